This design comes from an exercise in tuning for small area on the open sky130 flow, not from production work.
The RTL was checked by simulation tests, not by an equivalence proof against the original design.
Order is by start time. A run may have started before the one above it ended, and the first run may already hold edits.
The series may have gaps, and a smaller design here may also do less where the tests do not look.
Power is estimated from default activity; no workload was simulated.

--- design/flow/design.v ---
module flappy_bird
	(
		clk,
		resetn,
		key1,
		x,
		y,
		colour,
		plot,
		crash,
		HEX0,
		HEX1
	);
	input			clk;
	input			resetn;
	input			key1;
	output	[7:0]	x;
	output	[6:0]	y;
	output	[2:0]	colour;
	output			plot;
	output			crash;
	output	[6:0]	HEX0;
	output	[6:0]	HEX1;
	wire [2:0] colour;
	wire [7:0] x;
	wire [6:0] y;
	wire writeEn;
	assign plot = writeEn;
	wire [2:0] colour_clear;
	wire [7:0] x_clear;
	wire [6:0] y_clear;
	wire [2:0] colour_go;
	wire [7:0] x_go;
	wire [6:0] y_go;
	wire clr_go;
	wire clr_load_en;
	wire clr_end_signal;
	wire [7:0] scores;
	wire fm;
	wire old_cur;
	wire load_en;
	wire [6:0] y_out;
	wire printEnd;
	wire moveEn_ac;
	wire moveEn_pp;
	wire jumpEn;
	wire jump_c2;
	wire is_crash;
	datapath d0(.x_in(8'd78), .y_in(y_out), .load_en(load_en), .pp_move_en(moveEn_pp),
	.x_out(x_go), .y_out(y_go), .clk(clk), .reset_n(resetn), .color_output(colour_go), .old_cur(old_cur), 
	.all_end_signal(printEnd), .is_crash(is_crash), .scores(scores));
	control c0(.key1(key1), .frame(fm), .clk(clk), .reset_n(resetn), .print_end(printEnd), .is_crash(is_crash), .clear_end_signal(clr_end_signal),
	.write_en(writeEn), .old_cur(old_cur), .load_en(load_en), .move_en_ac(moveEn_ac), .move_en_pp(moveEn_pp),
	.clr_load_en(clr_load_en), .clr_go(clr_go));
	control_2 c1(.click(key1), .jump_en(jump_c2), .clk(clk), .reset_n(resetn));
	gravity g(.move_signal(moveEn_ac), .jump_enable(jumpEn), .old_cur(old_cur), .y_out(y_out), .clk(clk), .reset_n(resetn));
	FrameCounter fc(.frame(clk), .reset_n(resetn), .fm(fm));
	clear_go cg(.clr_go(clr_go), .x_clear_in(x_clear), .y_clear_in(y_clear), .clear_color(colour_clear),
				.x_go_in(x_go), .y_go_in(y_go), .go_color(colour_go),
				.x_out(x), .y_out(y), .color_out(colour));
	datapath_clear dc(.color_input(3'b000), .load_en(clr_load_en), .x_out(x_clear), .y_out(y_clear), .clk(clk), .reset_n(resetn), 
				.color_output(colour_clear), .end_signal(clr_end_signal));
	decoder dec0(.in(scores[3:0]), .hex(HEX0));
	decoder dec1(.in(scores[7:4]), .hex(HEX1));
	assign jumpEn = jump_c2 & !is_crash;
	assign crash = is_crash;
endmodule
module control(key1, frame, clk, reset_n, print_end, is_crash, clear_end_signal, write_en, 
			old_cur, load_en, move_en_ac, move_en_pp, clr_load_en, clr_go);
	input key1;
	input frame;
	input clk;
	input reset_n;
	input print_end;
	input is_crash;
	input clear_end_signal;
	output reg write_en;
	output reg old_cur;
	output reg load_en;
	output reg move_en_ac;
	output reg move_en_pp;
	output reg clr_load_en;
	output reg clr_go;
   localparam  KEEP = 4'd0,
               CLEAN_LOAD = 4'd1,
					CLEAN = 4'd2,
					PRINT_LOAD = 4'd3,
					PRINT = 4'd4,
					MOVE = 4'd5,
					CRASH_CHECK = 4'd6,
					CRASH = 4'd7,
					CLEAR = 4'd8,
					CLEAR_LOAD = 4'd9,
					FIRST_FRAME_LOAD = 4'd10,
					FIRST_FRAME = 4'd11,
					START_WAIT = 4'd12;
	reg [3:0] next_state;
	reg [3:0] current_state;
   always@(*)
   begin: state_table 
           case (current_state)
					CLEAR_LOAD: 			next_state = CLEAR; 
					CLEAR:					next_state = clear_end_signal ? FIRST_FRAME_LOAD : CLEAR;
					FIRST_FRAME_LOAD: 	next_state = FIRST_FRAME;
					FIRST_FRAME: 			next_state = print_end ? START_WAIT : FIRST_FRAME;
					START_WAIT: 			next_state = key1 ? START_WAIT : KEEP;
					KEEP: 					next_state = frame ? CLEAN_LOAD : KEEP;
					CLEAN_LOAD: 			next_state = CLEAN;
					CLEAN: 					next_state = print_end ? PRINT_LOAD: CLEAN;
					PRINT_LOAD: 			next_state = PRINT;
               PRINT: 					next_state = print_end ? CRASH_CHECK : PRINT;
					CRASH_CHECK: 			next_state = is_crash ? CRASH : MOVE;
					MOVE: 					next_state = KEEP;
					CRASH: 					next_state = KEEP;
					default:     next_state = KEEP;
       endcase
   end  
   always@(posedge clk)
   begin: state_FFs
		if(!reset_n)
			begin
				current_state <= CLEAR_LOAD;
			end
      else
           current_state <= next_state;
   end  
	always @(*)
	begin: enable_signals
		move_en_ac = 1'b0;
		move_en_pp = 1'b0;
		clr_load_en = 1'b0;
		clr_go = 1'b1;
		write_en = 1'b0;
		load_en = 1'b0;
		old_cur = 1'b0;
		case (current_state)
			KEEP:	write_en = 1'b0;
			CLEAN_LOAD: begin
				load_en = 1'b1;
				old_cur = 1'b0;
			end
			CLEAN: begin
				load_en = 1'b0;
				write_en = 1'b1;
			end
			PRINT_LOAD: begin
				load_en = 1'b1;
				old_cur = 1'b1;
				if (is_crash)
					move_en_pp = 1'b0;
				else
					move_en_pp = 1'b1;
			end
			PRINT: begin
				load_en = 1'b0;
				write_en = 1'b1;
			end
			MOVE: begin
				move_en_ac = 1'b1;
			end
			CRASH: begin
				move_en_ac = 1'b1;
			end
			CLEAR_LOAD: begin
				clr_load_en = 1'b1;
				clr_go = 1'b0;
			end
			CLEAR: begin
				clr_load_en = 1'b0;
				clr_go = 1'b0;
				write_en = 1'b1;
			end
			FIRST_FRAME_LOAD: begin
				load_en = 1'b1;
				old_cur = 1'b1;
				move_en_pp = 1'b0;
			end
			FIRST_FRAME: begin
				load_en = 1'b0;
				write_en = 1'b1;
			end
		endcase
	end
endmodule
module datapath(x_in, y_in, load_en, pp_move_en, x_out, y_out, clk, reset_n, color_output, old_cur, 
		all_end_signal, is_crash, scores);
	input [7:0] x_in;
	input [6:0] y_in;
	input load_en;
	input pp_move_en;
	input clk;
	input reset_n;
	input old_cur;
	output reg [7:0] scores;
	output reg [7:0] x_out;
	output reg [6:0] y_out;
	output reg [2:0] color_output;
	output reg all_end_signal;
	output is_crash;
	reg [2:0] ac_pp;
	reg [7:0] x;
	reg [6:0] y;
	reg [3:0] count;
	reg [7:0] x_pp_1;
	reg [6:0] y_pp_1;
	reg [7:0] x_pp_2;
	reg [6:0] y_pp_2;
	reg [7:0] x_pp_3;
	reg [6:0] y_pp_3;
	reg [4:0] count_width;
	reg [7:0] count_height;
	reg upper_half_end;
	reg [2:0] color_ac;
	reg [2:0] color_pp;
	reg [2:0] color_coin;
	wire [2:0] speed;
	assign speed = 3'd1;
	wire [7:0] height;
	wire [4:0] width;
	assign height = 8'd40;  
	assign width = 5'd6;  
	reg [4:0] new_pipe_y;
	wire is_crash_1;
	wire is_crash_2;
	wire is_crash_3;
	wire is_crash_4;
	wire is_ac;
	assign is_ac = (ac_pp > 0) ? 1'b0 : 1'b1;  
	crash ck0(.check_en(1'b1), .craft_x(x_in), .craft_y(y_in), .pipe_x(x_pp_1), .pipe_y(y_pp_1), .clk(clk),
			.reset_n(reset_n), .height(height), .width(width), .is_crash(is_crash_1));
	crash ck1(.check_en(1'b1), .craft_x(x_in), .craft_y(y_in), .pipe_x(x_pp_2), .pipe_y(y_pp_2), .clk(clk),
			.reset_n(reset_n), .height(height), .width(width), .is_crash(is_crash_2));
	crash ck2(.check_en(1'b1), .craft_x(x_in), .craft_y(y_in), .pipe_x(x_pp_3), .pipe_y(y_pp_3), .clk(clk),
			.reset_n(reset_n), .height(height), .width(width), .is_crash(is_crash_3));
	crash_ground ck3(.check_en(1'b1), .craft_y(y_in), .reset_n(reset_n), .clk(clk), .is_crash(is_crash_4));
	assign is_crash = is_crash_1 | is_crash_2 | is_crash_3 | is_crash_4;
	always @(posedge clk)
	begin
		if (reset_n == 1'b0)
		begin
			x <= 8'd78;
			y <= 7'd58;
			x_out <= 8'd0;
			y_out <= 7'd0;
			x_pp_1 <= 8'd135;
			y_pp_1 <= 7'd40;
			x_pp_2 <= 8'd20;
			y_pp_2 <= 7'd60;
			x_pp_3 <= 8'd60;
			y_pp_3 <= 7'd30;
			scores <= 8'd0;
			ac_pp <= 3'd7;
			color_coin <= 3'd0;
			count_width <= 5'd0;
			count_height <= 8'd0;
			upper_half_end <= 1'd0;
			color_ac <= 3'd0;
			color_pp <= 3'd0;
			count <= 4'd0;
			all_end_signal <= 1'd0;
			color_output <= 3'd0;
		end
		else if (load_en == 1'b1)
		begin
				x <= x_in;
				x_out <= x_in;
				y <= y_in;
				x_out <= y_in;
				count <= 4'b0000;
				all_end_signal <= 1'b0;
				ac_pp = 1'b0;
				if (old_cur == 1'b1)
					if (x_pp_1 - speed >= 8'd160)
					begin
						x_pp_1 <= 8'd154;
						y_pp_1 <= 7'd30 + new_pipe_y;
					end
					else
					begin
						if (!is_crash) 
						begin
							if (x_pp_1 + width >= 8'd78 && x_pp_1 + width - speed < 8'd78)
								scores <= scores + 1;
							x_pp_1 <= x_pp_1 - speed;
						end
						else
							x_pp_1 <= x_pp_1;
					end
				else
					x_pp_1 <= x_pp_1;
				if (old_cur == 1'b1)
					if (x_pp_2 - speed >= 8'd160)
					begin
						x_pp_2 <= 8'd160;
						y_pp_2 <= 7'd20 + new_pipe_y;
					end
					else
					begin
						if (!is_crash)
						begin
							if (x_pp_2 + width >= 8'd78 && x_pp_2 + width - speed < 8'd78)
								scores <= scores + 1;
							x_pp_2 <= x_pp_2 - speed;
						end
						else
							x_pp_2 <= x_pp_2;
					end
				else
					x_pp_2 <= x_pp_2;
				if (old_cur == 1'b1)
					if (x_pp_3 - speed >= 8'd160)
					begin
						x_pp_3 <= 8'd160;
						y_pp_3 <= 7'd40 + new_pipe_y;
					end
					else
					begin
						if (!is_crash)
						begin
							if (x_pp_3 + width >= 8'd78 && x_pp_3 + width - speed < 8'd78)
								scores <= scores + 1;
							x_pp_3 <= x_pp_3 - speed;
						end
						else
							x_pp_3 <= x_pp_3;
					end
				else
					x_pp_3 <= x_pp_3;
				x_out <= 8'd0;
				y_out <= 7'd0;
				count_width <= 5'd0;
				count_height <= 8'd0;
				all_end_signal <= 1'b0;
				upper_half_end <= 1'b0;
				if (old_cur == 1'b0)
				begin
					color_ac <= 3'b000;
					color_pp <= 3'b000;
					color_coin <= 3'b000;
				end
				else
				begin
					color_ac <= 3'b100;
					color_pp <= 3'b010;
					color_coin <= 3'b110;
				end
		end
		else if (ac_pp == 3'b0)
		begin
			color_output <= color_ac;
			if (count != 4'b1111)
			begin
				x_out <= x + count[3:2];
				y_out <= y + count[1:0];
				count <= count + 1'b1;
			end
			else
			begin
				x_out <= x + count[3:2];
				y_out <= y + count[1:0];
				ac_pp = 3'd1;
			end
		end
		else if (ac_pp == 3'b1)
		begin
			color_output <= color_pp;
			if (!upper_half_end)
			begin
				if (count_width != (width - 1) || y_out != 0)  
				begin
					if (count_width < width)
					begin  
						color_output <= color_pp;
						x_out <= x_pp_1 + count_width;
						count_width <= count_width + 1'b1;
						y_out <= y_pp_1 - count_height;
					end
					else
					begin  
						count_width <= 0;
						count_height <= count_height + 1;
						x_out <= x_pp_1;
						y_out <= y_pp_1 - count_height;
					end
				end
				else
				begin  
					x_out <= x_pp_1 + count_width;
					count_width <= 0;
					count_height <= height;
					upper_half_end <= 1'b1;
				end
			end
			else
			begin
				if (count_width != (width - 1) || y_out != 119)  
				begin
					if (count_width < width)
					begin  
						x_out <= x_pp_1 + count_width;
						count_width <= count_width + 1'b1;
						y_out <= y_pp_1 + count_height;
					end
					else
					begin  
						count_width <= 0;
						count_height <= count_height + 1;
						x_out <= x_pp_1;
						y_out <= y_pp_1 + count_height;
					end
				end
				else
				begin  
					x_out <= x_pp_1 + count_width;
					upper_half_end <= 1'b0;
					count_width <= 5'd0;
					count_height <= 8'd0;
					count <= 4'b0000;
					if (x_pp_1 >= 8'd82)
						ac_pp <= 3'd4;
					else
						ac_pp <= 3'd2;
				end
			end
		end
		else if (ac_pp == 3'd4)
		begin  
			color_output <= color_coin;
			if (count != 4'b1111)
			begin
				x_out <= x_pp_1 + count[3:2];
				y_out <= y_pp_1 + 7'd19 + count[1:0];
				count <= count + 1'b1;
			end
			else
			begin
				x_out <= x_pp_1 + count[3:2];
				y_out <= y_pp_1 + 7'd19 + count[1:0];
				ac_pp <= 3'd2;
			end
		end
		else if (ac_pp == 3'd2)
		begin
			color_output <= color_pp;
			if (!upper_half_end)
			begin
				if (count_width != (width - 1) || y_out != 0)  
				begin
					if (count_width < width)
					begin  
						color_output <= color_pp;
						x_out <= x_pp_2 + count_width;
						count_width <= count_width + 1'b1;
						y_out <= y_pp_2 - count_height;
					end
					else
					begin  
						count_width <= 0;
						count_height <= count_height + 1;
						x_out <= x_pp_2;
						y_out <= y_pp_2 - count_height;
					end
				end
				else
				begin  
					x_out <= x_pp_2 + count_width;
					count_width <= 0;
					count_height <= height;
					upper_half_end <= 1'b1;
				end
			end
			else
			begin
				if (count_width != (width - 1) || y_out != 119)  
				begin
					if (count_width < width)
					begin  
						x_out <= x_pp_2 + count_width;
						count_width <= count_width + 1'b1;
						y_out <= y_pp_2 + count_height;
					end
					else
					begin  
						count_width <= 0;
						count_height <= count_height + 1;
						x_out <= x_pp_2;
						y_out <= y_pp_2 + count_height;
					end
				end
				else
				begin  
					x_out <= x_pp_2 + count_width;	
					upper_half_end <= 1'b0;
					count_width <= 5'd0;
					count_height <= 8'd0;
					count <= 4'b0000;
					if (x_pp_2 >= 8'd82)
						ac_pp <= 3'd5;
					else
						ac_pp <= 3'd3;
				end
			end
		end
		else if (ac_pp == 3'd5)
		begin  
			color_output <= color_coin;
			if (count != 4'b1111)
			begin
				x_out <= x_pp_2 + count[3:2];
				y_out <= y_pp_2 + 7'd19 + count[1:0];
				count <= count + 1'b1;
			end
			else
			begin
				x_out <= x_pp_2 + count[3:2];
				y_out <= y_pp_2 + 7'd19 + count[1:0];
				ac_pp <= 3'd3;
			end
		end
		else if (ac_pp == 3'd3)
		begin
			color_output <= color_pp;
			if (!upper_half_end)
			begin
				if (count_width != (width - 1) || y_out != 0)  
				begin
					if (count_width < width)
					begin  
						color_output <= color_pp;
						x_out <= x_pp_3 + count_width;
						count_width <= count_width + 1'b1;
						y_out <= y_pp_3 - count_height;
					end
					else
					begin  
						count_width <= 0;
						count_height <= count_height + 1;
						x_out <= x_pp_3;
						y_out <= y_pp_3 - count_height;
					end
				end
				else
				begin  
					x_out <= x_pp_3 + count_width;
					count_width <= 0;
					count_height <= height;
					upper_half_end <= 1'b1;
				end
			end
			else
			begin
				if (count_width != (width - 1) || y_out != 119)  
				begin
					if (count_width < width)
					begin  
						x_out <= x_pp_3 + count_width;
						count_width <= count_width + 1'b1;
						y_out <= y_pp_3 + count_height;
					end
					else
					begin  
						count_width <= 0;
						count_height <= count_height + 1;
						x_out <= x_pp_3;
						y_out <= y_pp_3 + count_height;
					end
				end
				else
				begin  
					x_out <= x_pp_3 + count_width;	
					upper_half_end <= 1'b0;
					count_width <= 5'd0;
					count_height <= 8'd0;
					count <= 4'b0000;
					if (x_pp_3 >= 8'd82)
						ac_pp <= 3'd6;
					else
						all_end_signal = 1'b1;
				end
			end
		end  
		else if (ac_pp == 3'd6)
		begin  
			color_output <= color_coin;
			if (count != 4'b1111)
			begin
				x_out <= x_pp_3 + count[3:2];
				y_out <= y_pp_3 + 7'd19 + count[1:0];
				count <= count + 1'b1;
			end
			else
			begin
				x_out <= x_pp_3 + count[3:2];
				y_out <= y_pp_3 + 7'd19 + count[1:0];
				all_end_signal = 1'b1;
			end
		end
	end
	always @(posedge clk)
	begin
		if (!reset_n)
			new_pipe_y <= 7'd0;
		else
			new_pipe_y <= new_pipe_y + 4'd5;
	end
endmodule
module clear_go(clr_go, x_clear_in, y_clear_in, clear_color, x_go_in, y_go_in, go_color, x_out, y_out, color_out);
	input clr_go;
	input [7:0] x_clear_in;
	input [6:0] y_clear_in;
	input [2:0] clear_color;
	input [7:0] x_go_in;
	input [6:0] y_go_in;
	input [2:0] go_color;
	output reg [7:0] x_out;
	output reg [6:0] y_out;
	output reg [2:0] color_out;
	always @(*)
	begin
		case (clr_go)
			1'b0:
			begin
				x_out = x_clear_in;
				y_out = y_clear_in;
				color_out = clear_color;
			end
			1'b1:
			begin
				x_out = x_go_in;
				y_out = y_go_in;
				color_out = go_color;
			end
		endcase
	end
endmodule
module datapath_clear(color_input, load_en, x_out, y_out, clk, reset_n, color_output, end_signal);
	input load_en;
	input clk;
	input reset_n;
	input [2:0] color_input;
	output reg [7:0] x_out;
	output reg [6:0] y_out;
	output reg [2:0] color_output;
	output reg end_signal;
	reg [7:0] x;
	reg [6:0] y;
	reg [7:0] count_x;
	reg [6:0] count_y;
	always @(posedge clk)
	begin
		if (reset_n == 1'b0)
		begin
			x <= 8'd0;
			y <= 7'd0;
		end
		else if (load_en == 1'b1)
		begin
			x_out <= x;
			y_out <= y;
			count_x <= 8'd0;
			count_y <= 7'd0;
			end_signal <= 1'b0;
			color_output <= color_input;
		end
		else	
		begin
			if (count_y != 7'd120)
			begin
				if (count_x != 8'd160)
				begin
					x_out <= x + count_x;
					y_out <= y + count_y;
					count_x <= count_x + 1'd1;
					color_output <= color_input;
				end
				else if (count_x == 8'd160)
				begin
					count_x <= 8'd0;
					x_out <= x + count_x;
					y_out <= y + count_y;
					count_y <= count_y + 1'd1;
					color_output <= color_input;
				end
			end
			else
			begin
				x_out <= x + count_x;
				y_out <= y + count_y;
				color_output <= color_output;
				end_signal <= 1'b1;
			end
		end
	end
endmodule
module control_2(click, jump_en, clk, reset_n);
	input click;
	input clk;
	input reset_n;
	output reg jump_en;
	reg [4:0] current_state;
	reg [4:0] next_state;
	localparam JUMP = 2'd0,  JUMP_WAIT = 2'd1;
	always @(*)
	begin
		case (current_state)
			JUMP:			next_state = JUMP_WAIT;
			JUMP_WAIT:  next_state = click ? JUMP_WAIT : JUMP;
			default: 	next_state = JUMP_WAIT;
		endcase
	end
	always @(posedge clk)
   begin: state_FFs
		if(!reset_n)
			begin
				current_state <= JUMP_WAIT;
			end
      else
           current_state <= next_state;
   end
	always @(*)
	begin
		case (current_state)
			JUMP: jump_en = 1'b1;
			JUMP_WAIT: jump_en = 1'b0;
			default: jump_en = 1'b0;
		endcase
	end
endmodule
module gravity(move_signal, jump_enable, old_cur, y_out, clk, reset_n);
	input move_signal;
	input jump_enable;
	input clk;
	input reset_n;
	input old_cur;
	output wire [6:0] y_out;
	reg signed [7:0] y_cur;
	reg signed [7:0] y_old;
	reg signed [6:0] velocity;
	wire [3:0] gravity;
	wire [6:0] init_v;
	assign y_out = old_cur ? y_cur : y_old;
	assign gravity = 4'd1;
	assign init_v = 7'd2;
	always @(posedge clk)
	begin
		if (!reset_n)
		begin
			y_cur <= 8'd58;
			y_old <= 8'd58;
			velocity <= init_v;
		end
		if (jump_enable)
		begin
			velocity <= init_v;
			if (move_signal)
			begin
				y_old <= y_cur;
				y_cur <= y_cur - init_v;
			end
		end	
		else if (move_signal)
			begin
				if (y_cur - velocity >= 0 && y_cur - velocity <= 116)
				begin
					y_old <= y_cur;
					y_cur <= y_cur - velocity;
					velocity <= velocity - gravity;
				end
				else if (y_cur - velocity < 0)
				begin
					if (y_cur == 8'd0)
						y_old <= 8'd0;
					else
						y_old <= y_cur;
					y_cur <= 8'd0;
					velocity <= velocity - gravity;
				end
				else if (y_cur - velocity > 116)
				begin
					if (y_cur == 8'd116)
						y_old <= 8'd116;
					else
						y_old <= y_cur;
					y_cur <= 116;
				end
			end
	end
endmodule
module crash(check_en, craft_x, craft_y, pipe_x, pipe_y, reset_n, clk, height, width, is_crash);
	input check_en;
	input [7:0] craft_x;
	input [6:0] craft_y;
	input [7:0] pipe_x;
	input [6:0] pipe_y;
	input reset_n;
	input [7:0] height;
	input [4:0] width;
	input clk;
	output reg is_crash;
	always@(posedge clk)
	if (!reset_n)
		is_crash <= 1'b0;
	else
	begin
		if (check_en)
		begin
			if (is_crash == 0)
			begin
				if (pipe_x - 4 <= craft_x && craft_x <= pipe_x + width && craft_y <= pipe_y + 1)
					is_crash <= 1'b1;
				else if (pipe_x - 4 <= craft_x && craft_x <= pipe_x + width && craft_y >= pipe_y + height - 4)
					is_crash <= 1'b1;
				else
					is_crash <= 1'b0;
			end
			else
				is_crash <= 1'b1;
		end
	end
endmodule
module crash_ground(check_en, craft_y, reset_n, clk, is_crash);
	input check_en;
	input [6:0] craft_y;
	input reset_n;
	input clk;
	output reg is_crash;
	always@(posedge clk)
	if (!reset_n)
		is_crash <= 1'b0;
	else
	begin
		if (check_en)
		begin
			if (is_crash == 0)
			begin
				if (craft_y >= 7'd116)
					is_crash <= 1'b1;
				else
					is_crash <= 1'b0;
			end
			else
				is_crash <= 1'b1;
		end
	end
endmodule
module FrameCounter(frame, reset_n, fm);
	input frame;
	input reset_n;
	output fm;
	reg [40:0] q;
	always @(posedge frame)
	begin
		if (reset_n == 1'b0)
			q <= 0;
		else
		begin
			if (q == 0)
					q <= 8191; 
			else
				q <= q - 1'b1;
		end
	end
	assign fm = (q == 0) ? 1 : 0;
endmodule
module decoder(in, hex);
	input [3:0] in;
   	output [6:0] hex;
	assign hex[0] = ~((in[3] | in[2] | in[1] | ~in[0]) & (in[3] | ~in[2] | in[1] | in[0])
		& (~in[3] | ~in[2] | in[1] | ~in[0]) & (~in[3] | in[2] | ~in[1] | ~in[0]));
	assign hex[1] = ~((in[3] | ~in[2] | in[1] | ~in[0]) & (~in[3] | ~in[2] | in[1] | in[0]) 
		& (~in[3] | ~in[1] | ~in[0]) & (~in[2] | ~in[1] | in[0]));
	assign hex[2] = ~((~in[3] | ~in[2] | in[1] | in[0]) & (in[3] | in[2] | ~in[1] | in[0]) 
		& (~in[3] | ~in[2] | ~in[1]));
	assign hex[3] = ~((in[3] | ~in[2] | in[1] | in[0]) & (in[3] | in[2] | in[1] | ~in[0]) 
		& (~in[2] | ~in[1] | ~in[0]) & (~in[3] | in[2] | ~in[1] | in[0]));
	assign hex[4] = ~((in[3] | ~in[2] | in[1]) & (in[2] | in[1] | ~in[0]) & (in[3] | ~in[0]));
	assign hex[5] = ~((~in[3] | ~in[2] | in[1] | ~in[0]) & (in[3] | in[2] | ~in[0]) 
		& (in[3] | in[2] | ~in[1]) & (in[3] | ~in[1] | ~in[0]));
	assign hex[6] = ~((in[3] | in[2] | in[1]) & (in[3] | ~in[2] | ~in[1] | ~in[0]) 
		& (~in[3] | ~in[2] | in[1] | in[0]));
endmodule
--- design/flow/run.sh ---
#!/bin/bash
# synth_recipe.tcl (not shown) runs the flow's synth.tcl, then flattens the netlist and writes it again
# the make line also repeats each setting of config.mk as NAME=value (left out here)
make -C /OpenROAD-flow-scripts/flow DESIGN_CONFIG=/design/flow/config.mk WORK_HOME=/design/flow/orfs CLKGATE_MAP_FILE= SYNTH_SCRIPT=/design/flow/synth_recipe.tcl finish
--- design/flow/config.mk ---
export PLATFORM = sky130hd
export DESIGN_NAME = flappy_bird
export DESIGN_NICKNAME = flappy_bird
export VERILOG_FILES = /design/flow/design.v
export SDC_FILE = /design/flow/constraint.sdc
export NUM_CORES = 4
export LEC_CHECK = 0
export CAP_MARGIN = 20
export CORE_MARGIN = 2
export CORE_UTILIZATION = 40
export SLEW_MARGIN = 20
--- design/flow/constraint.sdc ---
create_clock -name core_clock -period 10.0 [get_ports {clk}]
set_input_delay 2.0000 -clock core_clock [delete_from_list [all_inputs] [get_ports {clk}]]
set_output_delay 2.0000 -clock core_clock [all_outputs]
set_load 0.01 [all_outputs]
==> impl_metrics.ini, run 1 <==
[timing]
final.setup.tns_ps = 0
fin_ws_ps = 5430
hold_violations = 0
fmax_ghz = 0.219
setup_viol = 0
rsz0062_at_grt = false
period_share_pct = 45.7
fin_skew_ps = 20.5
tightest_slew_ps = 972
final_max_slew_viol_count = 0
maxSlewHeadroom_pct = 35.2
post-route-min-period_ps = 4570

[yosys]
synth_edf_count = 32
synth_compound_area_share_pct = 21.0
synth_top_family_by_area = simple AND/OR/NAND/NOR gates
yosys_warnings = 9
synth_ff_type = dfxtp_1
synth_top_area_share_pct = 21.3
synthArstFlopShare_pct = 0
synth-xor-area-share_pct = 8.90
ys_types = 91
synth_cells = 2056
synthMuxAreaShare_pct = 2.00
synth.cells.most_frequent = 240 x nor2_1, 173 x dfxtp_1, 172 x nand2_1, 163 x ha_1, 155 x a21oi_1
syn_area_sq_mm = 0.0162
yosys.area_share.simple_pct = 21.3
yosysTopAreaCell = dfxtp_1
syn_avg_cell_area_sq_um = 7.90
synth-seq-cells = 205
yosysMostFrequentCell = nor2_1
synthAdderAreaFrac_pct = 14.3
yosys-top-cells-area = dfxtp_1 21%, ha_1 13%, edfxtp_1 5.9%, nor2_1 5.5%, xnor2_1 5.4%
synth.yosys.seq_area_share_pct = 27.2
syn_nets = 2236

[cells_and_area]
fin_util_pct = 44.7
fin_area_sq_mm = 0.0178
n_antenna_cell = 0
fin_cells = 2570
layout.nets = 2207
syn_to_final_growth_pct = 9.88
layout-drive-gt1-share_pct = 5.87

[outcome]
run_status = no timing/DRC/antenna violations

[clock_network]
htreeDepth = 1
path_clk_slew_ps = 60
cts_resized = 0
tritoncts.num_buffers = 24
clock_latency_ps = 550
ctsHoldBuffers = 0
cts_setup_buffers = 0
root_buffer = clkbuf_16
clockBufferDepth = 3
cts_tree = done
clkSinkCount = 205

[grt]
grt_start_max_net_pins = 57
grt_pass1_vias = 13900
grt_antenna_before_repair = 2
grt_usage_pct = 22.1
grt_pass1_wl_mm = 74.9
grt_overflow = 0

[floorplan]
fp.dieH_microns = 205
rows = 73
num_io_pins = 37
die_w_microns = 205
dieArea_sq_mm = 0.0422
initial_core_util_pct = 40.7
design.core.area_sq_mm = 0.0399

[power_and_ir_drop]
vdd_ir_drop_max_uv = 124
leakage_nw = 7.09
power.density_mw_per_mm2 = 159

[placement]
dp.cells = 2526
place_ws_ps = 5720
io_buffers = 35
place_area_sq_mm = 0.0169
gp_congestion = 0.971
hpwl_mm = 35.0

[flow_run]
cap_violations = 0

[routing]
vias_per_cell = 5.70
totalWireLength_mm = 46.7
drt_iter0_markers = 1062
dr.pass1.iters = 7
routedWlPerCell_microns = 18.2
vias = 14600
drc = 0
final_antenna_net_count = 0

[setup_path]
crit_path_cell_trace = nand2_1 > nor2_1 > buf_4 > mux2_2 > clkdlybuf4s50_1
endpoint_kind = output pin
cp_slowest_cell = dfxtp_1
crit_buf_inv = 2
crit_path_start = c0.current_state[3]
cp.required_ps = 8000
criticalPathCategory = flip-flop to output pin
start_kind = flip-flop
cp_slowest_stage_delay_ps = 620
arrival_ps = 2570
path_delay_family = buffers and inverters
crit_fanout = 18
r2r-start = c0.current_state[3]

[hold_path]
hp-class = flip-flop to flip-flop
hp-start = c1.current_state[0]
==> cell type report <==
cell class,count,area [sq um]
Clock inverter,16,226
Clock buffer,28,678
Timing Repair Buffer,51,465
Multi-Input combinational cell,1634,11000
Sequential cell,205,4420
Inverter,111,417
Fill cell,3963,22100
Tap cell,525,657
==> cell usage in the layout, fill, tap and decap left out, drive strengths merged, types with 30 or more instances in the layout <==
master,instances
a21oi,155
clkdlybuf4s50,34
dfxtp,173
edfxtp,32
ha,163
inv,110
nand2,173
nand3,65
nor2,244
nor2b,30
nor3,53
o211ai,31
o21ai,126
xnor2,100
xor2,65
==> worst paths after layout <==
path / slack (ps) / cells past startpoint / to
min: 440 / 1 / c1.current_state[0]
max: 5430 / 5 / y[6]
min reg2reg: 440 / 1 / c1.current_state[0]
max reg2reg: 5810 / 13 / d0.ck0.is_crash
==> kinds of logic (layout without fill, tap and decap cells) <==
| logic type | Yosys count | in the layout |
|---|---|---|
| AND/OR/NAND/NOR | 722 | 722 |
| multiplexers | 30 | 30 |
| buffers and inverters | 217 | 206 |
| flip-flops | 205 | 205 |
| AO/OA/AOI/OAI | 538 | 538 |
| XOR/XNOR | 165 | 165 |
| adder cells (fa/ha/maj) | 178 | 178 |
| other | 1 | 1 |
==> where the power goes <==
group,switching [mW],internal [mW],total [mW],leakage (nW)
Combinational,0.427,0.337,0.764,4.93
Sequential,0.120,0.953,1.07,1.73
Clock,0.377,0.616,0.993,0.427
Total,0.924,1.91,2.83,7.09
==> stage by stage <==
step | power (mW) | hold WS, ps
2_1_floorplan | 1.67 | 389
4_1_cts | 2.85 | 440
3_3_place_gp | 1.83 | 404
6_report | 2.83 | 438
3_5_place_dp | 1.85 | 423
5_1_grt | 2.99 | 456
==> state kept, by name (all words and copies together) (netlist names), 8 cells and up <==
name / count
d0.scores: 8
dc.count_x: 8
fc.q: 41
dc.x_out: 8
d0.x_pp_1: 8
d0.x_pp_3: 8
d0.x_pp_2: 8
g.y_cur: 8
d0.x_out: 8
==> routing by layer <==
metal / GRT usage (%) / vias to the layer above / wire length, microns
li1: - / 7245 / -
met1: 30.6 / 6940 / 21800
met2: 36.1 / 381 / 21200
met3: 2.11 / 78 / 2370
met4: 6.96 / 2 / 1240
met5: 0 / - / 17
==> worst reg2reg max path, delay by kind of cell, from the launching register on <==
kind,cells,cell delay (ps)
XOR/XNOR,1,120
adder cells (fa/ha/maj),1,360
buffers and inverters,2,740
AO/OA/AOI/OAI,7,1710
AND/OR/NAND/NOR,2,500
flip-flops,1,620
==> inputs of run 2 (changes only) <==
==> design/flow/design.v (replaced) <==
module flappy_bird
	(
		clk,
		resetn,
		key1,
		x,
		y,
		colour,
		plot,
		crash,
		HEX0,
		HEX1
	);
	input			clk;
	input			resetn;
	input			key1;
	output	[7:0]	x;
	output	[6:0]	y;
	output	[2:0]	colour;
	output			plot;
	output			crash;
	output	[6:0]	HEX0;
	output	[6:0]	HEX1;
	localparam	S_KEEP        = 4'd0,
				S_CLEAN_LOAD  = 4'd1,
				S_PRINT_LOAD  = 4'd2,
				S_FF_LOAD     = 4'd3,
				S_CRASH_CHECK = 4'd4,
				S_MOVE        = 4'd5,
				S_START_WAIT  = 4'd6,
				S_CLEAR_LOAD  = 4'd7,
				S_CLEAN       = 4'd8,
				S_PRINT       = 4'd9,
				S_FF          = 4'd10,
				S_CLEAR       = 4'd11;
	localparam	D_P0 = 2'd0, D_BIRD = 2'd1, D_PIPE = 2'd2, D_COIN = 2'd3;
	reg [3:0] st;
	reg [12:0] fc;
	reg jmp;
	reg crash_r;
	reg [7:0] score;
	reg signed [7:0] yc;
	reg [6:0] yo;
	reg signed [4:0] vel;
	reg [7:0] x1, x2, x3;
	reg [6:0] y1, y2, y3;
	reg [1:0] dph;
	reg [1:0] k;
	reg up;
	reg [2:0] cw;
	reg [1:0] j;
	reg [6:0] yd;
	reg p;
	reg [7:0] cx;
	wire load     = (st == S_CLEAN_LOAD) | (st == S_PRINT_LOAD) | (st == S_FF_LOAD);
	wire old_cur  = (st == S_PRINT_LOAD) | (st == S_FF_LOAD);
	wire drawing  = (st == S_CLEAN) | (st == S_PRINT) | (st == S_FF);
	wire clearing = (st == S_CLEAR);
	wire move_ac  = (st == S_MOVE);
	wire fm       = (fc == 13'd0);
	assign plot = st[3];
	assign crash = crash_r;
	reg [7:0] xk;
	always @(*)
		case (k)
			2'd1: xk = x1;
			2'd2: xk = x2;
			default: xk = x3;
		endcase
	wire coin_k = (xk >= 8'd82);
	wire [1:0] m = k + (((dph == D_PIPE) & ~up & ~coin_k) | (dph == D_COIN));
	reg [6:0] ym;
	always @(*)
		case (m)
			2'd1: ym = y1;
			2'd2: ym = y2;
			default: ym = y3;
		endcase
	wire [6:0] ybird = p ? yc[6:0] : yo;
	wire [2:0] xoff = (cw == 3'd6) ? 3'd0 : cw;
	wire [7:0] xbase = (dph == D_P0) ? 8'd0 : (dph == D_BIRD) ? 8'd78 : xk;
	assign x = clearing ? cx : xbase + xoff;
	assign y = yd + j;
	wire coin3 = (x3 >= 8'd82);
	assign colour[0] = 1'b0;
	assign colour[1] = ~clearing & ((dph == D_P0) ? ~p : p & dph[1]);
	assign colour[2] = ~clearing & ((dph == D_P0) ? ~p & coin3 : p & dph[0]);
	wire row_end   = (cw == 3'd5) & (up ? (yd == 7'd0) : (yd == 7'd119));
	wire blk_end   = (cw[1:0] == 2'd3) & (j == 2'd3);
	wire pipe_done = (dph == D_PIPE) & ~up & row_end & ~coin_k;
	wire coin_done = (dph == D_COIN) & blk_end;
	wire print_end = (k == 2'd3) & (pipe_done | coin_done);
	wire clear_end = (yd == 7'd120);
	always @(posedge clk) begin
		if (load) begin
			dph <= D_P0;
			k <= 2'd1;
			cw <= 3'd0;
			j <= 2'd0;
			yd <= 7'd0;
			p <= old_cur;
		end else if (clearing) begin
			if (dph == D_P0)
				dph <= D_BIRD;
			else if (cx == 8'd160) begin
				cx <= 8'd0;
				yd <= yd + 7'd1;
			end else
				cx <= cx + 8'd1;
		end else if (st == S_CLEAR_LOAD) begin
			dph <= D_P0;
			yd <= 7'd0;
			j <= 2'd0;
			cx <= 8'd0;
		end else begin
			case (dph)
				D_P0: begin
					dph <= D_BIRD;
					yd <= ybird;
				end
				D_BIRD, D_COIN: begin
					j <= j + 2'd1;
					if (j == 2'd3)
						cw <= cw + 3'd1;
					if (blk_end) begin
						dph <= D_PIPE;
						up <= 1'b1;
						cw <= 3'd0;
						yd <= ym;
						if (dph == D_COIN)
							k <= k + 2'd1;
					end
				end
				D_PIPE: begin
					if (row_end) begin
						cw <= 3'd0;
						if (up) begin
							up <= 1'b0;
							yd <= ym + 7'd40;
						end else if (coin_k) begin
							dph <= D_COIN;
							yd <= ym + 7'd19;
						end else begin
							up <= 1'b1;
							yd <= ym;
							k <= k + 2'd1;
						end
					end else if (cw == 3'd6) begin
						cw <= 3'd0;
						yd <= up ? yd - 7'd1 : yd + 7'd1;
					end else
						cw <= cw + 3'd1;
				end
			endcase
		end
	end
	always @(posedge clk) begin
		if (!resetn)
			st <= S_CLEAR_LOAD;
		else
			case (st)
				S_CLEAR_LOAD:  st <= S_CLEAR;
				S_CLEAR:       st <= clear_end ? S_FF_LOAD : S_CLEAR;
				S_FF_LOAD:     st <= S_FF;
				S_FF:          st <= print_end ? S_START_WAIT : S_FF;
				S_START_WAIT:  st <= key1 ? S_START_WAIT : S_KEEP;
				S_KEEP:        st <= fm ? S_CLEAN_LOAD : S_KEEP;
				S_CLEAN_LOAD:  st <= S_CLEAN;
				S_CLEAN:       st <= print_end ? S_PRINT_LOAD : S_CLEAN;
				S_PRINT_LOAD:  st <= S_PRINT;
				S_PRINT:       st <= print_end ? S_CRASH_CHECK : S_PRINT;
				S_CRASH_CHECK: st <= S_MOVE;
				default:       st <= S_KEEP;
			endcase
	end
	always @(posedge clk)
		if (!resetn)
			fc <= 13'd0;
		else
			fc <= fc + 13'd1;
	wire [4:0] npy = {fc[4:2] + fc[2:0], fc[1:0]};
	always @(posedge clk)
		if (!resetn)
			jmp <= 1'b0;
		else
			jmp <= ~jmp & ~key1;
	wire jump_en = jmp & ~crash_r;
	wire signed [8:0] dy = yc - vel;
	always @(posedge clk) begin
		if (!resetn) begin
			yc <= 8'sd58;
			yo <= 7'd58;
			vel <= 5'sd2;
		end else if (jump_en) begin
			vel <= 5'sd2;
			if (move_ac) begin
				yo <= yc[6:0];
				yc <= yc - 8'sd2;
			end
		end else if (move_ac) begin
			yo <= yc[6:0];
			if (dy > 9'sd116)
				yc <= 8'sd116;
			else begin
				vel <= vel - 5'sd1;
				yc <= dy[8] ? 8'sd0 : dy[7:0];
			end
		end
	end
	wire [6:0] cy = old_cur ? yc[6:0] : yo;
	function hit;
		input [7:0] px;
		input [6:0] py;
		input [6:0] by;
		begin
			hit = (px >= 8'd72) && (px <= 8'd82) &&
				(({1'b0, by} <= {1'b0, py} + 8'd1) || ({1'b0, by} >= {1'b0, py} + 8'd36));
		end
	endfunction
	always @(posedge clk)
		if (!resetn)
			crash_r <= 1'b0;
		else if (hit(x1, y1, cy) | hit(x2, y2, cy) | hit(x3, y3, cy) | (cy >= 7'd116))
			crash_r <= 1'b1;
	always @(posedge clk) begin
		if (!resetn) begin
			x1 <= 8'd135; y1 <= 7'd40;
			x2 <= 8'd20;  y2 <= 7'd60;
			x3 <= 8'd60;  y3 <= 7'd30;
			score <= 8'd0;
		end else if (old_cur) begin
			if (x1 == 8'd0) begin
				x1 <= 8'd154; y1 <= 7'd30 + npy;
			end else if (!crash_r)
				x1 <= x1 - 8'd1;
			if (x2 == 8'd0) begin
				x2 <= 8'd160; y2 <= 7'd20 + npy;
			end else if (!crash_r)
				x2 <= x2 - 8'd1;
			if (x3 == 8'd0) begin
				x3 <= 8'd160; y3 <= 7'd40 + npy;
			end else if (!crash_r)
				x3 <= x3 - 8'd1;
			if (!crash_r && (x1 == 8'd72 || x2 == 8'd72 || x3 == 8'd72))
				score <= score + 8'd1;
		end
	end
	decoder dec0(.in(score[3:0]), .hex(HEX0));
	decoder dec1(.in(score[7:4]), .hex(HEX1));
endmodule
module decoder(in, hex);
	input [3:0] in;
   	output [6:0] hex;
	assign hex[0] = ~((in[3] | in[2] | in[1] | ~in[0]) & (in[3] | ~in[2] | in[1] | in[0])
		& (~in[3] | ~in[2] | in[1] | ~in[0]) & (~in[3] | in[2] | ~in[1] | ~in[0]));
	assign hex[1] = ~((in[3] | ~in[2] | in[1] | ~in[0]) & (~in[3] | ~in[2] | in[1] | in[0]) 
		& (~in[3] | ~in[1] | ~in[0]) & (~in[2] | ~in[1] | in[0]));
	assign hex[2] = ~((~in[3] | ~in[2] | in[1] | in[0]) & (in[3] | in[2] | ~in[1] | in[0]) 
		& (~in[3] | ~in[2] | ~in[1]));
	assign hex[3] = ~((in[3] | ~in[2] | in[1] | in[0]) & (in[3] | in[2] | in[1] | ~in[0]) 
		& (~in[2] | ~in[1] | ~in[0]) & (~in[3] | in[2] | ~in[1] | in[0]));
	assign hex[4] = ~((in[3] | ~in[2] | in[1]) & (in[2] | in[1] | ~in[0]) & (in[3] | ~in[0]));
	assign hex[5] = ~((~in[3] | ~in[2] | in[1] | ~in[0]) & (in[3] | in[2] | ~in[0]) 
		& (in[3] | in[2] | ~in[1]) & (in[3] | ~in[1] | ~in[0]));
	assign hex[6] = ~((in[3] | in[2] | in[1]) & (in[3] | ~in[2] | ~in[1] | ~in[0]) 
		& (~in[3] | ~in[2] | in[1] | in[0]));
endmodule
==> run 2 against run 1 <==
- routed wire length fell by 47%
- first-iteration DRC count fell by 43%
- power fell by 40%
- worst setup slack got worse by 1400 ps
- sequential share of layout area fell by 2.0 points
- via count fell by 40%
- critical path depth rose by 7
- largest power group is now the clock network
- count of clock-buffer cells in the layout fell by 7
- critical path type unchanged
- highest routed layer is now met4
==> impl_metrics.ini, run 2 <==
[timing]
setup_viol = 0
tightest_slew_ps = 1150
fmax_ghz = 0.169
post-route-min-period_ps = 5930
final.setup.tns_ps = 0
hold_violations = 0
final_max_slew_viol_count = 0
period_share_pct = 59.3
whs_ps = 448
fin_skew_ps = 6.75
fin_ws_ps = 4070
maxSlewHeadroom_pct = 21.2
rsz0062_at_grt = false

[routing]
vias = 8741
routedWlPerCell_microns = 15.7
drc = 0
totalWireLength_mm = 24.9
final_antenna_net_count = 0
drt_iter0_markers = 607
dr.pass1.iters = 7
vias_per_cell = 5.51

[floorplan]
initial_core_util_pct = 40.7
num_io_pins = 37
design.core.area_sq_mm = 0.0235
die_w_microns = 158
rows = 56
fp.dieH_microns = 158
dieArea_sq_mm = 0.0251

[setup_path]
criticalPathCategory = flip-flop to output pin
cp_slowest_stage_delay_ps = 600
start_kind = flip-flop
ff2ff_path_depth = 19
arrival_ps = 3930
cp.required_ps = 8000
r2r_slack_ps = 4740
cp_slowest_cell = clkdlybuf4s50_1
crit_fanout = 17
crit_path_cell_trace = inv_1 > ha_1 > a221oi_1 > o31ai_1 > ha_1 > a21o_1 > a21oi_1 > nor3_1 > nand3_1 > xnor2_1 > o31ai_1 > clkdlybuf4s50_1
endpoint_kind = output pin

[placement]
place_area_sq_mm = 0.0100
place_ws_ps = 4440
io_buffers = 35
dp.cells = 1554
hpwl_mm = 18.5
gp_congestion = 0.868

[hold_path]
hold_path_depth = 1
hp-class = flip-flop to flip-flop

[yosys]
yosysTopAreaCell = dfxtp_1
synth.cells.most_frequent = 153 x nand2_1, 109 x nor2_1, 106 x dfxtp_1, 97 x ha_1, 91 x o21ai_0
synth_ff_type = dfxtp_1
synth_top_area_share_pct = 22.2
syn_avg_cell_area_sq_um = 7.57
synth.yosys.seq_area_share_pct = 25.4
synth-seq-cells = 116
synthArstFlopShare_pct = 0
ys_types = 79
yosys-top-cells-area = dfxtp_1 22%, ha_1 13%, nand2_1 6.0%, o21ai_0 4.8%, xnor2_1 4.6%
synth_cells = 1260
syn_area_sq_mm = 0.00954
yosys_warnings = 1
synth_edf_count = 10
yosysMostFrequentCell = nand2_1
syn_nets = 1364

[power_and_ir_drop]
power.density_mw_per_mm2 = 160
leakage_nw = 4.04
vdd_ir_drop_max_uv = 103
power_mw = 1.70

[clock_network]
path_clk_slew_ps = 60
cts_tree = done
clockBufferDepth = 2
ctsHoldBuffers = 0
htreeDepth = 4
clkSinkCount = 116
cts_resized = 0
cts_setup_buffers = 0
tritoncts.num_buffers = 17
root_buffer = clkbuf_16
clock_latency_ps = 420

[cells_and_area]
layout-drive-gt1-share_pct = 4.74
layout_commonest_cell = nand2_1
top_register = fc
largest_reg_flops = 13
mostFrequentLayoutCells = 153 x nand2_1, 109 x nor2_1, 106 x dfxtp_1
fin_area_sq_mm = 0.0106
layout.nets = 1358
fin_util_pct = 45.3
syn_to_final_growth_pct = 11.3
n_antenna_cell = 0
fin_cells = 1585

[grt]
grt_pass1_wl_mm = 40.2
grt_start_max_net_pins = 51
grt_overflow = 0
grt_usage_pct = 20.1
grt_pass1_vias = 7893
grt_antenna_before_repair = 1

[flow_run]
cap_violations = 0

[outcome]
run_status = no timing/DRC/antenna violations
-- run 2: worst paths after layout --
path | to | start
worst max-delay path | x[7] | k[0]
worst min-delay path | jmp | jmp
worst max register to register | yd[6] | k[0]
worst min register to register | jmp | jmp
-- run 2: metal layers --
layer  GRT usage [%]  up-vias  routed length [microns]
li1                -     4490                        -
met1            28.5     4022                    12300
met2            31.1      195                    11000
met3            3.35       34                     1050
met4            6.74        0                      544
met5               0        -                        0
-- run 2: final cells by class --
cell class / count / area [sq um]
Tap cell: 319 / 399
Sequential cell: 116 / 2420
Clock buffer: 21 / 472
Fill cell: 2351 / 12800
Multi-Input combinational cell: 1003 / 6530
Clock inverter: 10 / 121
Timing Repair Buffer: 41 / 395
Inverter: 75 / 282
-- run 2: power breakdown --
group / leakage (nW) / switching, mW / internal [mW]
combinational: 2.79 / 0.279 / 0.213
sequential: 0.957 / 0.0801 / 0.511
clock: 0.286 / 0.233 / 0.389
total: 4.04 / 0.592 / 1.11
-- run 2: worst max-delay path: cells and delay by family (launching register included) --
| family | cells | cell delay, ps |
|---|---|---|
| and+or+nand+nor | 2 | 210 |
| DFF | 1 | 380 |
| xor gates and xnor gates | 1 | 70 |
| AOI/OAI and AO/OA | 5 | 1280 |
| buffers and inverters | 2 | 680 |
| adders and majority gates | 2 | 880 |
-- run 2: logic make-up after synthesis --
logic type / synth area share (%)
other: 0.0393
adders and majority gates: 13.7
and+or+nand+nor: 24.6
muxes: 1.72
DFF: 25.4
buffers and inverters: 6.17
xor gates and xnor gates: 7.52
AOI/OAI and AO/OA: 20.9
==> inputs of run 3 (changes only) <==
==> design/flow/design.v (replaced) <==
module flappy_bird
	(
		clk,
		resetn,
		key1,
		x,
		y,
		colour,
		plot,
		crash,
		HEX0,
		HEX1
	);
	input			clk;
	input			resetn;
	input			key1;
	output	[7:0]	x;
	output	[6:0]	y;
	output	[2:0]	colour;
	output			plot;
	output			crash;
	output	[6:0]	HEX0;
	output	[6:0]	HEX1;
	localparam	S_KEEP        = 4'd0,
				S_CLEAN_LOAD  = 4'd1,
				S_PRINT_LOAD  = 4'd2,
				S_FF_LOAD     = 4'd3,
				S_CRASH_CHECK = 4'd4,
				S_MOVE        = 4'd5,
				S_START_WAIT  = 4'd6,
				S_CLEAR_LOAD  = 4'd7,
				S_CLEAR       = 4'd8,
				S_FF          = 4'd9,
				S_CLEAN       = 4'd10,
				S_PRINT       = 4'd11;
	reg [3:0] st;
	reg [12:0] fc;
	reg jmp;
	reg crash_r;
	reg [7:0] score;
	reg signed [7:0] yc;
	reg [6:0] yo;
	reg signed [4:0] vel;
	reg [7:0] x1, x2, x3;
	reg [6:0] y1, y2, y3;
	reg [2:0] ph;
	reg up;
	reg [2:0] cw;
	reg [1:0] j;
	reg [6:0] yd;
	reg ha, hb, sc;
	wire clean_load = (st == S_CLEAN_LOAD);
	wire print_load = (st == S_PRINT_LOAD);
	wire ff_load    = (st == S_FF_LOAD);
	wire load       = clean_load | print_load | ff_load;
	wire old_cur    = print_load | ff_load;
	wire drawing    = st[3] & (st[1] | st[0]);
	wire clearing   = (st == S_CLEAR);
	wire p          = st[0];
	wire fm         = (fc == 13'd0);
	assign plot = st[3];
	assign crash = crash_r;
	wire [1:0] k = ph[2:1];
	wire is_p0   = (ph == 3'd0);
	wire is_bird = (ph == 3'd1);
	wire is_pipe = (k != 2'd0) & ~ph[0];
	wire is_coin = (k != 2'd0) & ph[0];
	reg [7:0] xk;
	always @(*)
		case (k)
			2'd1: xk = x1;
			2'd2: xk = x2;
			default: xk = x3;
		endcase
	wire coin_k = (xk >= 8'd82);
	wire [1:0] m = k + (is_coin | (is_pipe & ~up & ~coin_k));
	reg [6:0] ym;
	always @(*)
		case (m)
			2'd2: ym = y2;
			2'd3: ym = y3;
			default: ym = y1;
		endcase
	wire [6:0] ybird = p ? yc[6:0] : yo;
	wire [2:0] xoff = (cw[2] & cw[1]) ? 3'd0 : cw;
	wire [7:0] xbase = is_p0 ? 8'd0 : is_bird ? 8'd78 : xk;
	assign x = xbase + xoff;
	assign y = yd + j;
	assign colour[0] = 1'b0;
	assign colour[1] = is_p0 ? ~p : p & (ph[2] | ph[1]);
	assign colour[2] = is_p0 ? ~p & coin_k : p & ph[0];
	wire row_end   = (cw == 3'd5) & (up ? (yd == 7'd0) : (yd == 7'd119));
	wire blk_end   = (cw[1:0] == 2'd3) & (j == 2'd3);
	wire print_end = ((ph == 3'd6) & ~up & row_end & ~coin_k) | ((ph == 3'd7) & blk_end);
	wire clear_end = (yd == 7'd120);
	always @(posedge clk) begin
		if (load) begin
			ph <= 3'd0;
			cw <= 3'd0;
			j <= 2'd0;
			yd <= 7'd0;
		end else if (st == S_CLEAR_LOAD) begin
			ph <= 3'd2;
			cw <= 3'd6;
			j <= 2'd0;
			yd <= 7'd0;
		end else if (clearing) begin
			cw <= 3'd0;
			if (cw == 3'd0 && x1 == 8'd160)
				yd <= yd + 7'd1;
		end else if (is_p0) begin
			ph <= 3'd1;
			yd <= ybird;
		end else if (~is_pipe) begin
			j <= j + 2'd1;
			if (j == 2'd3)
				cw <= cw + 3'd1;
			if (blk_end) begin
				ph <= ph + 3'd1;
				up <= 1'b1;
				cw <= 3'd0;
				yd <= ym;
			end
		end else begin
			if (row_end) begin
				cw <= 3'd0;
				if (up) begin
					up <= 1'b0;
					yd <= ym + 7'd40;
				end else if (coin_k) begin
					ph <= ph + 3'd1;
					yd <= ym + 7'd19;
				end else begin
					ph <= ph + 3'd2;
					up <= 1'b1;
					yd <= ym;
				end
			end else if (cw == 3'd6) begin
				cw <= 3'd0;
				yd <= up ? yd - 7'd1 : yd + 7'd1;
			end else
				cw <= cw + 3'd1;
		end
	end
	always @(posedge clk) begin
		if (!resetn)
			st <= S_CLEAR_LOAD;
		else
			case (st)
				S_CLEAR_LOAD:  st <= S_CLEAR;
				S_CLEAR:       st <= clear_end ? S_FF_LOAD : S_CLEAR;
				S_FF_LOAD:     st <= S_FF;
				S_FF:          st <= print_end ? S_START_WAIT : S_FF;
				S_START_WAIT:  st <= key1 ? S_START_WAIT : S_KEEP;
				S_KEEP:        st <= fm ? S_CLEAN_LOAD : S_KEEP;
				S_CLEAN_LOAD:  st <= S_CLEAN;
				S_CLEAN:       st <= print_end ? S_PRINT_LOAD : S_CLEAN;
				S_PRINT_LOAD:  st <= S_PRINT;
				S_PRINT:       st <= print_end ? S_CRASH_CHECK : S_PRINT;
				S_CRASH_CHECK: st <= S_MOVE;
				default:       st <= S_KEEP;
			endcase
	end
	always @(posedge clk)
		if (!resetn)
			fc <= 13'd0;
		else
			fc <= fc + 13'd1;
	wire [4:0] npy = {fc[4:2] + fc[2:0], fc[1:0]};
	always @(posedge clk)
		if (!resetn)
			jmp <= 1'b0;
		else
			jmp <= ~jmp & ~key1;
	wire jump_en = jmp & ~crash_r;
	wire signed [8:0] dy = yc - (jump_en ? 5'sd2 : vel);
	always @(posedge clk) begin
		if (!resetn) begin
			yc <= 8'sd58;
			yo <= 7'd58;
			vel <= 5'sd2;
		end else begin
			if (jump_en)
				vel <= 5'sd2;
			if (st == S_MOVE) begin
				yo <= yc[6:0];
				if (jump_en)
					yc <= dy[7:0];
				else if (dy > 9'sd116)
					yc <= 8'sd116;
				else begin
					vel <= vel - 5'sd1;
					yc <= dy[8] ? 8'sd0 : dy[7:0];
				end
			end
		end
	end
	wire [6:0] cy = old_cur ? yc[6:0] : yo;
	wire sel_b = cw[0];
	wire [6:0] cyc = sel_b ? yo : yc[6:0];
	wire xoffc = sel_b & ~crash_r;
	wire in_x = xoffc ? (xk >= 8'd73 && xk <= 8'd83) : (xk >= 8'd72 && xk <= 8'd82);
	wire in_y = ({1'b0, cyc} <= {1'b0, ym} + 8'd1) || ({1'b0, cyc} >= {1'b0, ym} + 8'd36);
	wire hit = in_x & in_y;
	wire acc = drawing & is_pipe & up;
	always @(posedge clk) begin
		if (load)
			ha <= 1'b0;
		else if (acc & ~sel_b & hit)
			ha <= 1'b1;
		if (clean_load) begin
			hb <= 1'b0;
			sc <= 1'b0;
		end else if (acc & ~p) begin
			if (sel_b & hit)
				hb <= 1'b1;
			if (xk == 8'd72)
				sc <= 1'b1;
		end
	end
	always @(posedge clk)
		if (!resetn)
			crash_r <= 1'b0;
		else if ((cy >= 7'd116) | (ha & (print_load | (st == S_KEEP))) | (hb & (st == S_PRINT)))
			crash_r <= 1'b1;
	always @(posedge clk) begin
		if (!resetn)
			score <= 8'd0;
		else if (print_load & ~crash_r & sc)
			score <= score + 8'd1;
	end
	always @(posedge clk) begin
		if (st == S_CLEAR_LOAD)
			x1 <= 8'd0;
		else if (clearing) begin
			if (cw == 3'd0)
				x1 <= (x1 == 8'd160) ? 8'd0 : x1 + 8'd1;
		end else if (ff_load) begin
			x1 <= 8'd134; y1 <= 7'd40;
			x2 <= 8'd19;  y2 <= 7'd60;
			x3 <= 8'd59;  y3 <= 7'd30;
		end else if (print_load) begin
			if (x1 == 8'd0) begin
				x1 <= 8'd154; y1 <= 7'd30 + npy;
			end else if (!crash_r)
				x1 <= x1 - 8'd1;
			if (x2 == 8'd0) begin
				x2 <= 8'd160; y2 <= 7'd20 + npy;
			end else if (!crash_r)
				x2 <= x2 - 8'd1;
			if (x3 == 8'd0) begin
				x3 <= 8'd160; y3 <= 7'd40 + npy;
			end else if (!crash_r)
				x3 <= x3 - 8'd1;
		end
	end
	decoder dec0(.in(score[3:0]), .hex(HEX0));
	decoder dec1(.in(score[7:4]), .hex(HEX1));
endmodule
module decoder(in, hex);
	input [3:0] in;
   	output [6:0] hex;
	assign hex[0] = ~((in[3] | in[2] | in[1] | ~in[0]) & (in[3] | ~in[2] | in[1] | in[0])
		& (~in[3] | ~in[2] | in[1] | ~in[0]) & (~in[3] | in[2] | ~in[1] | ~in[0]));
	assign hex[1] = ~((in[3] | ~in[2] | in[1] | ~in[0]) & (~in[3] | ~in[2] | in[1] | in[0]) 
		& (~in[3] | ~in[1] | ~in[0]) & (~in[2] | ~in[1] | in[0]));
	assign hex[2] = ~((~in[3] | ~in[2] | in[1] | in[0]) & (in[3] | in[2] | ~in[1] | in[0]) 
		& (~in[3] | ~in[2] | ~in[1]));
	assign hex[3] = ~((in[3] | ~in[2] | in[1] | in[0]) & (in[3] | in[2] | in[1] | ~in[0]) 
		& (~in[2] | ~in[1] | ~in[0]) & (~in[3] | in[2] | ~in[1] | in[0]));
	assign hex[4] = ~((in[3] | ~in[2] | in[1]) & (in[2] | in[1] | ~in[0]) & (in[3] | ~in[0]));
	assign hex[5] = ~((~in[3] | ~in[2] | in[1] | ~in[0]) & (in[3] | in[2] | ~in[0]) 
		& (in[3] | in[2] | ~in[1]) & (in[3] | ~in[1] | ~in[0]));
	assign hex[6] = ~((in[3] | in[2] | in[1]) & (in[3] | ~in[2] | ~in[1] | ~in[0]) 
		& (~in[3] | ~in[2] | in[1] | in[0]));
endmodule
==> design/flow/flow/run.sh (new file) <==
#!/bin/bash
# Layout flow: the standard synthesis, then the combinational logic
# between the registers is re-mapped by ABC for area (registers, their
# names and cell types are kept), then the standard layout from the
# re-mapped netlist. Each tool's output goes to a log file in this folder.
set -euo pipefail
R=orfs/results/${FLOW_PLATFORM}/flappy_bird/base
bash standard.sh synth > synth.log 2>&1
cp $R/1_2_yosys.v $R/1_2_yosys.std.v
LIB=$(ls ${FLOW_HOME}/platforms/${FLOW_PLATFORM}/lib/sky130_fd_sc_hd__tt_025C_1v80.lib)
YOSYS=$(command -v yosys || echo ${FLOW_HOME}/../tools/install/yosys/bin/yosys)
IN=$R/1_2_yosys.std.v OUT=$R/1_2_yosys.remap.v LIB=$LIB ABCSCRIPT=flow/abc.script \
  $YOSYS -c flow/remap.tcl > remap.log 2>&1
cp $R/1_2_yosys.remap.v $R/1_2_yosys.v
bash standard.sh finish > layout.log 2>&1
==> design/flow/flow/abc.script (new file) <==
strash
balance
rewrite
refactor
balance
rewrite
rewrite -z
balance
refactor -z
rewrite -z
balance
dch
amap
strash
dch
amap
topo
==> design/flow/flow/remap.tcl (new file) <==
yosys -import
set lib $::env(LIB)
set dont_use {}
foreach c {probe_p_8 probec_p_8 lpflow_bleeder_1 lpflow_clkbufkapwr_1 lpflow_clkbufkapwr_16
  lpflow_clkbufkapwr_2 lpflow_clkbufkapwr_4 lpflow_clkbufkapwr_8 lpflow_clkinvkapwr_1
  lpflow_clkinvkapwr_16 lpflow_clkinvkapwr_2 lpflow_clkinvkapwr_4 lpflow_clkinvkapwr_8
  lpflow_decapkapwr_12 lpflow_decapkapwr_3 lpflow_decapkapwr_4 lpflow_decapkapwr_6
  lpflow_decapkapwr_8 lpflow_inputiso0n_1 lpflow_inputiso0p_1 lpflow_inputiso1n_1
  lpflow_inputiso1p_1 lpflow_inputisolatch_1 lpflow_isobufsrc_1 lpflow_isobufsrc_16
  lpflow_isobufsrc_2 lpflow_isobufsrc_4 lpflow_isobufsrc_8 lpflow_isobufsrckapwr_16
  lpflow_lsbuf_lh_hl_isowell_tap_1 lpflow_lsbuf_lh_hl_isowell_tap_2
  lpflow_lsbuf_lh_hl_isowell_tap_4 lpflow_lsbuf_lh_isowell_4 lpflow_lsbuf_lh_isowell_tap_1
  lpflow_lsbuf_lh_isowell_tap_2 lpflow_lsbuf_lh_isowell_tap_4} {
  lappend dont_use -dont_use sky130_fd_sc_hd__$c
}
read_liberty -ignore_miss_func $lib
read_verilog $::env(IN)
hierarchy -top flappy_bird
# keep every sequential cell and tie cell as it is
set seq {}
foreach c [split [exec grep -o {sky130_fd_sc_hd__[a-z0-9_]*} $::env(IN)] "\n"] {
  if {[regexp {__(e?dfx|dfr|dfs|dfb|sdf|edfx|dl|conb)} $c]} { lappend seq $c }
}
set seq [lsort -unique $seq]
puts "kept cells: $seq"
foreach c $seq { delete $c }
read_liberty -lib -nooverwrite $lib
flatten -wb
opt_clean -purge
yosys rename -hide w:*.*
opt_clean -purge
stat
abc -liberty $lib {*}$dont_use -script $::env(ABCSCRIPT)
read_liberty -lib -nooverwrite $lib
opt_clean -purge
hilomap -singleton -hicell sky130_fd_sc_hd__conb_1 HI -locell sky130_fd_sc_hd__conb_1 LO
insbuf -buf sky130_fd_sc_hd__buf_4 A X
splitnets
opt_clean -purge
stat -liberty $lib
check -assert -mapped
select -module flappy_bird
write_verilog -noattr -nohex -nodec -selected $::env(OUT)
==> design/flow/standard.sh (new file) <==
#!/bin/bash
# synth_recipe.tcl (not shown) runs the flow's synth.tcl, then flattens the netlist and writes it again
# the make line also repeats each setting of config.mk as NAME=value (left out here)
make -C /OpenROAD-flow-scripts/flow DESIGN_CONFIG=/design/flow/config.mk WORK_HOME=/design/flow/orfs CLKGATE_MAP_FILE= SYNTH_SCRIPT=/design/flow/synth_recipe.tcl "${@:-finish}"
--- a/design/flow/config.mk
+++ b/design/flow/config.mk
@@ -6,4 +6,5 @@
 export NUM_CORES = 4
 export LEC_CHECK = 0
+export ABC_AREA = 1
 export CAP_MARGIN = 20
 export CORE_MARGIN = 2
removed: design/flow/run.sh
==> run 3 against run 2 <==
- critical path depth is 4 higher
- clock skew is 4.4 ps higher
- non-clock buffer count is 2 lower
- still clean
- count of clock-buffer cells in the layout is 11 lower
==> impl_metrics.ini, run 3 <==
[cells_and_area]
layout-drive-gt1-share_pct = 2.00
layout.nets = 1000
n_antenna_cell = 0
seqCellArea_sq_mm = 0.00254
layout_commonest_cell = nor2_1
mostFrequentLayoutCells = 232 x nor2_1, 123 x clkinv_1, 85 x nand2_1
largest_reg_flops = 13
multi_input_area_sq_mm = 0.00367
fin_util_pct = 46.2
fin_cells = 1222
top_register = fc
n_fill_cell = 1659
syn_to_final_growth_pct = 14.1
fin_area_sq_mm = 0.00761

[setup_path]
crit_path_cell_trace = clkinv_1 > nor2_1 > nor2_1 > a222oi_1 > clkinv_1 > o21ai_0 > nor2_1 > a21oi_1 > nand2_1 > o21ai_0 > and2_0 > nand2_1 > nor2_1 > nand2_1 > a211oi_1 > clkdlybuf4s50_1
ff2ff_path_depth = 22
r2r_slack_ps = 3850
crit_fanout = 11
cp_slowest_stage_delay_ps = 570
start_kind = flip-flop
r2r-start = ph[1]
critPathMostFrequentCell = nor2_1
criticalPathCategory = flip-flop to output pin
reg2reg_to = hb
arrival_ps = 4380
cp.required_ps = 8000
crit_buf_inv = 3
cp_slowest_cell = clkdlybuf4s50_1
path_delay_family = simple AND/OR/NAND/NOR gates
endpoint_kind = output pin

[timing]
fin_ws_ps = 3620
period_share_pct = 63.8
whs_ps = 412
hold_violations = 0
maxSlewHeadroom_pct = 39.4
fin_skew_ps = 11.1
fmax_ghz = 0.157
rsz0062_at_grt = false
final.setup.tns_ps = 0
setup_viol = 0
post-route-min-period_ps = 6380
final_max_slew_viol_count = 0
tightest_slew_ps = 905

[routing]
vias_per_cell = 5.61
drc = 0
drt_iter0_markers = 551
routedWlPerCell_microns = 15.0
totalWireLength_mm = 18.3
dr.pass1.iters = 6
vias = 6858
final_antenna_net_count = 0

[power_and_ir_drop]
leakage_nw = 2.58
power.density_mw_per_mm2 = 238
power_mw = 1.81
vdd_ir_drop_max_uv = 115

[placement]
hpwl_mm = 13.9
place_ws_ps = 3990
place_area_sq_mm = 0.00733
gp_congestion = 0.922
io_buffers = 35
dp.cells = 1206

[clock_network]
cts_setup_buffers = 0
cts_tree = done
cts_resized = 0
root_buffer = clkbuf_16
clockBufferDepth = 2
path_clk_slew_ps = 80
htreeDepth = 3
ctsHoldBuffers = 0
tritoncts.num_buffers = 9
clkSinkCount = 109
clock_latency_ps = 360

[hold_path]
hold_path_depth = 1
min_to = jmp
hp-class = flip-flop to flip-flop
hp-start = jmp

[yosys]
syn_nets = 950
syn_area_sq_mm = 0.00668
synth_cells = 947
yosys_warnings = 1
syn_avg_cell_area_sq_um = 7.05

[floorplan]
dieArea_sq_mm = 0.0177
rows = 47
initial_core_util_pct = 40.5
fp.dieH_microns = 133
num_io_pins = 37
die_w_microns = 133
design.core.area_sq_mm = 0.0165

[grt]
grt_start_max_net_pins = 27
grt_antenna_before_repair = 0
grt_pass1_wl_mm = 30.0
grt_usage_pct = 20.8
grt_pass1_vias = 6044
grt_overflow = 0

[outcome]
run_status = no timing/DRC/antenna violations

[flow_run]
cap_violations = 0
[run 3: cell types whose count changed in the layout (fill, tap and decap cells not counted), moves of 15 or more]
cell,previous run,this run
nor2_1,109,232
clkinv_1,1,123
ha_1,97,0
inv_1,74,0
nand2_1,153,85
nand3_1,62,7
xnor2_1,50,0
dfxtp_1,106,73
xor2_1,32,0
edfxtp_1,10,36
o22ai_1,13,35
o21ai_0,90,71
nor2b_1,23,8
[run 3: metal layers]
layer	vias up	track usage, %	part of all wire (%)
met2	209	32.4	44
met5	-	0	0
met4	0	7.57	2.3
li1	3546	-	-
met3	25	2.25	5.5
met1	3078	29.9	48
[run 3: worst max path at each step]
stage               cells past startpoint  endpoint  slack (ps)   from
floorplan                              15      x[7]        4930  ph[1]
CTS                                    16      x[7]        3630  ph[1]
detailed placement                     22        hb        3990  ph[1]
finish                                 16      x[7]        3620  ph[1]
global route                           23        hb        3040  ph[1]
global placement                       16      x[7]        4120  ph[1]
[run 3: cell type report]
type	count	share of cell area, %
multi-input cells	715	48.2
inverters	123	6.06
clock buffers	10	3.14
well taps	220	3.61
flip-flops and latches	109	33.4
clock inverters	6	0.575
repair buffers	39	5.00
[run 3: report_power, final]
part	internal, mW	total [mW]	switching, mW
registers	0.530	0.617	0.0865
logic	0.317	0.846	0.529
clock network	0.178	0.352	0.174
==> inputs of run 4 (changes only) <==
--- a/design/flow/design.v
+++ b/design/flow/design.v
@@ -22,16 +22,16 @@
 	output	[6:0]	HEX0;
 	output	[6:0]	HEX1;
-	localparam	S_KEEP        = 4'd0,
-				S_CLEAN_LOAD  = 4'd1,
-				S_PRINT_LOAD  = 4'd2,
-				S_FF_LOAD     = 4'd3,
-				S_CRASH_CHECK = 4'd4,
-				S_MOVE        = 4'd5,
-				S_START_WAIT  = 4'd6,
-				S_CLEAR_LOAD  = 4'd7,
-				S_CLEAR       = 4'd8,
-				S_FF          = 4'd9,
-				S_CLEAN       = 4'd10,
-				S_PRINT       = 4'd11;
+	localparam	S_KEEP        = 4'b0000,
+				S_CLEAN_LOAD  = 4'b0010,
+				S_FF_LOAD     = 4'b0001,
+				S_PRINT_LOAD  = 4'b0011,
+				S_CLEAR_LOAD  = 4'b0100,
+				S_MOVE        = 4'b0101,
+				S_START_WAIT  = 4'b0110,
+				S_CRASH_CHECK = 4'b0111,
+				S_CLEAR       = 4'b1000,
+				S_FF          = 4'b1001,
+				S_CLEAN       = 4'b1010,
+				S_PRINT       = 4'b1011;
 	reg [3:0] st;
 	reg [12:0] fc;
@@ -53,5 +53,5 @@
 	wire print_load = (st == S_PRINT_LOAD);
 	wire ff_load    = (st == S_FF_LOAD);
-	wire load       = clean_load | print_load | ff_load;
+	wire load       = ~st[3] & ~st[2] & (st[1] | st[0]);
 	wire old_cur    = print_load | ff_load;
 	wire drawing    = st[3] & (st[1] | st[0]);
@@ -60,4 +60,5 @@
 	wire fm         = (fc == 13'd0);
 	assign plot = st[3];
+	wire [6:0] cy = st[0] ? yc[6:0] : yo;
 	assign crash = crash_r;
 	wire [1:0] k = ph[2:1];
@@ -74,13 +75,13 @@
 		endcase
 	wire coin_k = (xk >= 8'd82);
-	wire [1:0] m = k + (is_coin | (is_pipe & ~up & ~coin_k));
+	wire [1:0] m = k + (is_bird | is_coin | (is_pipe & ~up & ~coin_k));
 	reg [6:0] ym;
 	always @(*)
 		case (m)
+			2'd0: ym = cy;
+			2'd1: ym = y1;
 			2'd2: ym = y2;
-			2'd3: ym = y3;
-			default: ym = y1;
+			default: ym = y3;
 		endcase
-	wire [6:0] ybird = p ? yc[6:0] : yo;
 	wire [2:0] xoff = (cw[2] & cw[1]) ? 3'd0 : cw;
 	wire [7:0] xbase = is_p0 ? 8'd0 : is_bird ? 8'd78 : xk;
@@ -94,22 +95,49 @@
 	wire print_end = ((ph == 3'd6) & ~up & row_end & ~coin_k) | ((ph == 3'd7) & blk_end);
 	wire clear_end = (yd == 7'd120);
-	always @(posedge clk) begin
+	reg ya, yen;
+	reg [6:0] yb;
+	always @(*) begin
+		ya = 1'b0;
+		yen = 1'b0;
+		yb = 7'd0;
+		if (clearing) begin
+			yen = (cw == 3'd0) && (x1 == 8'd160);
+			yb = 7'd1;
+		end else if (is_p0) begin
+			yen = 1'b1;
+			ya = 1'b1;
+		end else if (~is_pipe) begin
+			yen = blk_end;
+			ya = 1'b1;
+		end else if (row_end) begin
+			yen = 1'b1;
+			ya = 1'b1;
+			if (up)
+				yb = 7'd40;
+			else if (coin_k)
+				yb = 7'd19;
+		end else if (cw == 3'd6) begin
+			yen = 1'b1;
+			yb = up ? 7'h7f : 7'd1;
+		end
+	end
+	wire [6:0] ynext = (ya ? ym : yd) + yb;
+	always @(posedge clk) begin
+		if (load | (st == S_CLEAR_LOAD))
+			yd <= 7'd0;
+		else if (yen)
+			yd <= ynext;
 		if (load) begin
 			ph <= 3'd0;
 			cw <= 3'd0;
 			j <= 2'd0;
-			yd <= 7'd0;
 		end else if (st == S_CLEAR_LOAD) begin
 			ph <= 3'd2;
 			cw <= 3'd6;
 			j <= 2'd0;
-			yd <= 7'd0;
 		end else if (clearing) begin
 			cw <= 3'd0;
-			if (cw == 3'd0 && x1 == 8'd160)
-				yd <= yd + 7'd1;
 		end else if (is_p0) begin
 			ph <= 3'd1;
-			yd <= ybird;
 		end else if (~is_pipe) begin
 			j <= j + 2'd1;
@@ -120,24 +148,19 @@
 				up <= 1'b1;
 				cw <= 3'd0;
-				yd <= ym;
 			end
 		end else begin
 			if (row_end) begin
 				cw <= 3'd0;
-				if (up) begin
+				if (up)
 					up <= 1'b0;
-					yd <= ym + 7'd40;
-				end else if (coin_k) begin
+				else if (coin_k)
 					ph <= ph + 3'd1;
-					yd <= ym + 7'd19;
-				end else begin
+				else begin
 					ph <= ph + 3'd2;
 					up <= 1'b1;
-					yd <= ym;
 				end
-			end else if (cw == 3'd6) begin
+			end else if (cw == 3'd6)
 				cw <= 3'd0;
-				yd <= up ? yd - 7'd1 : yd + 7'd1;
-			end else
+			else
 				cw <= cw + 3'd1;
 		end
@@ -196,5 +219,4 @@
 		end
 	end
-	wire [6:0] cy = old_cur ? yc[6:0] : yo;
 	wire sel_b = cw[0];
 	wire [6:0] cyc = sel_b ? yo : yc[6:0];
==> design/flow/flow/abc.script (replaced) <==
strash
&get -n
&deepsyn -T 60
&put
dch
amap
strash
&get -n
&deepsyn -T 60
&put
dch
amap
topo
==> run 4 against run 3 <==
- still clean
- synthesized area decreased by 6.4%
- utilization increased by 0.81 points
- first-iteration DRC count shrank 10%
- non-clock buffer count fell by 2
- critical path depth fell by 3
- synthesized cell count decreased by 9.3%
- via count fell by 9.4%
- die area is 6.3% lower
- largest cell class unchanged
- largest power group unchanged
==> impl_metrics.ini, run 4 <==
[routing]
final_antenna_net_count = 0
drc = 0
routedWlPerCell_microns = 15.0
vias = 6211
dr.pass1.iters = 7
totalWireLength_mm = 16.9
vias_per_cell = 5.53
drt_iter0_markers = 494

[cells_and_area]
layout_commonest_cell = nor2_1
n_antenna_cell = 0
layout-drive-gt1-share_pct = 1.97
layout.nets = 910
top_register = fc
largest_reg_flops = 13
multi_input_area_sq_mm = 0.00320
seqCellArea_sq_mm = 0.00254
n_fill_cell = 1511
mostFrequentLayoutCells = 184 x nor2_1, 134 x clkinv_1, 73 x dfxtp_1
syn_to_final_growth_pct = 15.0

[floorplan]
design.core.area_sq_mm = 0.0153
dieArea_sq_mm = 0.0166
initial_core_util_pct = 40.9
die_w_microns = 129
rows = 45
num_io_pins = 37
fp.dieH_microns = 129

[placement]
gp_congestion = 0.937
io_buffers = 35
place_ws_ps = 3990
hpwl_mm = 13.0

[setup_path]
cp.required_ps = 8000
criticalPathCategory = flip-flop to output pin
start_kind = flip-flop
crit_fanout = 9
arrival_ps = 4240
endpoint_kind = output pin

[clock_network]
clkSinkCount = 109
cts_resized = 0
tritoncts.num_buffers = 9
root_buffer = clkbuf_16
clock_latency_ps = 370
path_clk_slew_ps = 80
htreeDepth = 3
clockBufferDepth = 2
ctsHoldBuffers = 0
cts_tree = done
cts_setup_buffers = 0

[power_and_ir_drop]
power.density_mw_per_mm2 = 257
vdd_ir_drop_max_uv = 144
leakage_nw = 2.40
power_mw = 1.85

[outcome]
run_status = no timing/DRC/antenna violations

[timing]
fin_skew_ps = 16.0
fmax_ghz = 0.160
tightest_slew_ps = 913
final_max_slew_viol_count = 0
rsz0062_at_grt = false
final.setup.tns_ps = 0
setup_viol = 0
post-route-min-period_ps = 6240
fin_ws_ps = 3760
period_share_pct = 62.4
maxSlewHeadroom_pct = 37.6
hold_violations = 0

[yosys]
syn_avg_cell_area_sq_um = 7.27
syn_nets = 862
yosys_warnings = 1
synth_cells = 859
syn_area_sq_mm = 0.00625

[grt]
grt_overflow = 0
grt_pass1_vias = 5522
grt_pass1_wl_mm = 27.9
grt_antenna_before_repair = 0
grt_start_max_net_pins = 30
grt_usage_pct = 21.2

[flow_run]
cap_violations = 0

[hold_path]
hp-class = flip-flop to flip-flop
[run 4: critical path: stages (launching register included)]
cell             delay [ps]
dfxtp_1                 380
clkinv_1                180
nor2_1                  450
nor2_1                  210
a222oi_1                660
o21ai_0                 240
o21ai_0                 320
o21ai_0                 170
nand2_1                 120
nor2_1                   70
nand2_1                 130
nor2_1                   60
a221oi_1                290
clkdlybuf4s50_1         580
[run 4: area by class of cell]
cell class,count,share of cell area [%]
Tap cell,211,3.68
Timing Repair Buffer,37,5.09
Clock inverter,7,1.12
Clock buffer,9,3.14
Multi-Input combinational cell,616,44.6
Inverter,134,7.00
Sequential cell,109,35.4
[run 4: path summary, 6_finish.rpt]
check	end	start	slack, ps	cells past startpoint
max reg2reg	yd[6]	ph[1]	3800	30
min reg2reg	jmp	jmp	410	1
max	x[7]	ph[1]	3760	13
min	jmp	jmp	410	1
[run 4: metal layers]
layer,vias to the layer above,track usage [%],part of all wire (%)
met4,0,5.43,1.2
met3,18,5.65,6.0
met5,-,0,0
met1,2836,29.5,49
li1,3177,-,-
met2,180,32.6,44
[run 4: power breakdown]
group          total [mW]  switching [mW]  internal, mW
sequential          0.550          0.0517         0.498
clock               0.368           0.189         0.180
combinational       0.930           0.576         0.354
[run 4: stage by stage]
stage | util, % | hold WS [ps] | cell area [sq um] | instances
finish | 47.1 | 410 | 7180 | 1123
global route | 47.1 | 424 | 7180 | 1123
CTS | 47.1 | 410 | 7180 | 1123
detailed placement | 45.1 | 399 | 6880 | 1107
global placement | 45.1 | 396 | 6880 | 1107
floorplan | - | 387 | 6250 | 859
==> inputs of run 5 (changes only) <==
--- a/design/flow/flow/run.sh
+++ b/design/flow/flow/run.sh
@@ -13,3 +13,3 @@
   $YOSYS -c flow/remap.tcl > remap.log 2>&1
 cp $R/1_2_yosys.remap.v $R/1_2_yosys.v
-bash standard.sh finish > layout.log 2>&1
+bash standard.sh "BUFFER_PORTS_ARGS=-buffer_cell sky130_fd_sc_hd__buf_1" "CTS_ARGS=-sink_clustering_enable -repair_clock_nets -buf_list sky130_fd_sc_hd__clkbuf_8 -dont_use_dummy_load" finish > layout.log 2>&1
==> design/flow/flow/abc.script (replaced) <==
strash
&get -n
&deepsyn -T 20
&put
dch
amap
strash
&get -n
&deepsyn -T 20
&put
dch
amap
topo
--- a/design/flow/config.mk
+++ b/design/flow/config.mk
@@ -10,3 +10,4 @@
 export CORE_MARGIN = 2
 export CORE_UTILIZATION = 40
+export CTS_BUF_LIST = sky130_fd_sc_hd__clkbuf_8
 export SLEW_MARGIN = 20
==> run 5 against run 4 <==
- combinational power down 21%
- via count down 0.82%
- largest cell class unchanged
- worst setup slack worse by 330 ps
- power down 19%
- non-clock buffer count up 2
- cell area down 6.4%
- count of clock-buffer cells in the layout unchanged
- highest routed layer unchanged
- final cell count down 3.3%
- register-to-register slack worse by 370 ps
- clock power down about 40%
- synthesized cell count down 1.0%
- die area down 0.72%
==> impl_metrics.ini, run 5 <==
[outcome]
run_status = no timing/DRC/antenna violations

[placement]
place_area_sq_mm = 0.00660
hpwl_mm = 13.5
gp_congestion = 1.00
io_buffers = 35

[setup_path]
r2r_slack_ps = 3430
cp.required_ps = 10270
r2r-start = ph[2]
crit_path_start = ph[2]
criticalPathCategory = flip-flop to flip-flop
endpoint_kind = flip-flop
start_kind = flip-flop
crit_fanout = 11
reg2reg_to = hb
arrival_ps = 6840
ff2ff_path_depth = 24
crit_end = hb

[floorplan]
num_io_pins = 37
dieArea_sq_mm = 0.0165
rows = 45
die_w_microns = 128
design.core.area_sq_mm = 0.0151
fp.dieH_microns = 128
initial_core_util_pct = 40.9

[clock_network]
ctsHoldBuffers = 0
clkSinkCount = 109
tritoncts.num_buffers = 9
cts_setup_buffers = 0
clockBufferDepth = 2
cts_resized = 0
cts_tree = done
clock_latency_ps = 390
htreeDepth = 3
root_buffer = clkbuf_8
path_clk_slew_ps = 90

[power_and_ir_drop]
vdd_ir_drop_max_uv = 84.7
leakage_nw = 2.20
power_mw = 1.50
power.density_mw_per_mm2 = 222

[cells_and_area]
top_register = fc
seqCellArea_sq_mm = 0.00254
n_fill_cell = 1562
layout.nets = 903
largest_reg_flops = 13
syn_to_final_growth_pct = 8.42
mostFrequentLayoutCells = 190 x nor2_1, 125 x clkinv_1, 73 x dfxtp_1
fin_area_sq_mm = 0.00672
multi_input_area_sq_mm = 0.00319
layout-drive-gt1-share_pct = 1.45
layout_commonest_cell = nor2_1
n_antenna_cell = 0

[routing]
dr.pass1.iters = 5
totalWireLength_mm = 17.4
drt_iter0_markers = 489
vias_per_cell = 5.67
routedWlPerCell_microns = 16.0
vias = 6160
drc = 0
final_antenna_net_count = 0

[yosys]
synth_cells = 850
syn_nets = 853
syn_area_sq_mm = 0.00620
yosys_warnings = 1
syn_avg_cell_area_sq_um = 7.29

[timing]
final.setup.tns_ps = 0
rsz0062_at_grt = false
period_share_pct = 65.7
hold_violations = 0
setup_viol = 0
tightest_slew_ps = 1000
fmax_ghz = 0.152
final_max_slew_viol_count = 0
maxSlewHeadroom_pct = 32.9
post-route-min-period_ps = 6570
fin_skew_ps = 31.3

[grt]
grt_pass1_wl_mm = 28.3
grt_start_max_net_pins = 31
grt_usage_pct = 21.5
grt_antenna_before_repair = 0
grt_pass1_vias = 5485
grt_overflow = 0

[flow_run]
cap_violations = 0

[hold_path]
hold_path_depth = 1
hp-class = flip-flop to flip-flop
hp-start = jmp
==> run 5: stage by stage <==
step                cells  setup slack [ps]  hold slack [ps]  utilization (%)
detailed placement   1077              3690              413             43.6
global placement     1077              4020              402             43.6
finish               1086              3430              429             44.4
global route         1086              2950              440             44.4
floorplan             850              4760              387                -
CTS                  1086              3630              425             44.4
==> run 5: layout make-up <==
type	count	area share (%)
timing repair buffer	39	2.40
sequential	109	37.8
inverter	125	6.98
tap	188	3.50
clock buffer	9	1.84
multi-input combinational	616	47.4
==> run 5: worst max-delay path, stage by stage (launching register included) <==
cell	delay, ps
dfxtp_1	380
nor2_1	170
nor2_1	440
clkinv_1	290
a222oi_1	470
clkinv_1	210
nor2_1	130
o2111a_1	190
o21ai_0	80
o21ai_0	190
and3_1	240
nor2_1	80
o21ai_0	360
clkinv_1	170
nor2_1	250
nand2_1	190
o221ai_1	460
o21ai_0	200
or2_0	240
or4_1	410
a41oi_1	200
a21oi_1	70
a2111oi_0	670
clkinv_1	140
o32ai_1	230
==> run 5: worst min path at each step <==
stage,slack (ps),endpoint
after floorplan,390,jmp
after global placement,400,jmp
after detailed placement,410,jmp
after CTS,430,jmp
after global routing,440,jmp
final,430,jmp
==> run 5: where the power goes <==
group	leakage, nW	switching, mW	internal (mW)
clock	0.0647	0.140	0.0813
sequential	0.919	0.0444	0.496
combinational	1.22	0.489	0.244
total	2.20	0.674	0.822
==> run 5: routing by layer <==
metal	routed length (microns)	vias to the layer above	global-route usage, %
met5	0	-	0
met3	937	26	4.82
met4	340	0	5.69
met2	7630	171	33.7
li1	-	3150	-
met1	8510	2813	30.2
==> inputs of run 6 (changes only) <==
--- a/design/flow/design.v
+++ b/design/flow/design.v
@@ -39,8 +39,12 @@
 	reg crash_r;
 	reg [7:0] score;
-	reg signed [7:0] yc;
+	reg [6:0] yc7;
+	wire signed [7:0] yc = {&yc7[6:1], yc7};
 	reg [6:0] yo;
 	reg signed [4:0] vel;
-	reg [7:0] x1, x2, x3;
+	reg [7:0] x1, x2;
+	reg g;
+	wire [7:0] x3 = g ? ((x2 == 8'd160) ? 8'd40 : 8'd160) :
+		(x2 >= 8'd121) ? x2 - 8'd121 : x2 + 8'd40;
 	reg [6:0] y1, y2, y3;
 	reg [2:0] ph;
@@ -200,5 +204,5 @@
 	always @(posedge clk) begin
 		if (!resetn) begin
-			yc <= 8'sd58;
+			yc7 <= 7'd58;
 			yo <= 7'd58;
 			vel <= 5'sd2;
@@ -209,10 +213,10 @@
 				yo <= yc[6:0];
 				if (jump_en)
-					yc <= dy[7:0];
+					yc7 <= dy[6:0];
 				else if (dy > 9'sd116)
-					yc <= 8'sd116;
+					yc7 <= 7'd116;
 				else begin
 					vel <= vel - 5'sd1;
-					yc <= dy[8] ? 8'sd0 : dy[7:0];
+					yc7 <= dy[8] ? 7'd0 : dy[6:0];
 				end
 			end
@@ -223,5 +227,6 @@
 	wire xoffc = sel_b & ~crash_r;
 	wire in_x = xoffc ? (xk >= 8'd73 && xk <= 8'd83) : (xk >= 8'd72 && xk <= 8'd82);
-	wire in_y = ({1'b0, cyc} <= {1'b0, ym} + 8'd1) || ({1'b0, cyc} >= {1'b0, ym} + 8'd36);
+	wire signed [7:0] dyk = {1'b0, cyc} - {1'b0, ym};
+	wire in_y = (dyk <= 8'sd1) || (dyk >= 8'sd36);
 	wire hit = in_x & in_y;
 	wire acc = drawing & is_pipe & up;
@@ -261,5 +266,6 @@
 			x1 <= 8'd134; y1 <= 7'd40;
 			x2 <= 8'd19;  y2 <= 7'd60;
-			x3 <= 8'd59;  y3 <= 7'd30;
+			y3 <= 7'd30;
+			g <= 1'b0;
 		end else if (print_load) begin
 			if (x1 == 8'd0) begin
@@ -271,8 +277,8 @@
 			end else if (!crash_r)
 				x2 <= x2 - 8'd1;
-			if (x3 == 8'd0) begin
-				x3 <= 8'd160; y3 <= 7'd40 + npy;
-			end else if (!crash_r)
-				x3 <= x3 - 8'd1;
+			if (x3 == 8'd0)
+				y3 <= 7'd40 + npy;
+			if (crash_r && (x2 == 8'd0 || x3 == 8'd0))
+				g <= 1'b1;
 		end
 	end
--- a/design/flow/flow/run.sh
+++ b/design/flow/flow/run.sh
@@ -13,3 +13,3 @@
   $YOSYS -c flow/remap.tcl > remap.log 2>&1
 cp $R/1_2_yosys.remap.v $R/1_2_yosys.v
-bash standard.sh "BUFFER_PORTS_ARGS=-buffer_cell sky130_fd_sc_hd__buf_1" "CTS_ARGS=-sink_clustering_enable -repair_clock_nets -buf_list sky130_fd_sc_hd__clkbuf_8 -dont_use_dummy_load" finish > layout.log 2>&1
+bash standard.sh "BUFFER_PORTS_ARGS=-buffer_cell sky130_fd_sc_hd__buf_1" "CTS_ARGS=-sink_clustering_enable -repair_clock_nets -buf_list {sky130_fd_sc_hd__clkbuf_4 sky130_fd_sc_hd__clkbuf_8} -dont_use_dummy_load" finish > layout.log 2>&1
==> run 6 against run 5 <==
- still clean on timing, DRC and antenna
- utilization shrank 0.47 points
- clock power shrank 3%
- global-route usage shrank 0.90 points
- sequential share of layout area shrank 2.8 points
- synthesized cell count grew 1.5%
- via count grew 1.7%
- routed wire length shrank 4.5%
- worst setup slack lost 1000 ps
- largest cell class unchanged
==> impl_metrics.ini, run 6 <==
[clock_network]
cts_setup_buffers = 0
path_clk_slew_ps = 100
cts_tree = done
ctsHoldBuffers = 0
cts_resized = 0
htreeDepth = 3
clockBufferDepth = 2
clkSinkCount = 101
tritoncts.num_buffers = 9
clock_latency_ps = 390
root_buffer = clkbuf_8

[routing]
drt_iter0_markers = 546
totalWireLength_mm = 16.6
dr.pass1.iters = 6
wl_met3_mm = 1.05
vias = 6266
vias_per_cell = 5.71
route.met2.wl_mm = 7.32
drc = 0
dr.max_layer_used = met4
met1_length_mm = 8.04
routedWlPerCell_microns = 15.2
final_antenna_net_count = 0

[cells_and_area]
largest_reg_flops = 13
top_register = fc
layout.nets = 914
layout-drive-gt1-share_pct = 1.21
mostFrequentLayoutCells = 192 x nor2_1, 127 x clkinv_1, 72 x dfxtp_1
layout_commonest_cell = nor2_1
fin_area_sq_mm = 0.00660
n_antenna_cell = 0
syn_to_final_growth_pct = 8.29
fin_cells = 1097
n_fill_cell = 1548

[grt]
grt_antenna_before_repair = 0
grt_pass1_vias = 5431
grt_start_max_net_pins = 25
grt_pass1_wl_mm = 27.2
grt_usage_pct = 20.6
grt_overflow = 0

[floorplan]
initial_core_util_pct = 40.5
fp.dieH_microns = 127
num_io_pins = 37
dieArea_sq_mm = 0.0162
die_w_microns = 127
rows = 45
design.core.area_sq_mm = 0.0150

[timing]
tightest_slew_ps = 796
final_max_slew_viol_count = 0
fin_skew_ps = 22.8
period_share_pct = 76.1
hold_violations = 0
final.setup.tns_ps = 0
rsz0062_at_grt = false
post-route-min-period_ps = 7610
setup_viol = 0
fmax_ghz = 0.131
maxSlewHeadroom_pct = 46.2

[placement]
io_buffers = 35
place_area_sq_mm = 0.00648
gp_congestion = 0.931
hpwl_mm = 12.7
dp.cells = 1088

[setup_path]
cp.required_ps = 10300
arrival_ps = 7910
critPathMostFrequentCell = o21ai_0
start_kind = flip-flop
path_delay_family = compound AO/OA/AOI/OAI gates
cp_slowest_cell = nor3_1
crit_buf_inv = 4
cp_slowest_stage_delay_ps = 420
r2r_slack_ps = 2390
endpoint_kind = flip-flop
ff2ff_path_depth = 35
reg2reg_to = hb
crit_fanout = 5
r2r-start = x2[1]
criticalPathCategory = flip-flop to flip-flop

[yosys]
yosys_warnings = 1
syn_area_sq_mm = 0.00609
syn_avg_cell_area_sq_um = 7.06
syn_nets = 866
synth_cells = 863

[hold_path]
hp-class = flip-flop to flip-flop
hp-start = jmp
hold_path_depth = 1
min_to = jmp

[power_and_ir_drop]
vdd_ir_drop_max_uv = 87.2
power.density_mw_per_mm2 = 232
leakage_nw = 2.15
power_mw = 1.53

[flow_run]
cap_violations = 0

[outcome]
run_status = no timing/DRC/antenna violations
## run 6: report_power, final
group / internal (mW) / switching, mW / total (mW)
Sequential: 0.459 / 0.0464 / 0.505
Combinational: 0.268 / 0.542 / 0.810
Clock: 0.0812 / 0.135 / 0.216
## run 6: stage by stage
step           setup WS [ps]  utilization, %  hold slack, ps
2_1_floorplan           3770               -             383
3_3_place_gp            3020            43.1             392
3_5_place_dp            2740            43.1             394
4_1_cts                 2630            43.9             408
5_1_grt                 1650            43.9             420
6_report                2390            43.9             408
## run 6: worst max-delay path by stage
stage,start,to,slack [ps],depth (start not counted)
finish,x2[1],hb,2390,35
global route,x2[1],ha,1650,35
CTS,x2[1],hb,2630,35
detailed placement,x2[1],hb,2740,35
global placement,x2[1],hb,3020,35
floorplan,x2[1],hb,3770,35
## run 6: layout make-up
type / count / area [sq um] / area share, %
Sequential cell: 101 / 2310 / 35.0
Multi-Input combinational cell: 635 / 3310 / 50.1
Inverter: 127 / 477 / 7.22
Clock buffer: 9 / 124 / 1.88
Tap cell: 188 / 235 / 3.56
Timing Repair Buffer: 37 / 146 / 2.22
## run 6: layer usage
metal	GRT usage, %	vias up
li1	-	3198
met1	29.2	2818
met2	32.4	223
met3	4.48	27
met4	4.46	0
met5	0	-
==> inputs of run 7 (changes only) <==
==> design/flow/flow/abc.script (replaced) <==
strash
&get -n
&deepsyn -T 20
&put
dch
amap
strash
&get -n
&deepsyn -T 20
&put
dch
amap
strash
&get -n
&deepsyn -T 20
&put
dch
amap
topo
==> run 7 against run 6 <==
- non-clock buffer count increased by 2
- global-route usage is 0.25 points higher
- critical path depth down 7
- combinational power grew 15%
- via count is 1.3% lower
- sequential power rose by 5.9%
==> impl_metrics.ini, run 7 <==
[routing]
dr.pass1.iters = 7
totalWireLength_mm = 16.5
vias = 6183
final_antenna_net_count = 0
drt_iter0_markers = 578
routedWlPerCell_microns = 15.4
vias_per_cell = 5.77
drc = 0

[clock_network]
path_clk_slew_ps = 110
clock_latency_ps = 390
cts_setup_buffers = 0
cts_resized = 0
tritoncts.num_buffers = 9
htreeDepth = 3
root_buffer = clkbuf_8
clkSinkCount = 101
cts_tree = done
ctsHoldBuffers = 0
clockBufferDepth = 2

[setup_path]
start_kind = flip-flop
crit_fanout = 8
cp_slowest_cell = o21ai_0
cp_slowest_stage_delay_ps = 540
endpoint_kind = flip-flop
arrival_ps = 7080
ff2ff_path_depth = 28
reg2reg_to = yd[6]
critPathMostFrequentCell = clkinv_1
r2r-start = ph[2]
r2r_slack_ps = 3210
criticalPathCategory = flip-flop to flip-flop
cp.required_ps = 10290

[grt]
grt_usage_pct = 20.9
grtUsageMet2_pct = 33.0
top_usage_layer = met2
grt_antenna_before_repair = 0
grt_use_met1_pct = 28.8
grt_overflow = 0
grt_start_max_net_pins = 24
grt_pass1_vias = 5383
grt_pass1_wl_mm = 27.0
use_met3_pct = 4.81

[floorplan]
fp.dieH_microns = 127
dieArea_sq_mm = 0.0161
num_io_pins = 37
initial_core_util_pct = 41.1
die_w_microns = 127
design.core.area_sq_mm = 0.0146
rows = 44

[timing]
hold_violations = 0
post-route-min-period_ps = 6790
final.setup.tns_ps = 0
setup_viol = 0
fmax_ghz = 0.147
fin_skew_ps = 32.9
rsz0062_at_grt = false
period_share_pct = 67.9
maxSlewHeadroom_pct = 43.6
tightest_slew_ps = 834
final_max_slew_viol_count = 0

[cells_and_area]
layout_commonest_cell = nor2_1
n_antenna_cell = 0
layout-drive-gt1-share_pct = 1.46
layout.nets = 893
mostFrequentLayoutCells = 186 x nor2_1, 117 x clkinv_1, 72 x dfxtp_1
fin_area_sq_mm = 0.00654
syn_to_final_growth_pct = 8.56
top_register = fc
largest_reg_flops = 13
n_fill_cell = 1513

[placement]
place_area_sq_mm = 0.00642
io_buffers = 35
gp_congestion = 0.965
hpwl_mm = 12.7

[outcome]
run_status = no timing/DRC/antenna violations

[power_and_ir_drop]
leakage_nw = 2.16
power.density_mw_per_mm2 = 257
vdd_ir_drop_max_uv = 120

[yosys]
syn_avg_cell_area_sq_um = 7.17
yosys_warnings = 1
syn_area_sq_mm = 0.00602
syn_nets = 843
synth_cells = 840

[hold_path]
hold_path_depth = 1
hp-class = flip-flop to flip-flop
min_to = jmp
hp-start = jmp

[flow_run]
cap_violations = 0
run 7: final cells by class:
class | instances | area, sq um | area share (%)
multi-input combinational | 622 | 3270 | 50.0
sequential | 101 | 2310 | 35.4
inverter | 117 | 439 | 6.72
tap | 184 | 230 | 3.52
timing repair buffer | 39 | 161 | 2.47
clock buffer | 9 | 124 | 1.89
run 7: critical path: cells and delay by family, from the launching register on:
family / cells / cell delay [ps]
AO/OA/AOI/OAI: 13 / 3190
buffers and inverters: 6 / 990
flip-flops: 1 / 480
AND/OR/NAND/NOR: 9 / 2040
run 7: metrics by stage:
step                      cells  hold slack [ps]  utilization, %  power (mW)  setup WS (ps)
final                      1072              409            44.7        1.68           3210
after detailed placement   1063              397            43.8        1.46           3400
after CTS                  1072              415            44.7        1.68           3350
after global placement     1063              393            43.8        1.45           3720
after global routing       1072              450            44.7        1.83           2440
after floorplan             840              383               -        1.23           4540
run 7: worst max-delay path by stage:
stage	cells after the start	startpoint	end
finish	28	ph[2]	yd[6]
CTS	28	ph[2]	yd[6]
global placement	28	ph[2]	yd[6]
global route	30	ph[1]	yd[6]
detailed placement	28	ph[2]	yd[6]
floorplan	31	x2[1]	yd[6]
run 7: where the power goes:
part           leakage [nW]  total [mW]  internal (mW)  switching [mW]
clock                0.0647       0.216         0.0812           0.134
combinational          1.25       0.932          0.316           0.616
sequential            0.850       0.535          0.479          0.0558
run 7: per-layer routing:
layer  routed length [microns]  vias up
li1                          -     3145
met3                       890       24
met4                       212        0
met2                      7400      174
met5                         0        -
met1                      8040     2840
==> inputs of run 8 (changes only) <==
--- a/design/flow/flow/run.sh
+++ b/design/flow/flow/run.sh
@@ -13,3 +13,3 @@
   $YOSYS -c flow/remap.tcl > remap.log 2>&1
 cp $R/1_2_yosys.remap.v $R/1_2_yosys.v
-bash standard.sh "BUFFER_PORTS_ARGS=-buffer_cell sky130_fd_sc_hd__buf_1" "CTS_ARGS=-sink_clustering_enable -repair_clock_nets -buf_list {sky130_fd_sc_hd__clkbuf_4 sky130_fd_sc_hd__clkbuf_8} -dont_use_dummy_load" finish > layout.log 2>&1
+bash standard.sh "BUFFER_PORTS_ARGS=-buffer_cell sky130_fd_sc_hd__buf_1" "CTS_ARGS=-sink_clustering_enable -repair_clock_nets -buf_list sky130_fd_sc_hd__clkbuf_8 -sink_clustering_size 16 -sink_clustering_max_diameter 80 -dont_use_dummy_load" finish > layout.log 2>&1
==> design/flow/flow/abc.script (replaced) <==
strash
&get -n
&deepsyn -T 5
&put
dch
amap
strash
&get -n
&deepsyn -T 5
&put
dch
amap
strash
&get -n
&deepsyn -T 5
&put
dch
amap
topo
==> run 8 against run 7 <==
- clock power about the same
- non-clock buffer count is 1 higher
- sequential power fell by 6.0%
- critical path depth is 9 higher
- global-route usage down 0.43 points
- worst setup slack worse by 1700 ps
- sequential cell count unchanged
- count of clock-buffer cells in the layout did not move
- largest cell class unchanged
==> impl_metrics.ini, run 8 <==
[floorplan]
rows = 45
fp.dieH_microns = 128
die_w_microns = 128
initial_core_util_pct = 40.5
num_io_pins = 37
design.core.area_sq_mm = 0.0151
dieArea_sq_mm = 0.0163

[routing]
drt_iter0_markers = 576
vias = 6226
vias_per_cell = 5.67
final_antenna_net_count = 0
drc = 0
routedWlPerCell_microns = 14.9
totalWireLength_mm = 16.4
dr.pass1.iters = 5

[setup_path]
crit_fanout = 8
critPathMostFrequentCell = nor2_1
crit_buf_inv = 4
arrival_ps = 8780
path_delay_family = compound AO/OA/AOI/OAI gates
criticalPathCategory = flip-flop to flip-flop
endpoint_kind = flip-flop
cp_slowest_stage_delay_ps = 720
cp_slowest_cell = a222oi_1
start_kind = flip-flop
cp.required_ps = 10310

[timing]
final.setup.tns_ps = 0
fmax_ghz = 0.118
post-route-min-period_ps = 8470
rsz0062_at_grt = false
final_max_slew_viol_count = 0
setup_viol = 0
tightest_slew_ps = 838
maxSlewHeadroom_pct = 42.7
fin_skew_ps = 22.9
hold_violations = 0
period_share_pct = 84.7

[flow_run]
cap_violations = 0

[grt]
grt_pass1_vias = 5492
grt_overflow = 0
grt_pass1_wl_mm = 26.8
grt_antenna_before_repair = 0
grt_usage_pct = 20.4
grt_start_max_net_pins = 32

[yosys]
syn_avg_cell_area_sq_um = 7.10
synth_cells = 861
yosys_warnings = 1
syn_area_sq_mm = 0.00611
syn_nets = 864

[placement]
gp_congestion = 0.939
io_buffers = 35
hpwl_mm = 12.5
place_area_sq_mm = 0.00652

[power_and_ir_drop]
leakage_nw = 2.21
power.density_mw_per_mm2 = 238
vdd_ir_drop_max_uv = 73.2

[cells_and_area]
top_register = fc
mostFrequentLayoutCells = 180 x nor2_1, 118 x clkinv_1, 84 x o21ai_0
syn_to_final_growth_pct = 8.64
layout-drive-gt1-share_pct = 1.54
fin_util_pct = 44.0
n_antenna_cell = 0
layout_commonest_cell = nor2_1
n_fill_cell = 1571
fin_area_sq_mm = 0.00664
largest_reg_flops = 13
layout.nets = 915

[clock_network]
path_clk_slew_ps = 80
cts_resized = 0
cts_setup_buffers = 0
tritoncts.num_buffers = 9
ctsHoldBuffers = 0
cts_tree = done
root_buffer = clkbuf_8
clock_latency_ps = 380
htreeDepth = 3
clkSinkCount = 101
clockBufferDepth = 2

[hold_path]
hp-class = flip-flop to flip-flop

[outcome]
run_status = no timing/DRC/antenna violations
==> run 8: per-stage QoR <==
| stage | hold WS (ps) | std cells | power, mW | setup WS, ps |
|---|---|---|---|---|
| 2_1_floorplan | 383 | 861 | 1.15 | 3160 |
| 3_3_place_gp | 394 | 1089 | 1.36 | 2050 |
| 3_5_place_dp | 395 | 1089 | 1.36 | 1830 |
| 4_1_cts | 408 | 1098 | 1.58 | 1740 |
| 5_1_grt | 454 | 1098 | 1.73 | 194 |
| 6_report | 407 | 1098 | 1.58 | 1530 |
==> run 8: final cells by class <==
type / count / area [sq um] / area share, %
multi-input combinational: 642 / 3360 / 50.6
inverter: 118 / 443 / 6.67
tap: 188 / 235 / 3.54
sequential: 101 / 2310 / 34.8
clock buffer: 9 / 124 / 1.86
timing repair buffer: 40 / 169 / 2.54
==> run 8: worst register-to-register path: cells and delay by family (launching register included) <==
kind	cells	cell delay [ps]
and+or+nand+nor	15	2430
DFF	1	460
buffers and inverters	4	780
AOI/OAI and AO/OA	18	4740
==> run 8: where the power goes <==
| part | internal (mW) | total (mW) | switching, mW |
|---|---|---|---|
| registers | 0.456 | 0.503 | 0.0469 |
| clock network | 0.0812 | 0.216 | 0.135 |
| logic | 0.299 | 0.863 | 0.564 |
==> run 8: worst paths after layout <==
kind                            endpoint  depth (start not counted)  start  slack, ps
worst max register to register        hb                         37  x2[0]       1530
worst min register to register       jmp                          1    jmp        410
worst min-delay path                 jmp                          1    jmp        410
worst max-delay path                  hb                         37  x2[0]       1530
==> run 8: routing by layer <==
layer  track usage, %  routed length [microns]  vias up  share of wire [%]
li1                 -                        -     3221                  -
met1             29.2                     7970     2792                 49
met2             31.4                     7250      191                 44
met3             3.56                      879       22                5.4
met4             6.66                      289        0                1.8
met5                0                        0        -                  0
==> inputs of run 9 (changes only) <==
--- a/design/flow/flow/run.sh
+++ b/design/flow/flow/run.sh
@@ -13,3 +13,3 @@
   $YOSYS -c flow/remap.tcl > remap.log 2>&1
 cp $R/1_2_yosys.remap.v $R/1_2_yosys.v
-bash standard.sh "BUFFER_PORTS_ARGS=-buffer_cell sky130_fd_sc_hd__buf_1" "CTS_ARGS=-sink_clustering_enable -repair_clock_nets -buf_list sky130_fd_sc_hd__clkbuf_8 -sink_clustering_size 16 -sink_clustering_max_diameter 80 -dont_use_dummy_load" finish > layout.log 2>&1
+bash standard.sh "BUFFER_PORTS_ARGS=-buffer_cell sky130_fd_sc_hd__buf_1" "CTS_ARGS=-sink_clustering_enable -repair_clock_nets -buf_list {sky130_fd_sc_hd__clkbuf_2 sky130_fd_sc_hd__clkbuf_4 sky130_fd_sc_hd__clkbuf_8 sky130_fd_sc_hd__clkbuf_16} -dont_use_dummy_load" finish > layout.log 2>&1
==> run 9 against run 8 <==
- clock power increased by 39%
- critical path type unchanged
- critical endpoint unchanged
- register-to-register slack about the same
- sequential power about the same
- still clean on timing, DRC and antenna
==> impl_metrics.ini, run 9 <==
[setup_path]
crit_path_start = x2[0]
ff2ff_path_depth = 37
endpoint_kind = flip-flop
criticalPathCategory = flip-flop to flip-flop
r2r_slack_ps = 1550
cp_slowest_cell = a222oi_1
cp_slowest_stage_delay_ps = 710
arrival_ps = 8740
critPathMostFrequentCell = nor2_1
crit_end = hb
cp.required_ps = 10290
crit_fanout = 8
start_kind = flip-flop
reg2reg_to = hb
r2r-start = x2[0]

[timing]
hold_violations = 0
final_max_slew_viol_count = 0
final.setup.tns_ps = 0
tightest_slew_ps = 825
fin_ws_ps = 1550
fin_skew_ps = 14.1
period_share_pct = 84.5
post-route-min-period_ps = 8450
whs_ps = 403
setup_viol = 0
maxSlewHeadroom_pct = 43.6
rsz0062_at_grt = false
fmax_ghz = 0.118

[routing]
final_antenna_net_count = 0
vias = 6207
routedWlPerCell_microns = 14.9
dr.pass1.iters = 5
vias_per_cell = 5.65
drc = 0
totalWireLength_mm = 16.4
drt_iter0_markers = 596

[placement]
dp.cells = 1089
place_area_sq_mm = 0.00652
place_ws_ps = 1830
hpwl_mm = 12.5
io_buffers = 35
gp_congestion = 0.939

[cells_and_area]
fin_area_sq_mm = 0.00674
layout_commonest_cell = nor2_1
layout.nets = 915
n_antenna_cell = 0
top_register = fc
mostFrequentLayoutCells = 180 x nor2_1, 118 x clkinv_1, 84 x o21ai_0
largest_reg_flops = 13
syn_to_final_growth_pct = 10.3
fin_util_pct = 44.7
layout-drive-gt1-share_pct = 1.54
fin_cells = 1098
n_fill_cell = 1556

[clock_network]
clkSinkCount = 101
cts_tree = done
clock_latency_ps = 350
root_buffer = clkbuf_16
htreeDepth = 3
cts_resized = 0
path_clk_slew_ps = 60
ctsHoldBuffers = 0
clockBufferDepth = 2
tritoncts.num_buffers = 9
cts_setup_buffers = 0

[yosys]
synth_cells = 861
syn_avg_cell_area_sq_um = 7.10
syn_nets = 864
yosys_warnings = 1
syn_area_sq_mm = 0.00611

[power_and_ir_drop]
power_mw = 1.67
power.density_mw_per_mm2 = 247
leakage_nw = 2.25
vdd_ir_drop_max_uv = 84.6

[grt]
grt_usage_pct = 20.4
grt_pass1_vias = 5489
grt_start_max_net_pins = 32
grt_overflow = 0
grt_antenna_before_repair = 0
grt_pass1_wl_mm = 26.8

[flow_run]
cap_violations = 0

[hold_path]
hp-class = flip-flop to flip-flop

[floorplan]
num_io_pins = 37
fp.dieH_microns = 128
die_w_microns = 128
design.core.area_sq_mm = 0.0151
rows = 45
initial_core_util_pct = 40.5
dieArea_sq_mm = 0.0163

[outcome]
run_status = no timing/DRC/antenna violations
[run 9: cell count changes in the layout (fill, tap and decap cells not counted)]
| cell | before | now |
|---|---|---|
| clkbuf_8 | 9 | 0 |
| clkbuf_16 | 0 | 9 |
[run 9: power breakdown]
| group | internal [mW] | switching (mW) | leakage [nW] |
|---|---|---|---|
| registers | 0.457 | 0.0465 | 0.849 |
| logic | 0.299 | 0.565 | 1.29 |
| clock network | 0.159 | 0.142 | 0.111 |
[run 9: how the worst min path moves through the flow]
stage,endpoint,cells after the start,start
2_1_floorplan,jmp,1,jmp
4_1_cts,jmp,1,jmp
3_3_place_gp,jmp,1,jmp
6_report,jmp,1,jmp
3_5_place_dp,jmp,1,jmp
5_1_grt,jmp,1,jmp
[run 9: final cells by class]
type / instances / area (sq um) / share of cell area (%)
multi-input cells: 642 / 3360 / 49.8
flip-flops and latches: 101 / 2310 / 34.3
inverters: 118 / 443 / 6.57
well taps: 188 / 235 / 3.49
clock buffers: 9 / 225 / 3.34
repair buffers: 40 / 169 / 2.50
[run 9: layer usage]
metal	global-route usage (%)	share of wire [%]
met1	29.1	49
met4	7.18	2.0
met5	0	0
met3	2.97	4.8
met2	31.4	44
[run 9: worst max-delay path: cells and delay by family, from the launching register on]
| kind | cells | cell delay (ps) |
|---|---|---|
| compound gates | 18 | 4740 |
| buf+inv | 4 | 790 |
| simple gates | 15 | 2440 |
| flops | 1 | 450 |
==> inputs of run 10 (changes only) <==
--- a/design/flow/flow/run.sh
+++ b/design/flow/flow/run.sh
@@ -13,3 +13,3 @@
   $YOSYS -c flow/remap.tcl > remap.log 2>&1
 cp $R/1_2_yosys.remap.v $R/1_2_yosys.v
-bash standard.sh "BUFFER_PORTS_ARGS=-buffer_cell sky130_fd_sc_hd__buf_1" "CTS_ARGS=-sink_clustering_enable -repair_clock_nets -buf_list {sky130_fd_sc_hd__clkbuf_2 sky130_fd_sc_hd__clkbuf_4 sky130_fd_sc_hd__clkbuf_8 sky130_fd_sc_hd__clkbuf_16} -dont_use_dummy_load" finish > layout.log 2>&1
+bash standard.sh "BUFFER_PORTS_ARGS=-buffer_cell sky130_fd_sc_hd__buf_1" "CTS_ARGS=-sink_clustering_enable -repair_clock_nets -buf_list {sky130_fd_sc_hd__clkbuf_4 sky130_fd_sc_hd__clkbuf_8} -dont_use_dummy_load" finish > layout.log 2>&1
==> design/flow/flow/abc.script (replaced) <==
strash
&get -n
&deepsyn -T 20
&put
dch
amap
strash
&get -n
&deepsyn -T 20
&put
dch
amap
strash
&get -n
&deepsyn -T 20
&put
dch
amap
topo
--- a/design/flow/config.mk
+++ b/design/flow/config.mk
@@ -7,7 +7,8 @@
 export LEC_CHECK = 0
 export ABC_AREA = 1
-export CAP_MARGIN = 20
+export CAP_MARGIN = 0
 export CORE_MARGIN = 2
 export CORE_UTILIZATION = 40
 export CTS_BUF_LIST = sky130_fd_sc_hd__clkbuf_8
-export SLEW_MARGIN = 20
+export GPL_TIMING_DRIVEN = 0
+export SLEW_MARGIN = 0
==> run 10 against run 9 <==
- largest power group unchanged
- largest cell class unchanged
- cell area is 3.4% lower
- synthesized area is 1.5% lower
- via count is 2.3% lower
- highest routed layer unchanged
==> impl_metrics.ini, run 10 <==
[cells_and_area]
largest_reg_flops = 13
n_antenna_cell = 0
layout-drive-gt1-share_pct = 1.13
layout_commonest_cell = nor2_1
layout.nets = 889
top_register = fc
syn_to_final_growth_pct = 8.14
mostFrequentLayoutCells = 186 x nor2_1, 117 x clkinv_1, 72 x dfxtp_1
fin_util_pct = 44.5
n_fill_cell = 1498

[routing]
vias_per_cell = 5.68
final_antenna_net_count = 0
totalWireLength_mm = 15.7
routedWlPerCell_microns = 14.7
drc = 0
drt_iter0_markers = 455
dr.pass1.iters = 5
vias = 6066

[floorplan]
num_io_pins = 37
fp.dieH_microns = 127
initial_core_util_pct = 41.1
die_w_microns = 127
dieArea_sq_mm = 0.0161
rows = 44
design.core.area_sq_mm = 0.0146

[timing]
hold_violations = 0
fin_skew_ps = 34.7
fmax_ghz = 0.138
rsz0062_at_grt = false
final_max_slew_viol_count = 0
final.setup.tns_ps = 0
period_share_pct = 72.4
maxSlewHeadroom_pct = 23.5
post-route-min-period_ps = 7240
setup_viol = 0
tightest_slew_ps = 1130

[setup_path]
crit_cells = 28
crit_buf_inv = 6
cp_slowest_stage_delay_ps = 650
path_delay_family = compound AO/OA/AOI/OAI gates
endpoint_kind = flip-flop
ff2ff_path_depth = 28
critPathMostFrequentCell = clkinv_1
crit_fanout = 8
start_kind = flip-flop
arrival_ps = 7520
cp.required_ps = 10280
criticalPathCategory = flip-flop to flip-flop
cp_slowest_cell = o21ai_0

[hold_path]
hp-class = flip-flop to flip-flop
hold_path_depth = 1

[clock_network]
path_clk_slew_ps = 90
root_buffer = clkbuf_8
ctsHoldBuffers = 0
cts_resized = 0
clock_latency_ps = 390
htreeDepth = 3
clockBufferDepth = 2
clkSinkCount = 101
cts_setup_buffers = 0
tritoncts.num_buffers = 9
cts_tree = done

[power_and_ir_drop]
power_mw = 1.68
power.density_mw_per_mm2 = 257
leakage_nw = 2.14
vdd_ir_drop_max_uv = 79.9

[grt]
grt_pass1_wl_mm = 26.4
grt_antenna_before_repair = 0
grt_overflow = 0
grt_start_max_net_pins = 24
grt_usage_pct = 20.0
grt_pass1_vias = 5289

[yosys]
yosys_warnings = 1
syn_area_sq_mm = 0.00602
syn_nets = 843
synth_cells = 840
syn_avg_cell_area_sq_um = 7.17

[flow_run]
cap_violations = 0

[outcome]
run_status = no timing/DRC/antenna violations

[placement]
gp_congestion = 0.861
io_buffers = 35
hpwl_mm = 12.1
==> run 10: changes by cell type in the layout (fill, tap and decap cells not counted), sizes merged, moves of 10 or more <==
cell	before	now
nand2	73	62
o32ai	8	18
o21ai	84	63
a221oi	14	3
o22ai	23	49
a21oi	67	53
==> run 10: per-stage QoR <==
stage	cells	setup slack [ps]	hold WS (ps)	instance area, sq um
final	1068	2760	413	6520
after global routing	1068	2040	417	6520
after CTS	1068	2850	410	6520
after detailed placement	1059	2920	398	6390
after global placement	1059	2920	392	6390
after floorplan	840	4540	383	6020
==> run 10: power breakdown <==
group	internal [mW]	switching, mW	total (mW)
combinational	0.312	0.613	0.926
clock	0.0810	0.129	0.210
sequential	0.480	0.0598	0.539
==> run 10: path summary, 6_finish.rpt <==
kind,startpoint,end,slack (ps)
min,jmp,jmp,410
max,ph[2],yd[6],2760
min reg2reg,jmp,jmp,410
max reg2reg,ph[2],yd[6],2760
==> run 10: final cells by class <==
class | count | area [sq um] | area share (%)
inverter | 117 | 439 | 6.74
sequential | 101 | 2310 | 35.5
tap | 184 | 230 | 3.53
clock buffer | 9 | 124 | 1.90
multi-input combinational | 622 | 3280 | 50.3
timing repair buffer | 35 | 131 | 2.02
==> run 10: routing by layer <==
layer  share of wire, %  wire, microns  GRT usage [%]  vias to the layer above
met3                4.2            653           3.80                       26
met2                 45           7060           32.1                      139
met4                1.8            279           5.75                        0
met5                  0              0              0                        -
met1                 49           7660           27.6                     2751
li1                   -              -              -                     3150
==> run 10: worst register-to-register path: cells and delay by family (launching register included) <==
family                 cells  cell delay, ps
AND/OR/NAND/NOR            9            2140
flip-flops                 1             530
buffers and inverters      6            1020
AO/OA/AOI/OAI             13            3470

[re-timing with driven ports]
The results above use ideal ports. As a check the final layouts listed here were re-extracted and re-timed, cells and wires unchanged.
Step 1: set_driving_cell puts a clkbuf_16 on clk and a buf_2 on each other input, an assumption about the parent block.
Step 2 also shifts input and output timing later by t, the mid clock arrival at the registers, as if the neighbouring blocks saw the same clock.
Slacks: ideal ports / drivers / drivers and shift; pairs: ideal ports / drivers.
run | t, ns | setup WS [ns] | latest minus earliest clock arrival (ns)
run 1 | 0.584 | 5.434 / 5.388 / 5.806 | 0.020 / 0.020
run 2 | 0.462 | 4.071 / 4.027 / 4.489 | 0.006 / 0.007
run 3 | 0.400 | 3.622 / 3.579 / 3.851 | 0.011 / 0.011
run 4 | 0.401 | 3.760 / 3.718 / 3.799 | 0.017 / 0.017
run 5 | 0.417 | 3.431 / 3.431 / 3.431 | 0.033 / 0.033
run 6 | 0.412 | 2.386 / 2.386 / 2.386 | 0.026 / 0.026
run 7 | 0.412 | 3.208 / 3.208 / 3.208 | 0.033 / 0.033
run 8 | 0.412 | 1.535 / 1.535 / 1.535 | 0.023 / 0.023
run 9 | 0.386 | 1.547 / 1.547 / 1.547 | 0.014 / 0.014
run 10 | 0.406 | 2.758 / 2.758 / 2.758 | 0.035 / 0.034
After both steps setup and hold are still met in every run listed.
